This design comes from an exercise in tuning for small area on the open sky130 flow, not from production work. Where RTL was checked, it was by simulation tests only, not by an equivalence proof against the original. Runs are listed by start time; runs that overlapped did not see each other's results, and the first one shown may already differ from the original design. Not every run is shown, and edits may drop behaviour that the tests do not exercise. Function not checked in run 11: the RTL went through the layout flow alone. No driver is modelled on the clock port, so clocking that relies on it looks cheaper here than on a real chip.

## design/flow/run.sh

```bash
#!/bin/bash
# synth_recipe.tcl (not shown) runs the flow's synth.tcl, then flattens the netlist and writes it again
# the make line also repeats each setting of config.mk as NAME=value (left out here)
make -C /OpenROAD-flow-scripts/flow DESIGN_CONFIG=/design/flow/config.mk WORK_HOME=/design/flow/orfs CLKGATE_MAP_FILE= SYNTH_SCRIPT=/design/flow/synth_recipe.tcl finish
```

## design/flow/design.v

```verilog
`timescale 1ns / 1ps
module ultrasonic_fsm(
input wire clk,
input wire rst,
input wire echo,
output reg trig_start,
output wire [13:0] distance_measure
    );
    localparam [2:0]
        IDLE = 0,
        TRIG = 1,
        WAIT = 2,
        MEASURE = 3,
        TENMS = 4;
    reg [2:0] current_state, next_state;
    reg [10:0] cnt12us;
    reg waiting_start;
    reg [15:0] cnt460us;
    reg measure_start;
    reg [24:0] cnt25ms;
    reg tenms_start;
    reg [19:0] cnt10ms;
    always @(posedge clk) begin
        if (rst) current_state <= IDLE;
        else current_state <= next_state;
    end
    always @(*) begin
        next_state = current_state;
        trig_start = 0;
        waiting_start = 0;
        measure_start = 0;
        tenms_start = 0;
        case(current_state)
            IDLE: begin
            if (rst == 0 ) next_state = TRIG;
            end
            TRIG: begin
            trig_start = 1;
            if (cnt12us >=1_599) next_state = WAIT;
            end
            WAIT: begin
            waiting_start = 1;
            if (echo) next_state = MEASURE;
            else if (cnt460us >= 45_999) next_state = TRIG;
            end
            MEASURE: begin
            measure_start = 1;
            if (echo == 0) begin             
            next_state = TENMS;
            end else if (cnt25ms >= 25'd1_999_999) next_state = TRIG;
            end
            TENMS: begin
            tenms_start = 1;
            if (cnt10ms >= 20'd999_999) next_state = IDLE;
            end
            default: next_state = IDLE;
        endcase
    end    
    always @(posedge clk) begin
        if (trig_start == 0) begin
        cnt12us <= 0; 
        end else if (cnt12us == 1_599) begin
        cnt12us <= 0;
        end else cnt12us <= cnt12us + 1;
    end 
    always @(posedge clk) begin
        if (waiting_start == 0) begin
          cnt460us <= 0;
        end else if (cnt460us == 45_999) begin
          cnt460us <= 0;
        end else cnt460us <= cnt460us + 1;
    end
    always @(posedge clk) begin
        if (measure_start == 0) begin
          cnt25ms <= 0;
        end else if (cnt25ms == 1_999_999) begin
          cnt25ms <= 0;
        end else cnt25ms <= cnt25ms + 1;
    end
    always @(posedge clk) begin
        if (tenms_start == 0) begin
          cnt10ms <= 0;
        end else if (cnt10ms == 999_999) begin
          cnt10ms <= 0;
        end else cnt10ms <= cnt10ms + 1;
    end
    reg [24:0] distance;
    always @(posedge clk) begin
    if (rst) distance <= 0;
    else if (current_state == MEASURE && (echo == 0)) begin
        distance <= cnt25ms;
    end
    end    
    assign distance_measure = distance/5830;
endmodule
```

## design/flow/config.mk

```make
export PLATFORM = sky130hd
export DESIGN_NAME = ultrasonic_fsm
export DESIGN_NICKNAME = ultrasonic_fsm
export VERILOG_FILES = /design/flow/design.v
export SDC_FILE = /design/flow/constraint.sdc
export NUM_CORES = 4
export LEC_CHECK = 0
export CAP_MARGIN = 20
export CORE_MARGIN = 2
export CORE_UTILIZATION = 40
export SLEW_MARGIN = 20
```

## design/flow/constraint.sdc

```tcl
create_clock -name core_clock -period 25.0 [get_ports {clk}]
set_input_delay 5.0000 -clock core_clock [delete_from_list [all_inputs] [get_ports {clk}]]
set_output_delay 5.0000 -clock core_clock [all_outputs]
set_load 0.01 [all_outputs]
```

==> results of run 1 <==
stage by stage:
step	instance area [µm²]	utilization (%)
6_report	11260	43.10
5_1_grt	11260	43.10
4_1_cts	11270	43.11
3_5_place_dp	10950	41.89
3_3_place_gp	10950	41.89
2_1_floorplan	10680	-
flip-flops by register name, indices dropped and copies added (netlist names):
| register | count |
|---|---|
| current_state | 3 |
| cnt25ms | 25 |
| cnt12us | 11 |
| cnt460us | 16 |
| cnt10ms | 20 |
| distance | 24 |
cell families after synthesis:
group	Yosys count	synth area share [%]
AND/OR/NAND/NOR	671	30.72
multiplexers	50	5.038
XOR/XNOR	123	10.16
flip-flops	99	18.56
buffers and inverters	120	4.792
other	1	0.03511
adder cells (fa/ha/maj)	6	0.6561
AO/OA/AOI/OAI	433	30.05
area by class of cell:
type | instances | area (µm²) | share of cell area, %
flip-flops and latches | 99 | 1982 | 17.60
clock buffers | 12 | 246.5 | 2.189
well taps | 335 | 419.2 | 3.722
repair buffers | 20 | 185.2 | 1.644
clock inverters | 4 | 73.82 | 0.6555
multi-input cells | 1284 | 8194 | 72.76
inverters | 41 | 161.4 | 1.433
cell usage after synthesis (all sizes together) (9+ instances only):
| cell type | n |
|---|---|
| a21o | 17 |
| buf | 21 |
| nand3 | 82 |
| o211a | 10 |
| o22ai | 9 |
| xor2 | 51 |
| xnor2 | 72 |
| o21ai | 72 |
| nand4 | 23 |
| nor2 | 160 |
| and3 | 26 |
| a211oi | 25 |
| nor3 | 57 |
| a31o | 9 |
| nand2b | 11 |
| inv | 39 |
| nor4 | 24 |
| mux2i | 36 |
| nand2 | 191 |
| o211ai | 26 |
| or2 | 13 |
| a21oi | 106 |
| and2 | 20 |
| a211o | 12 |
| clkbuf | 58 |
| a21boi | 9 |
| or3 | 19 |
| mux2 | 14 |
| a31oi | 14 |
| o31ai | 14 |
| dfxtp | 99 |
| o21a | 10 |
| nor2b | 10 |
worst max-delay path: cells and delay by family (launching register included):
kind                      cells  cell delay, ps
muxes                         3             870
AOI/OAI and AO/OA            25            6970
DFF                           1             640
xor gates and xnor gates      2             600
buffers and inverters         7            2180
and+or+nand+nor              16            5510
per-layer routing:
metal  wire length (µm)  track usage [%]
met2              12040            30.81
met5                  0                0
met4                401            4.461
met3                820            1.631
met1              13550            26.74
worst max-delay path by stage:
stage          slack [ps]                   to  depth (start not counted)    startpoint
2_1_floorplan        6980  distance_measure[0]                         55  distance[16]
3_3_place_gp         3770  distance_measure[0]                         53  distance[13]
3_5_place_dp         3440  distance_measure[0]                         53  distance[13]
4_1_cts              3060  distance_measure[0]                         53  distance[13]
5_1_grt              1460  distance_measure[0]                         51  distance[13]
6_report             2850  distance_measure[0]                         53  distance[13]
layout by cell type, fill, tap and decap left out, types with 16 or more instances in the layout:
master	count
nand2_1	188
nor2_1	159
a21oi_1	103
dfxtp_1	99
nand3_1	80
xnor2_1	72
o21ai_0	60
nor3_1	57
xor2_1	50
mux2i_1	35
inv_1	32
and3_1	25
nor4_1	23
nand4_1	22
o211ai_1	20
a211oi_1	20
and2_1	18
or3_1	18
a21o_1	16
==> results.json, run 1 <==
{
  "grt_pass1_vias": 9586,
  "drc": 0,
  "min-delay-start": "cnt460us[0]",
  "place_ws_ps": 3442,
  "fillCellCount": 2725,
  "clk_latency_ps": 340,
  "synthCells": 1503,
  "cp.arrival_ps": 17150,
  "path_clk_slew_ps": 70,
  "dr.pass1.iters": 5,
  "rsz0062_at_grt": "false",
  "dp_hpwl_um": 20160,
  "maxSlewHeadroom_pct": 31.77,
  "finalHoldViolCount": 0,
  "die_h_um": 167.4,
  "cap_violations": 0,
  "synth-edff-count": 0,
  "drt-total-wl_um": 26810,
  "placeableCoreArea_mm2": 0.02613,
  "holdPathEnd": "cnt460us[0]",
  "drt_iter0_markers": 759,
  "die-width_um": 167.4,
  "cts_tree": "yes",
  "dp.cells": 1779,
  "setup_ws_ps": 2847,
  "drive_above_1_share_pct": 7.397,
  "cts_setup_buffers": 0,
  "cts_max_path_buffers": 2,
  "vias": 10660,
  "avgSynthCellArea_um2": 7.106,
  "area_growth_pct": 5.448,
  "ys_seq_area_share_pct": 18.56,
  "setup_violations": 0,
  "synth-main-ff-cell": "dfxtp_1",
  "netlist_area_mm2": 0.01068,
  "clock.fmax_mhz": 45.14,
  "grt_first_pass_wirelength_um": 45900,
  "initial_utilization_pct": 40.87,
  "holdBufCountCts": 0,
  "rows": 59,
  "io_buffers": 16,
  "r2r_setup_slack_ps": 22030,
  "slew_viol_final": 0,
  "ioPinCount": 18,
  "diodes": 0,
  "reg2reg_depth": 10,
  "start_kind": "flip-flop",
  "period_needed_ps": 22150,
  "cp_slowest_cell": "nor2_1",
  "grt_overflow_total": 0,
  "synth_area_leader_cell": "dfxtp_1",
  "synth_area_leaders": "dfxtp_1, nand2_1, xnor2_1",
  "via_per_inst": 5.936,
  "path_class": "flip-flop to primary output",
  "final_antenna_net_count": 0,
  "ctsResizeCount": 0,
  "htree_levels": 3,
  "async_flop_share_pct": 0,
  "cp_max_fo": 22,
  "end_kind": "primary output",
  "min_period_over_period_pct": 88.61,
  "yosys_register_bits": 99,
  "numCtsBuffers": 9,
  "setup_tns_ps": 0,
  "grt_max_degree": 28,
  "antenna_found_initial": 0,
  "max_stage_delay_ps": 800,
  "nNetsFinal": 1462,
  "wl_per_cell_um": 14.94,
  "cts_root_buf": "clkbuf_16",
  "worst_pin_slew_ps": 1020,
  "yosysWarnings": 1,
  "numClockSinks": 99,
  "r2r_start": "cnt25ms[21]",
  "cp.required_ps": 20000,
  "final_cells": 1795,
  "worst_r2r_endpoint": "current_state[0]",
  "grt_usage_pct": 18.80,
  "outcome": "no timing/DRC/antenna violations",
  "crit_top_cell": "nor2_1",
  "finClkSkew_ps": 5.601,
  "synth.distinct_cells": 120,
  "hold_ws_ps": 435.6,
  "holdPathStages": 1,
  "place.gp.congestion": 0.8511,
  "synth_top_area_share_pct": 18.56,
  "dieArea_mm2": 0.02802,
  "hold_path_class": "flip-flop to flip-flop"
}
Power of run 1 is not shown: the default activity estimate is doubtful for this run.
==> run 2, diff against run 1 <==
==> design/flow/design.v (replaced) <==
`timescale 1ns / 1ps
module ultrasonic_fsm(
input wire clk,
input wire rst,
input wire echo,
output wire trig_start,
output wire [13:0] distance_measure
    );
    reg [2:0] ph;
    reg [12:0] r;
    reg [8:0] q;
    reg [8:0] d;
    wire trig = ph[2];
    wire idle = ~(ph[2] | ph[1] | ph[0]);
    wire wt   = ~ph[1] & ph[0];
    wire meas = ph[1] & ~ph[0];
    wire ten  = ph[1] & ph[0];
    wire r_wrap  = &(r | ~13'd5829);
    wire end_trg = &(r | ~13'd1599);
    wire end_wt  = &(q | ~9'd7)   & &(r | ~13'd5189);    
    wire end_ms  = &(q | ~9'd343) & &(r | ~13'd309);     
    wire end_tn  = &(q | ~9'd171) & &(r | ~13'd3069);    
    wire clr = idle | (trig & end_trg) | (wt & (echo | end_wt)) |
               (meas & (~echo | end_ms)) | (ten & end_tn);
    always @(posedge clk) begin
        if (rst) ph <= 3'b000;
        else if (idle) ph <= 3'b100;
        else if (trig) begin
            if (end_trg) ph <= 3'b001;
        end else if (wt) begin
            if (echo) ph <= 3'b010;
            else if (end_wt) ph <= 3'b100;
        end else if (meas) begin
            if (~echo) ph <= 3'b011;
            else if (end_ms) ph <= 3'b100;
        end else if (ten) begin
            if (end_tn) ph <= 3'b000;
        end
    end
    always @(posedge clk) begin
        if (clr | r_wrap) r <= 13'd0;
        else r <= r + 13'd1;
        if (clr) q <= 9'd0;
        else if (r_wrap) q <= q + 9'd1;
    end
    always @(posedge clk) begin
        if (rst) d <= 9'd0;
        else if (meas & ~echo) d <= q;
    end
    assign trig_start = trig;
    assign distance_measure = {5'd0, d};
endmodule
==> results.json, run 2 <==
{
  "outcome": "no timing/DRC/antenna violations",
  "ctsResizeCount": 0,
  "numClockSinks": 34,
  "cp.arrival_ps": 6670,
  "dr.pass1.iters": 4,
  "start_kind": "input pin",
  "grt_pass1_vias": 1315,
  "grt_max_degree": 23,
  "clock.fmax_mhz": 152.9,
  "setup_tns_ps": 0,
  "synthAdderAreaFrac_pct": 2.076,
  "numCtsBuffers": 5,
  "cts_root_buf": "clkbuf_8",
  "min_period_over_period_pct": 26.16,
  "synth_top_family_by_area": "simple AND/OR/NAND/NOR gates",
  "dp_hpwl_um": 2479,
  "slew_viol_final": 0,
  "synth_most_common_cell": "dfxtp_1",
  "synth_compound_area_share_pct": 7.751,
  "drive_above_1_share_pct": 13.43,
  "path_clk_slew_ps": 70,
  "synth-main-ff-cell": "dfxtp_1",
  "r2r_setup_slack_ps": 22640,
  "max_flop_register": "r",
  "finalHoldViolCount": 0,
  "area_growth_pct": 9.481,
  "vias": 1368,
  "synth_xor_area_share_pct": 9.204,
  "antenna_found_initial": 0,
  "crit_family": "compound AO/OA/AOI/OAI gates",
  "reg2reg_depth": 5,
  "synth-simple-area-share_pct": 28.37,
  "async_flop_share_pct": 0,
  "path_buf_inv": 2,
  "largest_reg_flops": 13,
  "cts_max_path_buffers": 2,
  "seq_area_um2": 680.7,
  "synth_common_cells": "dfxtp_1, nor2_1, nor3_1, xnor2_1",
  "setup_violations": 0,
  "cp_slowest_cell": "o211a_1",
  "yosys_register_bits": 34,
  "via_per_inst": 5.407,
  "cap_violations": 0,
  "period_needed_ps": 6539,
  "avgSynthCellArea_um2": 9.417,
  "diodes": 0,
  "io_buffers": 12,
  "yosysWarnings": 1,
  "grt_overflow_total": 0,
  "muxShareOfSynthArea_pct": 6.920,
  "place.gp.congestion": 0.8732,
  "finish.utilization_pct": 45.46,
  "ys_seq_area_share_pct": 37.65,
  "fillCellCount": 404,
  "clk_latency_ps": 280,
  "drt_iter0_markers": 96,
  "hold_path_class": "flip-flop to flip-flop",
  "ioPinCount": 18,
  "rows": 24,
  "dieArea_mm2": 0.005074,
  "placeableCoreArea_mm2": 0.004354,
  "cp.required_ps": 25130,
  "path_class": "input pin to flip-flop",
  "drc": 0,
  "synth_area_leader_cell": "dfxtp_1",
  "cp_max_fo": 22,
  "grt_first_pass_wirelength_um": 6168,
  "worst_r2r_endpoint": "q[4]",
  "cp_num_cells": 5,
  "synth.distinct_cells": 43,
  "synth_area_leaders": "dfxtp_1, xnor2_1, mux2i_1",
  "holdBufCountCts": 0,
  "r2r_start": "q[0]",
  "grt_usage_pct": 15.52,
  "drt-total-wl_um": 3576,
  "worst_pin_slew_ps": 878.1,
  "startpoint": "echo",
  "rsz0062_at_grt": "false",
  "end_kind": "flip-flop",
  "die-width_um": 71.23,
  "initial_utilization_pct": 41.52,
  "netlist_area_mm2": 0.001808,
  "finClkSkew_ps": 3.957,
  "final_antenna_net_count": 0,
  "multi_input_area_mm2": 0.001003,
  "wl_per_cell_um": 14.13,
  "synthCells": 192,
  "top_regs": "r (13), d (9), q (9)",
  "synth-edff-count": 0,
  "die_h_um": 71.23,
  "htree_levels": 2,
  "max_stage_delay_ps": 760,
  "cts_tree": "yes",
  "synth_top_area_share_pct": 37.65,
  "final_cell_mix": "dfxtp_1, nor3_1, xnor2_1",
  "layout_commonest_cell": "dfxtp_1",
  "maxSlewHeadroom_pct": 41.46,
  "worstSetupEndpoint": "q[4]",
  "cts_setup_buffers": 0,
  "nNetsFinal": 206,
  "crit_chain": "clkdlybuf4s50_1, inv_1, o211ai_1, o211a_1, nor3_1"
}
[run 2: cell types whose count changed after synthesis, sizes merged, moves of 48 or more]
cell	change
a21oi	-102
clkbuf	-56
dfxtp	-65
nand2	-183
nand3	-72
nor2	-144
o21ai	-71
xnor2	-56
xor2	-48
[run 2: cells by family (layout without fill, tap and decap cells)]
kind of cell	after synthesis	in the layout
simple gates	85	85
xor+xnor	19	19
buf+inv	20	25
other cells	1	5
compound gates	18	18
flops	34	34
mux	12	12
fa+ha+maj	3	3
[run 2: how the worst min path moves through the flow]
| stage | startpoint | to | slack [ps] | cells after the start |
|---|---|---|---|---|
| 3_3_place_gp | d[8] | d[8] | 480 | 2 |
| 4_1_cts | d[5] | d[5] | 510 | 2 |
| 3_5_place_dp | d[1] | d[1] | 490 | 2 |
| 6_report | d[6] | d[6] | 500 | 2 |
| 5_1_grt | d[0] | d[0] | 530 | 2 |
| 2_1_floorplan | q[8] | d[8] | 510 | 2 |
[run 2: area by class of cell]
class	instances	area share [%]
clock buffers	7	4.362
clock inverters	1	0.2528
well taps	52	3.287
inverters	5	0.9482
multi-input cells	142	50.70
flip-flops and latches	34	34.39
repair buffers	12	6.068
[run 2: through the flow]
step	hold slack (ps)	cells	setup WS (ps)	area (µm²)
floorplan	508.2	196	19050	1823
global placement	477.1	245	18130	1886
detailed placement	485.1	245	18100	1886
CTS	505.5	253	18380	1977
global route	532.5	253	18350	1979
finish	496.9	253	18460	1979
[run 2: layer usage]
metal	wire length (µm)	track usage [%]	up-vias	share of wire, %
li1	-	-	701	-
met1	1787	20.69	633	50
met2	1595	22.33	30	45
met3	159	5.345	4	4.4
met4	34	7.757	0	0.95
met5	0	0	-	0
[run 2: worst register-to-register path: stages (launching register included)]
cell and delay (ps):
dfxtp_1 420, ha_1 300, nand4_1 130, nor4_1 420, o211a_1 780, nor3_1 150
Power of run 2 is not shown: the default activity estimate is doubtful for this run.
==> run 3, diff against run 2 <==
--- a/design/flow/design.v
+++ b/design/flow/design.v
@@ -7,7 +7,7 @@
 output wire [13:0] distance_measure
     );
     reg [2:0] ph;
-    reg [12:0] r;
+    reg [12:0] z;    
     reg [8:0] q;
     reg [8:0] d;
     wire trig = ph[2];
@@ -15,11 +15,15 @@
     wire wt   = ~ph[1] & ph[0];
     wire meas = ph[1] & ~ph[0];
     wire ten  = ph[1] & ph[0];
-    wire r_wrap  = &(r | ~13'd5829);
-    wire end_trg = &(r | ~13'd1599);
-    wire end_wt  = &(q | ~9'd7)   & &(r | ~13'd5189);    
-    wire end_ms  = &(q | ~9'd343) & &(r | ~13'd309);     
-    wire end_tn  = &(q | ~9'd171) & &(r | ~13'd3069);    
+    wire r_wrap  = (((z ^ 13'd209) & 13'd5885) == 13'd0);   
+    wire r_trg   = (((z ^ 13'd294) & 13'd2415) == 13'd0);   
+    wire r_wt    = (((z ^ 13'd3160) & 13'd4059) == 13'd0);   
+    wire r_ms    = (((z ^ 13'd4120) & 13'd5145) == 13'd0);   
+    wire r_tn    = (((z ^ 13'd528) & 13'd2038) == 13'd0);   
+    wire end_trg = r_trg;
+    wire end_wt  = &(q | ~9'd7)   & r_wt;     
+    wire end_ms  = &(q | ~9'd343) & r_ms;     
+    wire end_tn  = &(q | ~9'd171) & r_tn;     
     wire clr = idle | (trig & end_trg) | (wt & (echo | end_wt)) |
                (meas & (~echo | end_ms)) | (ten & end_tn);
     always @(posedge clk) begin
@@ -38,8 +42,8 @@
         end
     end
     always @(posedge clk) begin
-        if (clr | r_wrap) r <= 13'd0;
-        else r <= r + 13'd1;
+        if (clr | r_wrap) z <= 13'd5200;
+        else z <= {~z[11:0], ~(z[0] ^ z[12])};
         if (clr) q <= 9'd0;
         else if (r_wrap) q <= q + 9'd1;
     end
==> results.json, run 3 <==
{
  "synth_most_common_cell": "dfxtp_1",
  "netlist_area_mm2": 0.001590,
  "reg2reg_depth": 4,
  "final_cell_mix": "dfxtp_1, nor2_1, clkdlybuf4s50_1",
  "drt-total-wl_um": 3484,
  "area_growth_pct": 13.53,
  "via_per_inst": 5.749,
  "cp.arrival_ps": 6570,
  "synth_top_area_share_pct": 42.80,
  "largest_reg_flops": 13,
  "synth_common_cells": "dfxtp_1, nor2_1, mux2i_1, nor3_1",
  "nNetsFinal": 188,
  "path_clk_slew_ps": 70,
  "outcome": "no timing/DRC/antenna violations",
  "drt_iter0_markers": 93,
  "dr.pass1.iters": 4,
  "drive_above_1_share_pct": 5.464,
  "synth_area_leaders": "dfxtp_1, mux2i_1, nor3_1",
  "numCtsBuffers": 5,
  "synth_area_leader_cell": "dfxtp_1",
  "layout_commonest_cell": "dfxtp_1",
  "r2r_start": "z[5]",
  "grt_pass1_vias": 1278,
  "numClockSinks": 34,
  "antenna_found_initial": 0,
  "dp_hpwl_um": 2593,
  "finClkSkew_ps": 7.818,
  "startpoint": "echo",
  "slew_viol_final": 0,
  "maxSlewHeadroom_pct": 58.50,
  "min_period_over_period_pct": 25.57,
  "setup_tns_ps": 0,
  "synth.distinct_cells": 42,
  "path_class": "input pin to flip-flop",
  "top_regs": "z (13), d (9), q (9)",
  "die_h_um": 67.06,
  "grt_usage_pct": 18.53,
  "htree_levels": 2,
  "grt_max_degree": 19,
  "yosys_register_bits": 34,
  "final_antenna_net_count": 0,
  "avgSynthCellArea_um2": 9.410,
  "setup_violations": 0,
  "max_flop_register": "z",
  "synth-main-ff-cell": "dfxtp_1",
  "grt_first_pass_wirelength_um": 6147,
  "grt_overflow_total": 0,
  "ioPinCount": 18,
  "cts_setup_buffers": 0,
  "placeableCoreArea_mm2": 0.003744,
  "cap_violations": 0,
  "synthCells": 169,
  "io_buffers": 12,
  "cts_tree": "yes",
  "cts_root_buf": "clkbuf_8",
  "end_kind": "flip-flop",
  "cp_max_fo": 18,
  "finish.utilization_pct": 48.23,
  "synth-edff-count": 0,
  "r2r_setup_slack_ps": 22940,
  "start_kind": "input pin",
  "rsz0062_at_grt": "false",
  "cts_max_path_buffers": 2,
  "clk_latency_ps": 280,
  "finalHoldViolCount": 0,
  "ys_seq_area_share_pct": 42.80,
  "period_needed_ps": 6392,
  "worstSetupEndpoint": "z[9]",
  "yosysWarnings": 1,
  "place.gp.congestion": 0.9217,
  "vias": 1328,
  "worst_pin_slew_ps": 621.8,
  "dieArea_mm2": 0.004496,
  "wl_per_cell_um": 15.08,
  "worst_r2r_endpoint": "q[2]",
  "drc": 0,
  "die-width_um": 67.06,
  "hold_path_class": "flip-flop to flip-flop",
  "cp.required_ps": 25180,
  "rows": 22,
  "diodes": 0,
  "holdBufCountCts": 0,
  "clock.fmax_mhz": 156.4,
  "initial_utilization_pct": 42.48,
  "async_flop_share_pct": 0,
  "ctsResizeCount": 0
}
run 3: changes by cell type in the layout (fill, tap and decap cells not counted), sizes merged, moves of 3 or more:
cell    previous run  this run
xnor2             16         0
nor3              26        11
nor4              11         1
a211oi             1         6
nor4b              0         5
o21ai              1         6
and3               0         4
a21oi              4         1
nand3             10         7
or3                2         5
run 3: cell families (layout without fill, tap and decap cells):
family / after synthesis / in the layout / share of synthesized area, %
simple gates: 76 / 76 / 28.40
flops: 34 / 34 / 42.80
compound gates: 26 / 26 / 12.67
buf+inv: 15 / 25 / 5.193
mux: 11 / 11 / 6.924
xor+xnor: 4 / 4 / 2.203
fa+ha+maj: 2 / 2 / 1.573
other cells: 1 / 5 / 0.2358
run 3: layer usage:
metal / up-vias / part of all wire [%] / global-route usage [%]
li1: 655 / - / -
met1: 627 / 47 / 23.09
met2: 38 / 45 / 28.84
met3: 8 / 5.5 / 5.912
met4: 0 / 2.2 / 8.418
met5: - / 0 / 0
run 3: stage by stage:
step	area (µm²)	instances	hold WS (ps)	setup slack (ps)
2_1_floorplan	1605	173	379.1	18640
3_3_place_gp	1729	224	399.7	18390
3_5_place_dp	1729	224	405.4	18320
4_1_cts	1805	231	421.1	18590
5_1_grt	1805	231	440.5	18380
6_report	1805	231	418.8	18610
run 3: worst min path at each step:
stage                     startpoint  slack (ps)  cells after the start     to
after detailed placement       z[11]         410                      1  z[12]
after floorplan                z[11]         380                      1  z[12]
after CTS                      z[11]         420                      1  z[12]
after global placement         z[11]         400                      1  z[12]
final                          z[11]         420                      1  z[12]
after global routing           z[11]         440                      1  z[12]
run 3: cell type report:
type / count / area (µm²)
fill: 371 / 1938
sequential: 34 / 680.7
timing repair buffer: 13 / 127.6
inverter: 5 / 18.77
tap: 48 / 60.06
multi-input combinational: 124 / 842.1
clock buffer: 7 / 76.32
run 3: worst max-delay path, stage by stage:
cell,delay [ps]
clkdlybuf4s50_1,540
nand2b_1,210
a41oi_1,220
o2bb2ai_1,110
buf_4,200
nor4b_1,270
Power of run 3 is not shown: the default activity estimate is doubtful for this run.
==> run 4, diff against run 3 <==
--- a/design/flow/config.mk
+++ b/design/flow/config.mk
@@ -8,4 +8,7 @@
 export CAP_MARGIN = 20
 export CORE_MARGIN = 2
 export CORE_UTILIZATION = 40
+export CTS_BUF_LIST = sky130_fd_sc_hd__clkbuf_4
+export CTS_CLUSTER_DIAMETER = 200
+export CTS_CLUSTER_SIZE = 50
 export SLEW_MARGIN = 20
==> results.json, run 4 <==
{
  "grt_overflow_total": 0,
  "place_ws_ps": 18320,
  "die-width_um": 67.06,
  "grt_max_degree": 19,
  "ys_seq_area_share_pct": 42.80,
  "via_per_inst": 5.784,
  "synth_top_area_share_pct": 42.80,
  "crit_chain": "clkdlybuf4s50_1",
  "r2r_start": "z[5]",
  "synthCells": 169,
  "max_stage_delay_ps": 590,
  "ctsResizeCount": 0,
  "fillCellCount": 370,
  "max_flop_register": "z",
  "cp.required_ps": 20000,
  "layout_commonest_cell": "dfxtp_1",
  "r2r_setup_slack_ps": 22930,
  "slew_viol_final": 0,
  "cp.arrival_ps": 1400,
  "numClockSinks": 34,
  "place_area_mm2": 0.001729,
  "setup_violations": 0,
  "rsz0062_at_grt": "false",
  "startpoint": "ph[2]",
  "io_buffers": 12,
  "holdBufCountCts": 0,
  "finalInstanceArea_mm2": 0.001782,
  "maxSlewHeadroom_pct": 58.44,
  "reg2reg_depth": 4,
  "nNetsFinal": 188,
  "synth_most_common_cell": "dfxtp_1",
  "yosysWarnings": 1,
  "area_growth_pct": 12.04,
  "yosys_register_bits": 34,
  "numCtsBuffers": 5,
  "die_h_um": 67.06,
  "synth_area_leaders": "dfxtp_1, mux2i_1, nor3_1",
  "worst_pin_slew_ps": 622.7,
  "setup_ws_ps": 18600,
  "path_buf_inv": 1,
  "grt_pass1_vias": 1279,
  "min_period_over_period_pct": 25.59,
  "grt_first_pass_wirelength_um": 6216,
  "path_clk_slew_ps": 100,
  "antenna_found_initial": 0,
  "start_kind": "flip-flop",
  "drc": 0,
  "ioPinCount": 18,
  "clock.fmax_mhz": 156.3,
  "cts_max_path_buffers": 2,
  "worstSetupEndpoint": "trig_start",
  "drive_above_1_share_pct": 6.557,
  "synth.distinct_cells": 42,
  "final_cell_mix": "dfxtp_1, nor2_1, clkdlybuf4s50_1",
  "final_antenna_net_count": 0,
  "crit_family": "buffers and inverters",
  "end_kind": "primary output",
  "cp_max_fo": 8,
  "clk_latency_ps": 330,
  "placeableCoreArea_mm2": 0.003744,
  "netlist_area_mm2": 0.001590,
  "period_needed_ps": 6398,
  "wl_per_cell_um": 15.19,
  "drt_iter0_markers": 104,
  "outcome": "no timing/DRC/antenna violations",
  "hold_path_class": "flip-flop to flip-flop",
  "cts_setup_buffers": 0,
  "grt_usage_pct": 18.70,
  "rows": 22,
  "setup_tns_ps": 0,
  "diodes": 0,
  "synth-main-ff-cell": "dfxtp_1",
  "cp_slowest_cell": "clkdlybuf4s50_1",
  "top_regs": "z (13), d (9), q (9)",
  "finClkSkew_ps": 11.65,
  "htree_levels": 2,
  "async_flop_share_pct": 0,
  "worst_r2r_endpoint": "q[2]",
  "place.gp.congestion": 0.9217,
  "cap_violations": 0,
  "path_class": "flip-flop to primary output",
  "largest_reg_flops": 13,
  "cts_tree": "yes",
  "vias": 1336,
  "dr.pass1.iters": 4,
  "dieArea_mm2": 0.004496,
  "synth_area_leader_cell": "dfxtp_1",
  "dp_hpwl_um": 2593,
  "drt-total-wl_um": 3510,
  "cp_num_cells": 1,
  "initial_utilization_pct": 42.48,
  "cts_root_buf": "clkbuf_4",
  "avgSynthCellArea_um2": 9.410,
  "synth_common_cells": "dfxtp_1, nor2_1, mux2i_1, nor3_1",
  "finalHoldViolCount": 0,
  "synth-edff-count": 0
}
-- run 4: area by class of cell --
cell class / instances / area, µm² / area share, %
tap: 48 / 60.06 / 3.371
timing repair buffer: 13 / 127.6 / 7.163
multi-input combinational: 124 / 842.1 / 47.26
inverter: 5 / 18.77 / 1.053
sequential: 34 / 680.7 / 38.20
clock buffer: 7 / 52.55 / 2.949
-- run 4: cells by family (layout without fill, tap and decap cells) --
kind of cell    Yosys count  after routing  synth area share (%)
buf+inv                  15             25                 5.193
other cells               1              5                0.2358
compound gates           26             26                 12.67
fa+ha+maj                 2              2                 1.573
simple gates             76             76                 28.40
xor+xnor                  4              4                 2.203
mux                      11             11                 6.924
flops                    34             34                 42.80
-- run 4: how the worst min path moves through the flow --
| stage | start | to | slack, ps | cells after the start |
|---|---|---|---|---|
| detailed placement | z[11] | z[12] | 410 | 1 |
| finish | z[11] | z[12] | 430 | 1 |
| floorplan | z[11] | z[12] | 380 | 1 |
| CTS | z[11] | z[12] | 430 | 1 |
| global route | z[9] | z[10] | 450 | 1 |
| global placement | z[11] | z[12] | 400 | 1 |
-- run 4: through the flow --
stage	std cells	util [%]	hold slack, ps
2_1_floorplan	173	-	379.1
3_3_place_gp	224	46.19	399.7
3_5_place_dp	224	46.19	405.4
4_1_cts	231	47.59	429.7
5_1_grt	231	47.59	449.6
6_report	231	47.59	425.8
-- run 4: layer usage --
metal / track usage, % / routed length (µm) / part of all wire (%)
met5: 0 / 0 / 0
met4: 8.418 / 79 / 2.3
met3: 5.912 / 209 / 6.0
met2: 29.08 / 1591 / 45
met1: 23.40 / 1629 / 46
Power of run 4 is not shown: the default activity estimate is doubtful for this run.
==> run 5, diff against run 4 <==
==> design/flow/flow/run.sh (new file) <==
#!/bin/bash
# Own layout flow: the standard synthesis, then an area-oriented ABC
# re-mapping of the combinational logic (registers kept as synthesized),
# then the standard ORFS layout with small port buffers and clock buffers.
set -euo pipefail
W=$PWD
RES=$W/orfs/results/$FLOW_PLATFORM/ultrasonic_fsm/base
LIB=$FLOW_HOME/platforms/$FLOW_PLATFORM/lib/sky130_fd_sc_hd__tt_025C_1v80.lib

bash standard.sh $RES/1_2_yosys.v > $W/synth.log 2>&1

cp $RES/1_2_yosys.v $W/synth_standard.v
DU=$(sed -n '/^export DONT_USE_CELLS/,/^$/p' $FLOW_HOME/platforms/$FLOW_PLATFORM/config.mk | tr -d '\\' | grep -o 'sky130_fd_sc_hd__[a-z0-9_]*' | sed 's/^/-dont_use /' | tr '\n' ' ')
cp flow/area.abc $W/area.abc
cat > $W/reopt.ys <<EOS
read_liberty -ignore_miss_func $LIB
read_verilog $W/synth_standard.v
hierarchy -top $FLOW_TOP
blackbox sky130_fd_sc_hd__dfxtp_1
flatten
hierarchy -top $FLOW_TOP
opt -purge
abc -liberty $LIB $DU -script $W/area.abc
opt_clean -purge
setundef -zero
hilomap -singleton -hicell sky130_fd_sc_hd__conb_1 HI -locell sky130_fd_sc_hd__conb_1 LO
splitnets
opt_clean -purge
insbuf -buf sky130_fd_sc_hd__buf_1 A X
tee -o $W/reopt_stat.txt stat -liberty $LIB
write_verilog -noexpr -noattr -nohex -nodec $RES/1_2_yosys.v
EOS
yosys -s $W/reopt.ys > $W/reopt.log 2>&1

bash standard.sh "BUFFER_PORTS_ARGS=-buffer_cell sky130_fd_sc_hd__buf_1" SKIP_REPAIR_TIE_FANOUT=1 finish > $W/layout.log 2>&1
==> design/flow/flow/area.abc (new file) <==
strash; dc2; balance; rewrite -z; refactor -z; rewrite -z; dch -f; map -a; topo
==> design/flow/standard.sh (new file) <==
#!/bin/bash
# synth_recipe.tcl (not shown) runs the flow's synth.tcl, then flattens the netlist and writes it again
# the make line also repeats each setting of config.mk as NAME=value (left out here)
make -C /OpenROAD-flow-scripts/flow DESIGN_CONFIG=/design/flow/config.mk WORK_HOME=/design/flow/orfs CLKGATE_MAP_FILE= SYNTH_SCRIPT=/design/flow/synth_recipe.tcl "${@:-finish}"
--- a/design/flow/config.mk
+++ b/design/flow/config.mk
@@ -8,7 +8,4 @@
 export CAP_MARGIN = 20
 export CORE_MARGIN = 2
 export CORE_UTILIZATION = 40
-export CTS_BUF_LIST = sky130_fd_sc_hd__clkbuf_4
-export CTS_CLUSTER_DIAMETER = 200
-export CTS_CLUSTER_SIZE = 50
 export SLEW_MARGIN = 20
removed: design/flow/run.sh
==> results.json, run 5 <==
{
  "max_stage_delay_ps": 360,
  "crit_top_cell": "nor2_1",
  "drt-total-wl_um": 2674,
  "via_per_inst": 4.938,
  "wl_per_cell_um": 11.14,
  "top_regs": "z (13), d (9), q (9)",
  "grt_use_met3_pct": 5.978,
  "cp_slowest_cell": "clkinv_1",
  "die_h_um": 62.21,
  "min_period_over_period_pct": 26.63,
  "grt_usage_pct": 15.99,
  "nNetsFinal": 196,
  "drt_iter0_markers": 54,
  "crit_family": "simple AND/OR/NAND/NOR gates",
  "antenna_found_initial": 0,
  "multi_input_area_um2": 524.3,
  "cts_setup_buffers": 0,
  "ctsResizeCount": 0,
  "grt_max_degree": 16,
  "clk_latency_ps": 340,
  "die-width_um": 62.21,
  "cap_violations": 0,
  "rows": 21,
  "grt_first_pass_wirelength_um": 4850,
  "numClockSinks": 34,
  "cts_tree": "yes",
  "diodes": 0,
  "cts_root_buf": "clkbuf_4",
  "fillCellCount": 358,
  "cp_max_fo": 10,
  "drc": 0,
  "seq_area_um2": 680.7,
  "reg2reg_depth": 13,
  "vias": 1185,
  "setup_tns_ps": 0,
  "clock.fmax_mhz": 150.2,
  "rsz0062_at_grt": "false",
  "groute.layer.met1.usage_pct": 19.86,
  "yosysWarnings": 1,
  "min-delay-start": "z[4]",
  "final_antenna_net_count": 0,
  "largest_reg_flops": 13,
  "maxSlewHeadroom_pct": 46.29,
  "period_needed_ps": 6657,
  "placeableCoreArea_mm2": 0.003284,
  "path_buf_inv": 4,
  "htree_levels": 2,
  "r2r_setup_slack_ps": 22490,
  "dp_hpwl_um": 2093,
  "finish.utilization_pct": 44.72,
  "layout_commonest_cell": "nor2_1",
  "start_kind": "input pin",
  "crit_chain": "buf_1, nand2_1, nand2_1, o311ai_0, nor2_1, clkinv_1, nor2_1, clkinv_1, nor2_1, clkinv_1, nor2_1",
  "grt_pass1_vias": 1086,
  "numCtsBuffers": 5,
  "setup_violations": 0,
  "end_kind": "flip-flop",
  "grt_overflow_total": 0,
  "drive_above_1_share_pct": 4.124,
  "netlist_area_mm2": 0.001355,
  "r2r_start": "ph[0]",
  "max_flop_register": "z",
  "outcome": "no timing/DRC/antenna violations",
  "worst_pin_slew_ps": 802.7,
  "place.gp.congestion": 0.8387,
  "path_class": "input pin to flip-flop",
  "synthCells": 187,
  "holdPathEnd": "z[5]",
  "holdBufCountCts": 0,
  "area_growth_pct": 8.403,
  "worst_r2r_endpoint": "z[3]",
  "final_cell_mix": "nor2_1, dfxtp_1, clkinv_1",
  "grt_use_met2_pct": 24.32,
  "initial_utilization_pct": 41.26,
  "path_clk_slew_ps": 90,
  "dr.pass1.iters": 4,
  "finClkSkew_ps": 5.495,
  "hold_path_class": "flip-flop to flip-flop",
  "io_buffers": 12,
  "cts_max_path_buffers": 2,
  "ioPinCount": 18,
  "cp.required_ps": 25280,
  "top_usage_layer": "met2",
  "cp.arrival_ps": 6930,
  "finalHoldViolCount": 0,
  "slew_viol_final": 0,
  "avgSynthCellArea_um2": 7.246,
  "dieArea_mm2": 0.003869,
  "holdPathStages": 1
}
run 5: cell types whose count changed in the layout (fill, tap and decap cells not counted), sizes merged, moves of 8 or more:
cell | previous run | this run
nor2 | 14 | 43
buf | 1 | 12
mux2i | 11 | 0
nand2 | 6 | 14
clkdlybuf4s50 | 12 | 0
clkinv | 0 | 28
a21oi | 1 | 10
run 5: final cells by class:
class                           instances  area share [%]
Sequential cell                        34           46.34
Multi-Input combinational cell        113           35.69
Inverter                               27           6.899
Tap cell                               46           3.918
Clock buffer                            7           3.748
Timing Repair Buffer                   12           3.066
Clock inverter                          1          0.3407
run 5: stage by stage:
stage	worst slack (ps)	area, µm²	cells	hold slack [ps]
after floorplan	18610	1355	187	378.9
after global placement	18200	1409	232	404.2
after detailed placement	17990	1409	232	411.3
after CTS	18340	1469	240	432.8
after global routing	17950	1469	240	441.8
final	18340	1469	240	425.5
run 5: worst max path at each step:
stage | endpoint | depth (start not counted) | slack [ps] | from
finish | z[3] | 11 | 18340 | echo
global route | z[3] | 11 | 17950 | echo
CTS | z[3] | 11 | 18340 | echo
detailed placement | z[3] | 11 | 17990 | echo
global placement | z[2] | 11 | 18200 | echo
floorplan | z[11] | 9 | 18610 | echo
run 5: per-layer routing:
layer,up-vias,wire length (µm)
li1,615,-
met3,8,149
met1,526,1273
met5,-,0
met4,0,63
met2,36,1188
run 5: worst reg2reg max path, cell delays in order (launching register included):
cell and delay [ps]:
dfxtp_1 370, clkinv_1 90, nor2_1 70, nand2_1 80
nor4_1 60, a21oi_1 150, o311ai_0 180, nor2_1 170
clkinv_1 100, nor2_1 330, clkinv_1 360, nor2_1 240
clkinv_1 140, nor2_1 110
Power of run 5 is not shown: the default activity estimate is doubtful for this run.
==> run 6, diff against run 5 <==
==> design/flow/flow/run.sh (replaced) <==
#!/bin/bash
# Own layout flow: the standard synthesis, then an area-oriented ABC
# re-mapping of the combinational logic (registers kept as synthesized),
# then the standard ORFS layout with small port buffers and a single clock
# buffer in place of the clock tree. Each tool's output goes to its own log.
set -euo pipefail
W=$PWD
RES=$W/orfs/results/$FLOW_PLATFORM/ultrasonic_fsm/base
LIB=$FLOW_HOME/platforms/$FLOW_PLATFORM/lib/sky130_fd_sc_hd__tt_025C_1v80.lib
CLKBUF=$(cut -d" " -f1 flow/clkbuf.txt)
NCLK=$(cut -d" " -f2 flow/clkbuf.txt)

bash standard.sh $RES/1_2_yosys.v > $W/synth.log 2>&1

cp $RES/1_2_yosys.v $W/synth_standard.v
DU=$(sed -n '/^export DONT_USE_CELLS/,/^$/p' $FLOW_HOME/platforms/$FLOW_PLATFORM/config.mk | tr -d '\\' | grep -o 'sky130_fd_sc_hd__[a-z0-9_]*' | sed 's/^/-dont_use /' | tr '\n' ' ')
reopt() {  # reopt NAME ABC-SCRIPT
  echo "$2" > $W/$1.abc
  cat > $W/$1.ys <<EOS
read_liberty -ignore_miss_func $LIB
read_verilog $W/synth_standard.v
hierarchy -top $FLOW_TOP
blackbox sky130_fd_sc_hd__dfxtp_1
flatten
hierarchy -top $FLOW_TOP
opt -purge
abc -liberty $LIB $DU -script $W/$1.abc
opt_clean -purge
setundef -zero
hilomap -singleton -hicell sky130_fd_sc_hd__conb_1 HI -locell sky130_fd_sc_hd__conb_1 LO
splitnets
opt_clean -purge
insbuf -buf sky130_fd_sc_hd__buf_1 A X
tee -o $W/$1_stat.txt stat -liberty $LIB
write_verilog -noexpr -noattr -nohex -nodec $W/$1.v
EOS
  timeout 900 yosys -s $W/$1.ys > $W/$1.log 2>&1 || true
  grep 'Chip area' $W/$1_stat.txt 2>/dev/null | awk '{print $NF}' || true
}
best=""; bestA=1e9
for cand in "ra|strash; dc2; balance; rewrite -z; refactor -z; rewrite -z; dch -f; map -a; topo" \
            "rb|strash; &get -n; &deepsyn -T 60; &put; map -a; topo"; do
  n=${cand%%|*}; s=${cand#*|}
  a=$(reopt $n "$s")
  echo "$n $a" >> $W/reopt_summary.txt
  if [[ -n "$a" ]] && python3 -c "import sys; sys.exit(0 if $a < $bestA else 1)"; then best=$n; bestA=$a; fi
done
echo "best $best $bestA" >> $W/reopt_summary.txt
cp $W/$best.v $RES/1_2_yosys.v

bash standard.sh "BUFFER_PORTS_ARGS=-buffer_cell sky130_fd_sc_hd__buf_1" SKIP_REPAIR_TIE_FANOUT=1 \
  PRE_CTS_TCL=$W/flow/pre_cts.tcl "CTS_ARGS=-clk_nets clk" MY_CLKBUF=$CLKBUF MY_NCLK=$NCLK finish > $W/layout.log 2>&1
==> design/flow/flow/clkbuf.txt (new file) <==
sky130_fd_sc_hd__clkbuf_16 1
==> design/flow/flow/pre_cts.tcl (new file) <==
# Replace the clock tree: split the register clock pins into MY_NCLK groups by
# location (k-means) and drive each group from one MY_CLKBUF buffer placed at
# the group's centre; the clock port drives only these buffers.
set block [ord::get_db_block]
set clknet [$block findNet clk]
set master [[ord::get_db] findMaster $::env(MY_CLKBUF)]
set k $::env(MY_NCLK)
set pins {}
foreach it [$clknet getITerms] {
  set loc [[$it getInst] getLocation]
  lappend pins [list $it [lindex $loc 0] [lindex $loc 1]]
}
set n [llength $pins]
set pins [lsort -real -index 1 $pins]
# initial centres: spread along x
set cx {}; set cy {}
for {set j 0} {$j < $k} {incr j} {
  set p [lindex $pins [expr {int(($j + 0.5) * $n / $k)}]]
  lappend cx [lindex $p 1]; lappend cy [lindex $p 2]
}
for {set iter 0} {$iter < 20} {incr iter} {
  set asg {}
  foreach p $pins {
    set best 0; set bd 1e18
    for {set j 0} {$j < $k} {incr j} {
      set d [expr {pow([lindex $p 1] - [lindex $cx $j], 2) + pow([lindex $p 2] - [lindex $cy $j], 2)}]
      if {$d < $bd} { set bd $d; set best $j }
    }
    lappend asg $best
  }
  set ncx {}; set ncy {}
  for {set j 0} {$j < $k} {incr j} {
    set sx 0.0; set sy 0.0; set m 0
    foreach p $pins a $asg { if {$a == $j} { set sx [expr {$sx + [lindex $p 1]}]; set sy [expr {$sy + [lindex $p 2]}]; incr m } }
    if {$m > 0} { lappend ncx [expr {$sx / $m}]; lappend ncy [expr {$sy / $m}] } else { lappend ncx [lindex $cx $j]; lappend ncy [lindex $cy $j] }
  }
  set cx $ncx; set cy $ncy
}
for {set j 0} {$j < $k} {incr j} {
  set newnet [odb::dbNet_create $block clk_root_$j]
  $newnet setSigType CLOCK
  set inst [odb::dbInst_create $block $master clkbuf_root_$j]
  set m 0
  foreach p $pins a $asg {
    if {$a == $j} { set it [lindex $p 0]; $it disconnect; $it connect $newnet; incr m }
  }
  [$inst findITerm A] connect $clknet
  [$inst findITerm X] connect $newnet
  $inst setLocation [expr {int([lindex $cx $j])}] [expr {int([lindex $cy $j])}]
  $inst setPlacementStatus PLACED
  puts "pre_cts: clkbuf_root_$j drives $m clock pins"
}
--- a/design/flow/config.mk
+++ b/design/flow/config.mk
@@ -7,5 +7,6 @@
 export LEC_CHECK = 0
 export CAP_MARGIN = 20
 export CORE_MARGIN = 2
-export CORE_UTILIZATION = 40
+export CORE_UTILIZATION = 70
+export PLACE_DENSITY = 0.85
 export SLEW_MARGIN = 20
removed: design/flow/flow/area.abc
==> results.json, run 6 <==
{
  "outcome": "no timing/DRC/antenna violations",
  "place.gp.congestion": 0.9204,
  "grt_pass1_vias": 934,
  "placeableCoreArea_mm2": 0.001745,
  "cp.arrival_ps": 6760,
  "via_per_inst": 5.568,
  "startpoint": "echo",
  "drive_above_1_share_pct": 2.299,
  "dr.pass1.iters": 4,
  "dp_hpwl_um": 1915,
  "die_h_um": 47.18,
  "cp.required_ps": 25060,
  "period_needed_ps": 6706,
  "layout_commonest_cell": "dfxtp_1",
  "top_regs": "z (13), d (9), q (9)",
  "grt_overflow_total": 0,
  "dieArea_mm2": 0.002225,
  "rows": 15,
  "path_clk_slew_ps": 110,
  "cap_violations": 0,
  "avgSynthCellArea_um2": 7.500,
  "start_kind": "input pin",
  "clock.fmax_mhz": 149.1,
  "path_buf_inv": 3,
  "max_stage_delay_ps": 360,
  "final_antenna_net_count": 0,
  "diodes": 0,
  "vias": 1108,
  "path_class": "input pin to flip-flop",
  "setup_violations": 0,
  "clk_latency_ps": 170,
  "ctsResizeCount": 0,
  "drt-total-wl_um": 2482,
  "hold_path_class": "flip-flop to flip-flop",
  "cts_setup_buffers": 0,
  "crit_family": "simple AND/OR/NAND/NOR gates",
  "drc": 0,
  "holdBufCountCts": 0,
  "cp_slowest_cell": "nand2_1",
  "rsz0062_at_grt": "false",
  "finClkSkew_ps": 7.916,
  "io_buffers": 12,
  "grt_max_degree": 35,
  "antenna_found_initial": 0,
  "yosysWarnings": 1,
  "final_cell_mix": "dfxtp_1, nor2_1, clkinv_1",
  "initial_utilization_pct": 74.77,
  "min_period_over_period_pct": 26.82,
  "nNetsFinal": 179,
  "die-width_um": 47.18,
  "cp_max_fo": 13,
  "ioPinCount": 18,
  "netlist_area_mm2": 0.001305,
  "slew_viol_final": 0,
  "finalHoldViolCount": 0,
  "grt_first_pass_wirelength_um": 3974,
  "r2r_start": "z[10]",
  "largest_reg_flops": 13,
  "max_flop_register": "z",
  "synthCells": 174,
  "area_growth_pct": 4.027,
  "setup_tns_ps": 0,
  "drt_iter0_markers": 63,
  "grt_usage_pct": 24.01,
  "crit_chain": "buf_1, clkinv_1, nor4_1, nand3_1, nand2_1, o31ai_1, nand2_1, clkinv_1, o21ai_0, a21oi_1",
  "end_kind": "flip-flop",
  "wl_per_cell_um": 12.47,
  "min-delay-start": "z[11]"
}
==> run 6: worst paths after layout <==
path / end / slack (ps) / cells past startpoint
worst min register to register: z[12] / 420 / 1
worst max register to register: q[8] / 22340 / 11
worst min-delay path: z[12] / 420 / 1
worst max-delay path: q[8] / 18290 / 10
==> run 6: metrics by stage <==
stage	utilization [%]	hold slack (ps)	std cells	cell area (µm²)	setup WS, ps
floorplan	-	369.3	174	1305	18770
global placement	76.34	394.0	198	1333	18420
detailed placement	76.34	391.5	198	1333	18240
CTS	77.78	392.6	199	1358	18140
global route	77.78	438.5	199	1358	18210
finish	77.78	423.1	199	1358	18290
==> run 6: cell type report <==
| cell class | count | area, µm² |
|---|---|---|
| multi-input combinational | 102 | 481.7 |
| timing repair buffer | 12 | 45.04 |
| tap | 25 | 31.28 |
| buffer | 1 | 25.02 |
| inverter | 25 | 93.84 |
| sequential | 34 | 680.7 |
| fill | 132 | 387.9 |
==> run 6: per-layer routing <==
metal | routed length [µm] | part of all wire, % | global-route usage [%]
met5 | 0 | 0 | 0
met4 | 38 | 1.5 | 3.333
met3 | 136 | 5.5 | 1.923
met2 | 1127 | 45 | 42.19
met1 | 1179 | 48 | 33.09
==> run 6: worst reg2reg max path, cell delays in order, from the launching register on <==
cell,delay (ps)
dfxtp_1,370
nor4_1,400
clkinv_1,160
nor3_1,310
nand2_1,130
nor2_1,190
nand2_1,100
nor2_1,180
nand2_1,120
nor3_1,310
o21ai_0,180
a21oi_1,150
Power of run 6 is not shown: the default activity estimate is doubtful for this run.
==> run 7, diff against run 6 <==
--- a/design/flow/config.mk
+++ b/design/flow/config.mk
@@ -7,6 +7,5 @@
 export LEC_CHECK = 0
 export CAP_MARGIN = 20
 export CORE_MARGIN = 2
-export CORE_UTILIZATION = 70
-export PLACE_DENSITY = 0.85
+export CORE_UTILIZATION = 40
 export SLEW_MARGIN = 20
==> results.json, run 7 <==
{
  "outcome": "no timing/DRC/antenna violations",
  "ioPinCount": 18,
  "min_period_over_period_pct": 26.18,
  "finish.utilization_pct": 44.88,
  "grt_pass1_vias": 854,
  "largest_reg_flops": 13,
  "drc": 0,
  "drt-total-wl_um": 2457,
  "die_h_um": 61.12,
  "max_stage_delay_ps": 370,
  "final_cell_mix": "dfxtp_1, nor2_1, clkinv_1",
  "netlist_area_mm2": 0.001305,
  "cp.arrival_ps": 6670,
  "placeableCoreArea_mm2": 0.003078,
  "crit_chain": "buf_1, clkinv_1, nor4_1, nand3_1, nand2_1, o31ai_1, nand2_1, nor2_1, clkinv_1, nor2_1",
  "grt_overflow_total": 0,
  "io_buffers": 12,
  "end_kind": "flip-flop",
  "finalHoldViolCount": 0,
  "drt_iter0_markers": 47,
  "layout_commonest_cell": "dfxtp_1",
  "cap_violations": 0,
  "dp_hpwl_um": 1930,
  "hold_path_class": "flip-flop to flip-flop",
  "period_needed_ps": 6545,
  "cp_max_fo": 13,
  "via_per_inst": 4.881,
  "grt_first_pass_wirelength_um": 3988,
  "top_regs": "z (13), d (9), q (9)",
  "start_kind": "input pin",
  "ctsResizeCount": 0,
  "path_clk_slew_ps": 120,
  "holdBufCountCts": 0,
  "path_class": "input pin to flip-flop",
  "grt_usage_pct": 13.41,
  "dieArea_mm2": 0.003736,
  "initial_utilization_pct": 42.40,
  "cp_slowest_cell": "o31ai_1",
  "area_growth_pct": 5.848,
  "yosysWarnings": 1,
  "die-width_um": 61.12,
  "max_flop_register": "z",
  "antenna_found_initial": 0,
  "final_antenna_net_count": 0,
  "clock.fmax_mhz": 152.8,
  "hold_ws_ps": 405.9,
  "finClkSkew_ps": 4.302,
  "setup_violations": 0,
  "diodes": 0,
  "slew_viol_final": 0,
  "rows": 20,
  "synthCells": 174,
  "avgSynthCellArea_um2": 7.500,
  "vias": 1064,
  "clk_latency_ps": 180,
  "nNetsFinal": 179,
  "cts_setup_buffers": 0,
  "rsz0062_at_grt": "false",
  "dr.pass1.iters": 4,
  "setup_tns_ps": 0,
  "grt_max_degree": 35,
  "drive_above_1_share_pct": 2.299,
  "fillCellCount": 333,
  "cp.required_ps": 25120,
  "wl_per_cell_um": 11.27,
  "place.gp.congestion": 0.8143
}
==> run 7: per-layer routing <==
metal	track usage [%]	share of wire, %	vias up
met5	0	0	-
met2	22.49	44	19
met1	19.87	51	476
li1	-	-	567
met3	0.8403	3.5	2
met4	0.9317	0.69	0
==> run 7: final cells by class <==
class	instances	area (µm²)	area share, %
Inverter	25	93.84	6.794
Buffer	1	25.02	1.812
Multi-Input combinational cell	102	481.7	34.87
Sequential cell	34	680.7	49.28
Timing Repair Buffer	12	45.04	3.261
Tap cell	44	55.05	3.986
==> run 7: worst paths after layout <==
check	startpoint	to	slack (ps)	cells past startpoint
max	echo	z[9]	18460	10
min	z[11]	z[12]	410	1
max reg2reg	z[10]	q[8]	22480	11
min reg2reg	z[11]	z[12]	410	1
==> run 7: critical path, delay by kind of cell <==
kind | cells | cell delay [ps]
AO/OA/AOI/OAI | 1 | 370
buffers and inverters | 3 | 320
AND/OR/NAND/NOR | 6 | 960
==> run 7: metrics by stage <==
stage                     std cells  area, µm²  worst slack [ps]
after detailed placement        217       1356             18290
final                           218       1381             18460
after CTS                       218       1381             18270
after global routing            218       1381             18200
after global placement          217       1356             18400
after floorplan                 174       1305             18770
Power of run 7 is not shown: the default activity estimate is doubtful for this run.
==> run 8, diff against run 7 <==
==> design/flow/design.v (replaced) <==
`timescale 1ns / 1ps
module ultrasonic_fsm(
input wire clk,
input wire rst,
input wire echo,
output wire trig_start,
output wire [13:0] distance_measure
    );
    reg [2:0] ph;
    reg [12:0] z;    
    reg [8:0] q;
    reg [8:0] d;
    wire trig = ph[2];
    wire idle = ~(ph[2] | ph[1] | ph[0]);
    wire wt   = ~ph[1] & ph[0];
    wire meas = ph[1] & ~ph[0];
    wire ten  = ph[1] & ph[0];
    wire r_wrap = (((z ^ 13'd3084) & 13'd4095) == 13'd0);
    wire r_ms   = (((z ^ 13'd216) & 13'd221) == 13'd0);
    wire end_wt = &(q | ~9'd7)   & r_wrap;   
    wire end_ms = &(q | ~9'd343) & r_ms;     
    wire end_tn = &(q | ~9'd171) & r_wrap;   
    wire go_trg  = idle | (wt & ~echo & end_wt) | (meas & echo & end_ms);
    wire go_wt   = trig & r_wrap;             
    wire go_ms   = wt & echo;
    wire go_tn   = meas & ~echo;
    wire clr = go_trg | go_wt | go_ms | go_tn;
    always @(posedge clk) begin
        if (rst) ph <= 3'b000;
        else if (go_trg) ph <= 3'b100;
        else if (go_wt) ph <= 3'b001;
        else if (go_ms) ph <= 3'b010;
        else if (go_tn) ph <= 3'b011;
        else if (ten & end_tn) ph <= 3'b000;
    end
    always @(posedge clk) begin
        if (clr) z <= 13'd2638 ^ ({13{go_trg}} & 13'd672) ^ ({13{go_wt}} & 13'd518) ^ ({13{go_tn}} & 13'd2050);
        else if (r_wrap) z <= 13'd2638;
        else z <= {~z[11:0], z[4] ^ z[12]};
        if (clr) q <= 9'd0;
        else if (r_wrap) q <= q + 9'd1;
    end
    always @(posedge clk) begin
        if (rst) d <= 9'd0;
        else if (go_tn) d <= q;
    end
    assign trig_start = trig;
    assign distance_measure = {5'd0, d};
endmodule
--- a/design/flow/flow/run.sh
+++ b/design/flow/flow/run.sh
@@ -38,10 +38,17 @@
   grep 'Chip area' $W/$1_stat.txt 2>/dev/null | awk '{print $NF}' || true
 }
 best=""; bestA=1e9
-for cand in "ra|strash; dc2; balance; rewrite -z; refactor -z; rewrite -z; dch -f; map -a; topo" \
-            "rb|strash; &get -n; &deepsyn -T 60; &put; map -a; topo"; do
-  n=${cand%%|*}; s=${cand#*|}
-  a=$(reopt $n "$s")
+reopt ra "strash; dc2; balance; rewrite -z; refactor -z; rewrite -z; dch -f; map -a; topo" > $W/ra.area
+for round in 1 2; do
+  for seed in 1 2 3 4; do
+    s=$(( seed + 4 * (round - 1) ))
+    if (( round == 1 )); then map="&nf -a -E 100 -Q 100; &put"; else map="&put; map -a"; fi
+    reopt rs$s "strash; &get -n; &deepsyn -T 120 -S $s; $map; topo" > $W/rs$s.area &
+  done
+  wait
+done
+for n in ra rs1 rs2 rs3 rs4 rs5 rs6 rs7 rs8; do
+  a=$(cat $W/$n.area)
   echo "$n $a" >> $W/reopt_summary.txt
   if [[ -n "$a" ]] && python3 -c "import sys; sys.exit(0 if $a < $bestA else 1)"; then best=$n; bestA=$a; fi
 done
--- a/design/flow/config.mk
+++ b/design/flow/config.mk
@@ -7,5 +7,6 @@
 export LEC_CHECK = 0
 export CAP_MARGIN = 20
 export CORE_MARGIN = 2
-export CORE_UTILIZATION = 40
+export CORE_UTILIZATION = 70
+export PLACE_DENSITY = 0.85
 export SLEW_MARGIN = 20
==> results.json, run 8 <==
{
  "fillCellCount": 137,
  "hold_path_class": "flip-flop to flip-flop",
  "path_clk_slew_ps": 110,
  "grt_usage_pct": 23.74,
  "placeableCoreArea_mm2": 0.001708,
  "hold_ws_ps": 427.3,
  "diodes": 0,
  "rows": 15,
  "die-width_um": 46.53,
  "dp_hpwl_um": 1820,
  "max_flop_register": "z",
  "final_antenna_net_count": 0,
  "r2r_start": "z[4]",
  "grt_first_pass_wirelength_um": 3774,
  "cp.arrival_ps": 6870,
  "place.gp.congestion": 0.8876,
  "cp_slowest_cell": "clkinv_1",
  "slew_viol_final": 0,
  "layout_commonest_cell": "dfxtp_1",
  "crit_top_cell": "nor2_1",
  "cp.required_ps": 25100,
  "largest_reg_flops": 13,
  "grt_max_degree": 35,
  "dieArea_mm2": 0.002165,
  "netlist_area_mm2": 0.001266,
  "worstSetupEndpoint": "z[5]",
  "die_h_um": 46.53,
  "r2r_setup_slack_ps": 21910,
  "drt_iter0_markers": 20,
  "cts_setup_buffers": 0,
  "max_stage_delay_ps": 330,
  "cap_violations": 0,
  "reg2reg_depth": 15,
  "crit_chain": "buf_1, nor2_1, nor2_1, nand2_1, nor2_1, clkinv_1, nor2_1, clkinv_1, o21ai_0",
  "avgSynthCellArea_um2": 7.674,
  "min_period_over_period_pct": 27.07,
  "synthCells": 165,
  "setup_violations": 0,
  "grt_overflow_total": 0,
  "finClkSkew_ps": 6.442,
  "nNetsFinal": 170,
  "io_buffers": 12,
  "drc": 0,
  "path_buf_inv": 3,
  "final_cell_mix": "dfxtp_1, nor2_1, clkinv_1",
  "initial_utilization_pct": 74.14,
  "area_growth_pct": 4.150,
  "rsz0062_at_grt": "false",
  "path_class": "input pin to flip-flop",
  "antenna_found_initial": 0,
  "ioPinCount": 18,
  "period_needed_ps": 6766,
  "drive_above_1_share_pct": 1.212,
  "clk_latency_ps": 170,
  "finalHoldViolCount": 0,
  "cp_max_fo": 11,
  "setup_tns_ps": 0,
  "top_regs": "z (13), d (9), q (9)",
  "holdBufCountCts": 0,
  "outcome": "no timing/DRC/antenna violations",
  "wl_per_cell_um": 12.16,
  "vias": 1018,
  "drt-total-wl_um": 2311,
  "startpoint": "echo",
  "worst_r2r_endpoint": "q[8]",
  "yosysWarnings": 1,
  "cp_num_cells": 9,
  "end_kind": "flip-flop",
  "via_per_inst": 5.358,
  "dr.pass1.iters": 4,
  "clock.fmax_mhz": 147.8,
  "crit_family": "simple AND/OR/NAND/NOR gates",
  "start_kind": "input pin",
  "ctsResizeCount": 0,
  "grt_pass1_vias": 880
}
[run 8: cell count changes in the layout (fill, tap and decap cells not counted), moves of 2 or more]
| cell | previous run | this run |
|---|---|---|
| nor3_1 | 15 | 10 |
| a21oi_1 | 3 | 8 |
| nand4_1 | 7 | 4 |
| nand2_1 | 14 | 9 |
| nor4_1 | 2 | 4 |
[run 8: cell type report]
cell class / instances / area [µm²] / area share, %
Tap cell: 25 / 31.28 / 2.372
Timing Repair Buffer: 12 / 45.04 / 3.416
Sequential cell: 34 / 680.7 / 51.61
Multi-Input combinational cell: 93 / 442.9 / 33.59
Buffer: 1 / 25.02 / 1.898
Inverter: 25 / 93.84 / 7.116
[run 8: metrics by stage]
| stage | std cells | setup WS (ps) | cell area, µm² | utilization (%) |
|---|---|---|---|---|
| CTS | 190 | 18050 | 1319 | 77.22 |
| floorplan | 165 | 18580 | 1266 | - |
| detailed placement | 189 | 18040 | 1294 | 75.75 |
| finish | 190 | 18230 | 1319 | 77.22 |
| global placement | 189 | 18220 | 1294 | 75.75 |
| global route | 190 | 17850 | 1319 | 77.22 |
[run 8: routing by layer]
layer,track usage [%],up-vias,part of all wire (%)
met5,0,-,0
li1,-,534,-
met4,5.714,0,1.6
met3,0.7843,4,3.7
met2,40.83,28,47
met1,32.76,452,47
[run 8: worst min path at each step]
stage | from | to | slack [ps] | cells after the start
after floorplan | z[5] | z[6] | 370 | 1
after global placement | z[5] | z[6] | 380 | 1
after detailed placement | z[5] | z[6] | 380 | 1
after CTS | z[2] | z[3] | 400 | 1
after global routing | z[2] | z[3] | 430 | 1
final | z[9] | z[10] | 430 | 1
Power of run 8 is not shown: the default activity estimate is doubtful for this run.
==> run 9, diff against run 8 <==
--- a/design/flow/flow/run.sh
+++ b/design/flow/flow/run.sh
@@ -39,15 +39,19 @@
 }
 best=""; bestA=1e9
 reopt ra "strash; dc2; balance; rewrite -z; refactor -z; rewrite -z; dch -f; map -a; topo" > $W/ra.area
-for round in 1 2; do
+for round in 1 2 3; do
   for seed in 1 2 3 4; do
     s=$(( seed + 4 * (round - 1) ))
-    if (( round == 1 )); then map="&nf -a -E 100 -Q 100; &put"; else map="&put; map -a"; fi
+    case $round in
+      1) map="&put; dc2; &get -n; &nf -a -E 100 -Q 100; &put" ;;
+      2) map="&nf -a -E 100 -Q 100; &put" ;;
+      3) map="&put; map -a" ;;
+    esac
     reopt rs$s "strash; &get -n; &deepsyn -T 120 -S $s; $map; topo" > $W/rs$s.area &
   done
   wait
 done
-for n in ra rs1 rs2 rs3 rs4 rs5 rs6 rs7 rs8; do
+for n in ra rs1 rs2 rs3 rs4 rs5 rs6 rs7 rs8 rs9 rs10 rs11 rs12; do
   a=$(cat $W/$n.area)
   echo "$n $a" >> $W/reopt_summary.txt
   if [[ -n "$a" ]] && python3 -c "import sys; sys.exit(0 if $a < $bestA else 1)"; then best=$n; bestA=$a; fi
--- a/design/flow/config.mk
+++ b/design/flow/config.mk
@@ -6,7 +6,7 @@
 export NUM_CORES = 4
 export LEC_CHECK = 0
 export CAP_MARGIN = 20
-export CORE_MARGIN = 2
-export CORE_UTILIZATION = 70
+export CORE_AREA = 2 2 62 62
+export DIE_AREA = 0 0 64 64
 export PLACE_DENSITY = 0.85
 export SLEW_MARGIN = 20
==> results.json, run 9 <==
{
  "min_period_over_period_pct": 27.47,
  "place_ws_ps": 17940,
  "rows": 21,
  "rsz0062_at_grt": "false",
  "holdPathStages": 1,
  "initial_utilization_pct": 37.10,
  "holdBufCountCts": 0,
  "finalInstanceArea_mm2": 0.001344,
  "netlist_area_mm2": 0.001257,
  "grt_overflow_total": 0,
  "ctsResizeCount": 0,
  "setup_ws_ps": 18130,
  "max_stage_delay_ps": 540,
  "final_cell_mix": "dfxtp_1, nor2_1, buf_1",
  "period_needed_ps": 6868,
  "reg2reg_depth": 7,
  "cp_max_fo": 13,
  "die-width_um": 64,
  "slew_viol_final": 0,
  "maxSlewHeadroom_pct": 35.43,
  "synthCells": 133,
  "drt-total-wl_um": 2308,
  "yosysWarnings": 1,
  "nNetsFinal": 139,
  "path_class": "input pin to flip-flop",
  "cp.arrival_ps": 6980,
  "place_area_mm2": 0.001319,
  "drive_above_1_share_pct": 1.493,
  "ioPinCount": 18,
  "dr.pass1.iters": 4,
  "dp_hpwl_um": 1732,
  "area_growth_pct": 6.866,
  "place.gp.congestion": 0.8211,
  "cap_violations": 0,
  "max_flop_register": "z",
  "largest_reg_flops": 13,
  "path_clk_slew_ps": 120,
  "vias": 955,
  "finalHoldViolCount": 0,
  "path_buf_inv": 1,
  "setup_tns_ps": 0,
  "clk_latency_ps": 180,
  "grt_usage_pct": 10.97,
  "wl_per_cell_um": 12.82,
  "final_antenna_net_count": 0,
  "hold_path_class": "flip-flop to flip-flop",
  "cp.required_ps": 25120,
  "diodes": 0,
  "io_buffers": 12,
  "layout_commonest_cell": "dfxtp_1",
  "worst_pin_slew_ps": 961.1,
  "cp_num_cells": 6,
  "drt_iter0_markers": 35,
  "end_kind": "flip-flop",
  "top_regs": "z (13), d (9), q (9)",
  "via_per_inst": 5.306,
  "finClkSkew_ps": 5.865,
  "clock.fmax_mhz": 145.6,
  "avgSynthCellArea_um2": 9.455,
  "die_h_um": 64,
  "grt_first_pass_wirelength_um": 3822,
  "grt_max_degree": 35,
  "antenna_found_initial": 0,
  "setup_violations": 0,
  "dieArea_mm2": 0.004096,
  "crit_chain": "buf_1, nor2_1, a221oi_1, o211ai_1, or2_0, o21ai_0",
  "crit_family": "compound AO/OA/AOI/OAI gates",
  "cts_setup_buffers": 0,
  "start_kind": "input pin",
  "placeableCoreArea_mm2": 0.003390,
  "cp_slowest_cell": "o211ai_1",
  "outcome": "no timing/DRC/antenna violations",
  "drc": 0,
  "grt_pass1_vias": 802
}
## run 9: metrics by stage
| stage | instances | hold slack [ps] | utilization (%) |
|---|---|---|---|
| final | 180 | 406.7 | 39.65 |
| after global routing | 180 | 433.7 | 39.65 |
| after CTS | 180 | 381.3 | 39.65 |
| after detailed placement | 179 | 381.3 | 38.91 |
| after global placement | 179 | 378.1 | 38.91 |
| after floorplan | 133 | 362.4 | - |
## run 9: cell type report
cell class	instances	area [µm²]
tap	46	57.56
fill	335	2046
inverter	2	7.507
multi-input combinational	84	520.5
buffer	1	25.02
timing repair buffer	13	52.55
sequential	34	680.7
## run 9: worst paths after layout
check / startpoint / to / slack, ps
min: z[5] / z[6] / 410
max reg2reg: z[4] / z[5] / 22190
max: echo / z[5] / 18130
min reg2reg: z[5] / z[6] / 410
## run 9: per-layer routing
layer / track usage, % / up-vias / part of all wire [%]
li1: - / 483 / -
met4: 0.2717 / 0 / 0
met1: 16.91 / 455 / 53
met2: 17.71 / 17 / 43
met5: 0 / - / 0
met3: 0.7042 / 0 / 4.5
Power of run 9 is not shown: the default activity estimate is doubtful for this run.
==> run 10, diff against run 9 <==
==> design/flow/flow/clkbuf.txt (replaced) <==
sky130_fd_sc_hd__buf_12 1
==> results.json, run 10 <==
{
  "final_antenna_net_count": 0,
  "dp_hpwl_um": 1732,
  "max_stage_delay_ps": 540,
  "dr.pass1.iters": 4,
  "die-width_um": 64,
  "hold_path_class": "flip-flop to flip-flop",
  "rows": 21,
  "diodes": 0,
  "netlist_area_mm2": 0.001257,
  "maxSlewHeadroom_pct": 35.43,
  "cp_slowest_cell": "o211ai_1",
  "grt_max_degree": 35,
  "grt_overflow_total": 0,
  "ctsResizeCount": 0,
  "path_buf_inv": 1,
  "die_h_um": 64,
  "cp.required_ps": 25090,
  "avgSynthCellArea_um2": 9.455,
  "path_class": "input pin to flip-flop",
  "place.gp.congestion": 0.8211,
  "slew_viol_final": 0,
  "rsz0062_at_grt": "false",
  "io_buffers": 12,
  "max_flop_register": "z",
  "via_per_inst": 5.300,
  "nNetsFinal": 139,
  "drive_above_1_share_pct": 1.493,
  "finalHoldViolCount": 0,
  "grt_pass1_vias": 802,
  "crit_chain": "buf_1, nor2_1, a221oi_1, o211ai_1, or2_0, o21ai_0",
  "holdBufCountCts": 0,
  "grt_first_pass_wirelength_um": 3822,
  "area_growth_pct": 6.467,
  "layout_commonest_cell": "dfxtp_1",
  "cap_violations": 0,
  "grt_usage_pct": 10.97,
  "clk_latency_ps": 150,
  "period_needed_ps": 6892,
  "setup_tns_ps": 0,
  "drt-total-wl_um": 2311,
  "synthCells": 133,
  "ioPinCount": 18,
  "drc": 0,
  "outcome": "no timing/DRC/antenna violations",
  "path_clk_slew_ps": 120,
  "worst_pin_slew_ps": 961.1,
  "setup_violations": 0,
  "min_period_over_period_pct": 27.57,
  "cts_setup_buffers": 0,
  "drt_iter0_markers": 39,
  "cp.arrival_ps": 6980,
  "end_kind": "flip-flop",
  "crit_family": "compound AO/OA/AOI/OAI gates",
  "largest_reg_flops": 13,
  "yosysWarnings": 1,
  "start_kind": "input pin",
  "wl_per_cell_um": 12.84,
  "final_cell_mix": "dfxtp_1, nor2_1, buf_1",
  "antenna_found_initial": 0,
  "finClkSkew_ps": 5.637,
  "dieArea_mm2": 0.004096,
  "clock.fmax_mhz": 145.1,
  "placeableCoreArea_mm2": 0.003390,
  "cp_max_fo": 13,
  "initial_utilization_pct": 37.10,
  "vias": 954,
  "top_regs": "z (13), d (9), q (9)"
}
run 10: metrics by stage:
| stage | setup WS, ps | cells | hold WS (ps) | utilization (%) | instance area [µm²] |
|---|---|---|---|---|---|
| after global placement | 18090 | 179 | 378.1 | 38.91 | 1319 |
| after floorplan | 18490 | 133 | 362.4 | - | 1257 |
| after CTS | 17940 | 180 | 381.3 | 39.50 | 1339 |
| after global routing | 17920 | 180 | 435.2 | 39.50 | 1339 |
| final | 18110 | 180 | 408.0 | 39.50 | 1339 |
| after detailed placement | 17940 | 179 | 381.3 | 38.91 | 1319 |
run 10: worst paths after layout:
check | startpoint | end | slack, ps | cells past startpoint
worst max-delay path | echo | z[5] | 18110 | 6
worst min register to register | z[5] | z[6] | 410 | 1
worst min-delay path | z[5] | z[6] | 410 | 1
worst max register to register | z[4] | z[5] | 22190 | 7
run 10: per-layer routing:
layer / wire length, µm / GRT usage (%) / up-vias
li1: - / - / 482
met1: 1217 / 16.91 / 455
met2: 990 / 17.71 / 17
met3: 104 / 0.7042 / 0
met4: 0 / 0.2717 / 0
met5: 0 / 0 / -
run 10: final cells by class:
class                   instances  area (µm²)
fillers                       336        2051
plain buffers                   1       20.02
flip-flops and latches         34       680.7
multi-input cells              84       520.5
repair buffers                 13       52.55
inverters                       2       7.507
well taps                      46       57.56
run 10: worst reg2reg max path, cell delays in order (launching register included):
cell	delay (ps)
dfxtp_1	370
or4_1	520
nor4_1	180
buf_4	230
a41oi_1	170
o211ai_1	810
or2_0	310
o21ai_0	100
Power of run 10 is not shown: the default activity estimate is doubtful for this run.
==> run 11, diff against run 10 <==
--- a/design/flow/design.v
+++ b/design/flow/design.v
@@ -17,14 +17,14 @@
     wire ten  = ph[1] & ph[0];
     wire r_wrap = (((z ^ 13'd3084) & 13'd4095) == 13'd0);
     wire r_ms   = (((z ^ 13'd216) & 13'd221) == 13'd0);
-    wire end_wt = &(q | ~9'd7)   & r_wrap;   
+    wire end_wt = q[3] & r_wrap;              
     wire end_ms = &(q | ~9'd343) & r_ms;     
     wire end_tn = &(q | ~9'd171) & r_wrap;   
     wire go_trg  = idle | (wt & ~echo & end_wt) | (meas & echo & end_ms);
     wire go_wt   = trig & r_wrap;             
     wire go_ms   = wt & echo;
     wire go_tn   = meas & ~echo;
-    wire clr = go_trg | go_wt | go_ms | go_tn;
+    wire qclr = go_trg | go_ms | go_tn;
     always @(posedge clk) begin
         if (rst) ph <= 3'b000;
         else if (go_trg) ph <= 3'b100;
@@ -34,10 +34,10 @@
         else if (ten & end_tn) ph <= 3'b000;
     end
     always @(posedge clk) begin
-        if (clr) z <= 13'd2638 ^ ({13{go_trg}} & 13'd672) ^ ({13{go_wt}} & 13'd518) ^ ({13{go_tn}} & 13'd2050);
+        if (qclr | go_wt) z <= 13'd2638 ^ ({13{go_trg}} & 13'd672) ^ ({13{go_wt}} & 13'd518) ^ ({13{go_tn}} & 13'd2050);
         else if (r_wrap) z <= 13'd2638;
         else z <= {~z[11:0], z[4] ^ z[12]};
-        if (clr) q <= 9'd0;
+        if (qclr) q <= 9'd0;
         else if (r_wrap) q <= q + 9'd1;
     end
     always @(posedge clk) begin
==> design/flow/flow/clkbuf.txt (replaced) <==
sky130_fd_sc_hd__clkbuf_16 1
--- a/design/flow/config.mk
+++ b/design/flow/config.mk
@@ -5,8 +5,8 @@
 export SDC_FILE = /design/flow/constraint.sdc
 export NUM_CORES = 4
 export LEC_CHECK = 0
-export CAP_MARGIN = 20
+export CAP_MARGIN = 0
 export CORE_AREA = 2 2 62 62
 export DIE_AREA = 0 0 64 64
 export PLACE_DENSITY = 0.85
-export SLEW_MARGIN = 20
+export SLEW_MARGIN = 0
==> results.json, run 11 <==
{
  "finalHoldViolCount": 0,
  "dr.pass1.iters": 5,
  "startpoint": "echo",
  "drt-total-wl_um": 2084,
  "antenna_found_initial": 0,
  "end_kind": "flip-flop",
  "drc": 0,
  "cap_violations": 0,
  "met1_length_um": 995,
  "path_class": "input pin to flip-flop",
  "area_growth_pct": 6.319,
  "synthCells": 132,
  "holdBufCountCts": 0,
  "grt_pass1_vias": 843,
  "routed-wl-met3_um": 115,
  "top_regs": "z (13), d (9), q (9)",
  "cts_setup_buffers": 0,
  "dr.max_layer_used": "met4",
  "wl_per_cell_um": 11.71,
  "avgSynthCellArea_um2": 9.450,
  "min-delay-start": "z[5]",
  "die-width_um": 64,
  "io_buffers": 12,
  "netlist_area_mm2": 0.001247,
  "dieArea_mm2": 0.004096,
  "final_cell_mix": "dfxtp_1, buf_1, a21oi_1",
  "ctsResizeCount": 0,
  "grt_usage_pct": 10.33,
  "setup_tns_ps": 0,
  "place_area_mm2": 0.001301,
  "period_needed_ps": 6701,
  "r2r_start": "z[6]",
  "dp_hpwl_um": 1577,
  "outcome": "no timing/DRC/antenna violations",
  "initial_utilization_pct": 36.80,
  "max_flop_register": "z",
  "cp.arrival_ps": 6810,
  "largest_reg_flops": 13,
  "worst_pin_slew_ps": 1319,
  "slew_viol_final": 0,
  "path_clk_slew_ps": 110,
  "dp.cells": 177,
  "diodes": 0,
  "final_cells": 178,
  "min_period_over_period_pct": 26.80,
  "grt_first_pass_wirelength_um": 3622,
  "finClkSkew_ps": 5.522,
  "drive_above_1_share_pct": 0.7576,
  "hold_path_class": "flip-flop to flip-flop",
  "cp_max_fo": 12,
  "placeableCoreArea_mm2": 0.003390,
  "fillCellCount": 315,
  "place_ws_ps": 18170,
  "drt_iter0_markers": 69,
  "ioPinCount": 18,
  "rows": 21,
  "setup_ws_ps": 18300,
  "cp.required_ps": 25110,
  "layout_commonest_cell": "dfxtp_1",
  "finalInstanceArea_mm2": 0.001326,
  "place.gp.congestion": 0.8135,
  "die_h_um": 64,
  "clk_latency_ps": 170,
  "start_kind": "input pin",
  "grt_max_degree": 35,
  "final_antenna_net_count": 0,
  "met2_length_um": 943,
  "vias": 916,
  "nNetsFinal": 137,
  "clock.fmax_mhz": 149.2,
  "yosysWarnings": 1,
  "rsz0062_at_grt": "false",
  "grt_overflow_total": 0,
  "via_per_inst": 5.146,
  "setup_violations": 0,
  "maxSlewHeadroom_pct": 11.31
}
-- run 11: changes by cell type in the layout (fill, tap and decap cells not counted), moves of 2 or more --
cell,change
a41oi_1,-2
xor2_1,+2
nor2b_1,+2
nand2_1,+4
a21oi_1,+2
nand4bb_1,+2
nor2_1,-3
nand3_1,-3
or3b_1,-2
a211oi_1,+2
and2_0,+3
-- run 11: cell type report --
| class | instances | area [µm²] | share of cell area, % |
|---|---|---|---|
| inverters | 2 | 7.507 | 0.5660 |
| plain buffers | 1 | 25.02 | 1.887 |
| multi-input cells | 83 | 510.5 | 38.49 |
| flip-flops and latches | 34 | 680.7 | 51.32 |
| repair buffers | 12 | 45.04 | 3.396 |
| well taps | 46 | 57.56 | 4.340 |
-- run 11: final timing paths --
check	end	slack, ps	depth (start not counted)
worst max-delay path	z[9]	18300	6
worst min-delay path	z[6]	410	1
worst max register to register	z[9]	21340	6
worst min register to register	z[6]	410	1
-- run 11: worst max-delay path, stage by stage --
cell and delay [ps]:
buf_1 90, mux2i_1 140, o21ai_0 600, o31ai_1 480, o21ai_0 330, xor2_1 170
-- run 11: metrics by stage --
step                util (%)  hold slack, ps
finish                 39.13           405.1
global placement       38.39           390.5
detailed placement     38.39           382.5
floorplan                  -           353.4
CTS                    39.13           382.5
global route           39.13           418.5
-- run 11: per-layer routing --
layer  track usage [%]  vias up
li1                  -      465
met5                 0        -
met4             2.174        0
met2             17.19       27
met3             1.056        4
met1             14.43      420
Power of run 11 is not shown: the default activity estimate is doubtful for this run.
==> run 12, diff against run 11 <==
--- a/design/flow/design.v
+++ b/design/flow/design.v
@@ -38,7 +38,7 @@
         else if (r_wrap) z <= 13'd2638;
         else z <= {~z[11:0], z[4] ^ z[12]};
         if (qclr) q <= 9'd0;
-        else if (r_wrap) q <= q + 9'd1;
+        else if (r_wrap) q <= {q[8] | (&q[7:0]), q[7:0] + 8'd1};   
     end
     always @(posedge clk) begin
         if (rst) d <= 9'd0;
--- a/design/flow/flow/run.sh
+++ b/design/flow/flow/run.sh
@@ -39,19 +39,21 @@
 }
 best=""; bestA=1e9
 reopt ra "strash; dc2; balance; rewrite -z; refactor -z; rewrite -z; dch -f; map -a; topo" > $W/ra.area
-for round in 1 2 3; do
+names="ra"
+for round in 1 2 3 4 5 6; do
   for seed in 1 2 3 4; do
     s=$(( seed + 4 * (round - 1) ))
-    case $round in
+    case $(( round % 3 )) in
       1) map="&put; dc2; &get -n; &nf -a -E 100 -Q 100; &put" ;;
       2) map="&nf -a -E 100 -Q 100; &put" ;;
-      3) map="&put; map -a" ;;
+      0) map="&put; map -a" ;;
     esac
-    reopt rs$s "strash; &get -n; &deepsyn -T 120 -S $s; $map; topo" > $W/rs$s.area &
+    reopt rs$s "strash; &get -n; &deepsyn -T 100 -S $s; $map; topo" > $W/rs$s.area &
+    names="$names rs$s"
   done
   wait
 done
-for n in ra rs1 rs2 rs3 rs4 rs5 rs6 rs7 rs8 rs9 rs10 rs11 rs12; do
+for n in $names; do
   a=$(cat $W/$n.area)
   echo "$n $a" >> $W/reopt_summary.txt
   if [[ -n "$a" ]] && python3 -c "import sys; sys.exit(0 if $a < $bestA else 1)"; then best=$n; bestA=$a; fi
==> results.json, run 12 <==
{
  "grt_overflow_total": 0,
  "cp_max_fo": 7,
  "synthCells": 130,
  "netlist_area_mm2": 0.001230,
  "wl_per_cell_um": 13.10,
  "period_needed_ps": 6406,
  "worst_pin_slew_ps": 662.6,
  "cts_setup_buffers": 0,
  "final_cell_mix": "dfxtp_1, buf_1, a21oi_1",
  "ioPinCount": 18,
  "ctsResizeCount": 0,
  "path_class": "input pin to flip-flop",
  "rows": 21,
  "finalInstanceArea_mm2": 0.001309,
  "finClkSkew_ps": 6.832,
  "rsz0062_at_grt": "false",
  "end_kind": "flip-flop",
  "drt-total-wl_um": 2306,
  "dp_hpwl_um": 1721,
  "die_h_um": 64,
  "antenna_found_initial": 0,
  "initial_utilization_pct": 36.29,
  "clk_latency_ps": 180,
  "cp.arrival_ps": 6480,
  "start_kind": "input pin",
  "dr.pass1.iters": 4,
  "placeableCoreArea_mm2": 0.003390,
  "cap_violations": 0,
  "hold_ws_ps": 407.4,
  "dieArea_mm2": 0.004096,
  "grt_usage_pct": 11.55,
  "hold_path_class": "flip-flop to flip-flop",
  "final_antenna_net_count": 0,
  "fillCellCount": 356,
  "largest_reg_flops": 13,
  "place_area_mm2": 0.001284,
  "clock.fmax_mhz": 156.1,
  "layout_commonest_cell": "dfxtp_1",
  "area_growth_pct": 6.409,
  "io_buffers": 12,
  "finish.utilization_pct": 38.61,
  "die-width_um": 64,
  "via_per_inst": 4.938,
  "outcome": "no timing/DRC/antenna violations",
  "yosysWarnings": 1,
  "vias": 869,
  "max_flop_register": "z",
  "grt_pass1_vias": 808,
  "holdBufCountCts": 0,
  "slew_viol_final": 0,
  "nNetsFinal": 135,
  "setup_violations": 0,
  "diodes": 0,
  "drive_above_1_share_pct": 0.7692,
  "drt_iter0_markers": 49,
  "finalHoldViolCount": 0,
  "maxSlewHeadroom_pct": 55.66,
  "cp.required_ps": 25070,
  "setup_tns_ps": 0,
  "grt_first_pass_wirelength_um": 3912,
  "grt_max_degree": 35,
  "path_clk_slew_ps": 120,
  "avgSynthCellArea_um2": 9.461,
  "min_period_over_period_pct": 25.63,
  "top_regs": "z (13), d (9), q (9)",
  "drc": 0,
  "place.gp.congestion": 0.8586
}
run 12: area by class of cell:
class                           instances  area, µm²  share of cell area (%)
Sequential cell                        34      680.7                   52.01
Multi-Input combinational cell         81      493.0                   37.67
Tap cell                               46      57.56                   4.398
Timing Repair Buffer                   12      45.04                   3.442
Buffer                                  1      25.02                   1.912
Inverter                                2      7.507                  0.5736
run 12: through the flow:
step	instances	setup WS, ps
after floorplan	130	18750
after global placement	175	18480
after detailed placement	175	18430
after CTS	176	18400
after global routing	176	18380
final	176	18590
run 12: path summary, 6_finish.rpt:
check,slack [ps],startpoint,cells after the start,endpoint
min,410,z[2],1,z[3]
max,18590,echo,7,ph[1]
min reg2reg,410,z[2],1,z[3]
max reg2reg,22970,z[3],6,ph[2]
run 12: layer usage:
metal	share of wire, %	track usage (%)	up-vias
met4	1.7	1.630	0
li1	-	-	455
met1	50	18.15	393
met3	4.9	0.5282	2
met5	0	0	-
met2	43	17.71	19
run 12: critical path, stage by stage:
cell and delay (ps):
buf_1 100, or3b_1 180, nand2_1 100, a21oi_1 360
and2_0 300, nor2_1 80, a2111oi_0 350
Power of run 12 is not shown: the default activity estimate is doubtful for this run.
==> run 13, diff against run 12 <==
--- a/design/flow/design.v
+++ b/design/flow/design.v
@@ -12,9 +12,9 @@
     reg [8:0] d;
     wire trig = ph[2];
     wire idle = ~(ph[2] | ph[1] | ph[0]);
-    wire wt   = ~ph[1] & ph[0];
-    wire meas = ph[1] & ~ph[0];
-    wire ten  = ph[1] & ph[0];
+    wire wt   = ph[1] & ph[0];
+    wire meas = ~ph[1] & ph[0];
+    wire ten  = ph[1] & ~ph[0];
     wire r_wrap = (((z ^ 13'd3084) & 13'd4095) == 13'd0);
     wire r_ms   = (((z ^ 13'd216) & 13'd221) == 13'd0);
     wire end_wt = q[3] & r_wrap;              
@@ -28,9 +28,9 @@
     always @(posedge clk) begin
         if (rst) ph <= 3'b000;
         else if (go_trg) ph <= 3'b100;
-        else if (go_wt) ph <= 3'b001;
-        else if (go_ms) ph <= 3'b010;
-        else if (go_tn) ph <= 3'b011;
+        else if (go_wt) ph <= 3'b011;
+        else if (go_ms) ph <= 3'b001;
+        else if (go_tn) ph <= 3'b010;
         else if (ten & end_tn) ph <= 3'b000;
     end
     always @(posedge clk) begin
--- a/design/flow/flow/run.sh
+++ b/design/flow/flow/run.sh
@@ -40,7 +40,7 @@
 best=""; bestA=1e9
 reopt ra "strash; dc2; balance; rewrite -z; refactor -z; rewrite -z; dch -f; map -a; topo" > $W/ra.area
 names="ra"
-for round in 1 2 3 4 5 6; do
+for round in 1 2 3 4 5 6 7 8; do
   for seed in 1 2 3 4; do
     s=$(( seed + 4 * (round - 1) ))
     case $(( round % 3 )) in
@@ -48,7 +48,7 @@
       2) map="&nf -a -E 100 -Q 100; &put" ;;
       0) map="&put; map -a" ;;
     esac
-    reopt rs$s "strash; &get -n; &deepsyn -T 100 -S $s; $map; topo" > $W/rs$s.area &
+    reopt rs$s "strash; &get -n; &deepsyn -T 90 -S $s; $map; topo" > $W/rs$s.area &
     names="$names rs$s"
   done
   wait
==> results.json, run 13 <==
{
  "holdBufCountCts": 0,
  "seq_area_um2": 680.7,
  "grt_overflow_total": 0,
  "dr.pass1.iters": 4,
  "area_growth_pct": 6.403,
  "period_needed_ps": 7046,
  "clk_latency_ps": 170,
  "grt_first_pass_wirelength_um": 3753,
  "rsz0062_at_grt": "false",
  "clock.fmax_mhz": 141.9,
  "grt_usage_pct": 10.74,
  "min_period_over_period_pct": 28.18,
  "initial_utilization_pct": 36.32,
  "placeableCoreArea_mm2": 0.003390,
  "drc": 0,
  "start_kind": "input pin",
  "max_flop_register": "z",
  "finish.utilization_pct": 38.65,
  "cp.required_ps": 25070,
  "fillCellCount": 344,
  "worst_pin_slew_ps": 981.8,
  "setup_ws_ps": 17950,
  "met1_length_um": 1108,
  "rows": 21,
  "maxSlewHeadroom_pct": 34.10,
  "setup_violations": 0,
  "finalHoldViolCount": 0,
  "hold_path_class": "flip-flop to flip-flop",
  "diodes": 0,
  "end_kind": "flip-flop",
  "die-width_um": 64,
  "dp_hpwl_um": 1659,
  "dieArea_mm2": 0.004096,
  "finClkSkew_ps": 2.596,
  "yosysWarnings": 1,
  "io_buffers": 12,
  "top_regs": "z (13), d (9), q (9)",
  "outcome": "no timing/DRC/antenna violations",
  "routed-wl-met3_um": 60,
  "multi_input_area_um2": 498.0,
  "path_class": "input pin to flip-flop",
  "place_ws_ps": 17820,
  "synthCells": 129,
  "grt_pass1_vias": 796,
  "hold_ws_ps": 407.4,
  "cp.arrival_ps": 7110,
  "cp_max_fo": 9,
  "largest_reg_flops": 13,
  "grt_max_degree": 35,
  "place.gp.congestion": 0.8327,
  "drive_above_1_share_pct": 0.7752,
  "path_clk_slew_ps": 110,
  "final_cell_mix": "dfxtp_1, nor2_1, buf_1",
  "drt_iter0_markers": 21,
  "nNetsFinal": 134,
  "netlist_area_mm2": 0.001231,
  "avgSynthCellArea_um2": 9.544,
  "antenna_found_initial": 0,
  "met2_length_um": 957,
  "drt-total-wl_um": 2153,
  "slew_viol_final": 0,
  "dr.max_layer_used": "met4",
  "wl_per_cell_um": 12.30,
  "vias": 899,
  "via_per_inst": 5.137,
  "setup_tns_ps": 0,
  "cap_violations": 0,
  "die_h_um": 64,
  "layout_commonest_cell": "dfxtp_1",
  "cts_setup_buffers": 0,
  "ctsResizeCount": 0,
  "ioPinCount": 18,
  "final_antenna_net_count": 0
}
-- run 13: cell type report --
cell class              count  area share [%]
plain buffers               1           1.910
inverters                   1          0.2865
multi-input cells          81           38.01
flip-flops and latches     34           51.96
well taps                  46           4.393
repair buffers             12           3.438
-- run 13: path summary, 6_finish.rpt --
path / start / to / slack [ps] / depth (start not counted)
worst max-delay path: echo / z[9] / 17950 / 6
worst min-delay path: z[5] / z[6] / 410 / 1
worst max register to register: ph[0] / z[9] / 22530 / 5
worst min register to register: z[5] / z[6] / 410 / 1
-- run 13: critical path, stage by stage --
cell and delay, ps:
buf_1 190, or3b_1 220, o311ai_0 230, a311oi_1 860
nor2_1 250, mux2_1 360
-- run 13: per-layer routing --
layer | track usage (%) | vias up
met2 | 16.67 | 15
met4 | 1.087 | 0
met5 | 0 | -
met3 | 0.5282 | 2
li1 | - | 469
met1 | 16.91 | 413
-- run 13: metrics by stage --
step           cell area (µm²)  instances
2_1_floorplan             1231        129
3_3_place_gp              1285        174
3_5_place_dp              1285        174
4_1_cts                   1310        175
5_1_grt                   1310        175
6_report                  1310        175
Power of run 13 is not shown: the default activity estimate is doubtful for this run.
==> run 14, diff against run 13 <==
--- a/design/flow/flow/run.sh
+++ b/design/flow/flow/run.sh
@@ -40,7 +40,7 @@
 best=""; bestA=1e9
 reopt ra "strash; dc2; balance; rewrite -z; refactor -z; rewrite -z; dch -f; map -a; topo" > $W/ra.area
 names="ra"
-for round in 1 2 3 4 5 6 7 8; do
+for round in 1; do
   for seed in 1 2 3 4; do
     s=$(( seed + 4 * (round - 1) ))
     case $(( round % 3 )) in
==> design/flow/flow/clkbuf.txt (replaced) <==
sky130_fd_sc_hd__buf_12 1
--- a/design/flow/config.mk
+++ b/design/flow/config.mk
@@ -8,5 +8,5 @@
 export CAP_MARGIN = 0
 export CORE_AREA = 2 2 62 62
 export DIE_AREA = 0 0 64 64
-export PLACE_DENSITY = 0.85
+export PLACE_DENSITY = 0.95
 export SLEW_MARGIN = 0
==> results.json, run 14 <==
{
  "die-width_um": 64,
  "final_cells": 178,
  "placeableCoreArea_mm2": 0.003390,
  "path_class": "input pin to flip-flop",
  "min_period_over_period_pct": 27.50,
  "end_kind": "flip-flop",
  "clk_latency_ps": 150,
  "max_flop_register": "z",
  "slew_viol_final": 0,
  "multi_input_area_um2": 504.2,
  "cap_violations": 0,
  "cp.arrival_ps": 6930,
  "place.gp.congestion": 0.9498,
  "hold_path_class": "flip-flop to flip-flop",
  "die_h_um": 64,
  "antenna_found_initial": 0,
  "reg2reg_depth": 6,
  "area_growth_pct": 5.983,
  "clock.fmax_mhz": 145.5,
  "grt_overflow_total": 0,
  "fillCellCount": 340,
  "finish.utilization_pct": 38.58,
  "final_cell_mix": "dfxtp_1, nor2_1, buf_1",
  "rows": 21,
  "seq_area_um2": 680.7,
  "holdBufCountCts": 0,
  "path_clk_slew_ps": 120,
  "ioPinCount": 18,
  "cts_setup_buffers": 0,
  "period_needed_ps": 6874,
  "dr.pass1.iters": 4,
  "yosysWarnings": 1,
  "netlist_area_mm2": 0.001234,
  "diodes": 0,
  "drc": 0,
  "via_per_inst": 5.213,
  "dp_hpwl_um": 1660,
  "worst_pin_slew_ps": 748.0,
  "holdPathStages": 1,
  "dp.cells": 177,
  "finClkSkew_ps": 4.532,
  "grt_max_degree": 35,
  "drive_above_1_share_pct": 0.7576,
  "vias": 928,
  "cp.required_ps": 25060,
  "drt-total-wl_um": 2199,
  "start_kind": "input pin",
  "grt_first_pass_wirelength_um": 3960,
  "wl_per_cell_um": 12.35,
  "setup_ws_ps": 18130,
  "finalHoldViolCount": 0,
  "grt_pass1_vias": 859,
  "setup_violations": 0,
  "nNetsFinal": 137,
  "io_buffers": 12,
  "ctsResizeCount": 0,
  "initial_utilization_pct": 36.40,
  "maxSlewHeadroom_pct": 49.61,
  "final_antenna_net_count": 0,
  "grt_usage_pct": 11.41,
  "top_regs": "z (13), d (9), q (9)",
  "setup_tns_ps": 0,
  "cp_max_fo": 9,
  "largest_reg_flops": 13,
  "layout_commonest_cell": "dfxtp_1",
  "dieArea_mm2": 0.004096,
  "rsz0062_at_grt": "false",
  "synthCells": 132,
  "place_ws_ps": 17980,
  "outcome": "no timing/DRC/antenna violations",
  "drt_iter0_markers": 71,
  "avgSynthCellArea_um2": 9.346
}
run 14: cell type report:
| cell class | count | share of cell area (%) |
|---|---|---|
| timing repair buffer | 12 | 3.445 |
| sequential | 34 | 52.06 |
| multi-input combinational | 85 | 38.56 |
| tap | 46 | 4.402 |
| buffer | 1 | 1.531 |
run 14: metal layers:
| layer | vias up | global-route usage [%] | wire (µm) |
|---|---|---|---|
| met2 | 15 | 18.88 | 1012 |
| met4 | 0 | 2.174 | 34 |
| met1 | 445 | 16.69 | 1088 |
| met3 | 2 | 0.3521 | 63 |
| met5 | - | 0 | 0 |
| li1 | 466 | - | - |
run 14: stage by stage:
stage,area (µm²),hold slack (ps)
after floorplan,1234,358.6
after global placement,1287,363.7
after detailed placement,1287,380.1
after CTS,1308,378.1
after global routing,1308,420.0
final,1308,405.0
run 14: worst max-delay path, stage by stage:
cell and delay (ps):
buf_1 120, nand4_1 100, or4_1 520, a211oi_1 410, a41oi_1 240, nand2_1 350, o21ba_1 180
run 14: worst paths after layout:
path	from	end	slack, ps
setup / recovery	echo	q[8]	18130
hold / removal	z[5]	z[6]	410
setup reg to reg	z[4]	q[8]	22660
hold reg to reg	z[5]	z[6]	410
Power of run 14 is not shown: the default activity estimate is doubtful for this run.
==> run 15, diff against run 14 <==
--- a/design/flow/flow/run.sh
+++ b/design/flow/flow/run.sh
@@ -40,7 +40,7 @@
 best=""; bestA=1e9
 reopt ra "strash; dc2; balance; rewrite -z; refactor -z; rewrite -z; dch -f; map -a; topo" > $W/ra.area
 names="ra"
-for round in 1; do
+for round in 1 2 3 4 5 6 7 8; do
   for seed in 1 2 3 4; do
     s=$(( seed + 4 * (round - 1) ))
     case $(( round % 3 )) in
==> results.json, run 15 <==
{
  "outcome": "no timing/DRC/antenna violations",
  "crit_chain": "buf_1, or3b_1, o311ai_0, a311oi_1, nor2_1, mux2_1",
  "cp_max_fo": 9,
  "nNetsFinal": 134,
  "holdBufCountCts": 0,
  "die-width_um": 64,
  "place.gp.congestion": 0.8757,
  "cap_violations": 0,
  "max_flop_register": "z",
  "rows": 21,
  "worst_pin_slew_ps": 962.5,
  "grt_max_degree": 35,
  "end_kind": "flip-flop",
  "drc": 0,
  "rsz0062_at_grt": "false",
  "grt_overflow_total": 0,
  "initial_utilization_pct": 36.32,
  "synthCells": 129,
  "maxSlewHeadroom_pct": 35.40,
  "ioPinCount": 18,
  "ctsResizeCount": 0,
  "max_stage_delay_ps": 840,
  "diodes": 0,
  "period_needed_ps": 7018,
  "min_period_over_period_pct": 28.07,
  "layout_commonest_cell": "dfxtp_1",
  "start_kind": "input pin",
  "placeableCoreArea_mm2": 0.003390,
  "largest_reg_flops": 13,
  "yosysWarnings": 1,
  "via_per_inst": 5.343,
  "dp_hpwl_um": 1735,
  "vias": 935,
  "area_growth_pct": 5.996,
  "avgSynthCellArea_um2": 9.544,
  "finClkSkew_ps": 9.228,
  "clock.fmax_mhz": 142.5,
  "drt_iter0_markers": 50,
  "cp.required_ps": 25050,
  "grt_first_pass_wirelength_um": 3953,
  "fillCellCount": 327,
  "drt-total-wl_um": 2229,
  "final_antenna_net_count": 0,
  "cp_slowest_cell": "a311oi_1",
  "dieArea_mm2": 0.004096,
  "io_buffers": 12,
  "path_clk_slew_ps": 120,
  "top_regs": "z (13), d (9), q (9)",
  "setup_tns_ps": 0,
  "wl_per_cell_um": 12.74,
  "cp.arrival_ps": 7070,
  "netlist_area_mm2": 0.001231,
  "drive_above_1_share_pct": 0.7752,
  "dr.pass1.iters": 4,
  "final_cell_mix": "dfxtp_1, nor2_1, buf_1",
  "die_h_um": 64,
  "setup_violations": 0,
  "path_class": "input pin to flip-flop",
  "grt_usage_pct": 11.33,
  "clk_latency_ps": 150,
  "cts_setup_buffers": 0,
  "grt_pass1_vias": 843,
  "antenna_found_initial": 0,
  "slew_viol_final": 0,
  "finalHoldViolCount": 0,
  "hold_path_class": "flip-flop to flip-flop"
}
-- run 15: path summary, 6_finish.rpt --
check	startpoint	depth (start not counted)	slack [ps]	endpoint
worst max register to register	ph[0]	5	22560	z[9]
worst max-delay path	echo	6	17980	z[9]
worst min register to register	z[5]	1	400	z[6]
worst min-delay path	z[5]	1	400	z[6]
-- run 15: final cells by class --
class	instances	area [µm²]	area share [%]
Buffer	1	20.02	1.534
Tap cell	46	57.56	4.410
Multi-Input combinational cell	81	498.0	38.16
Timing Repair Buffer	12	45.04	3.452
Sequential cell	34	680.7	52.16
Inverter	1	3.754	0.2876
-- run 15: critical path: cells and delay by family --
family	cells	cell delay [ps]
multiplexers	1	360
buffers and inverters	1	180
AO/OA/AOI/OAI	2	1050
AND/OR/NAND/NOR	2	470
-- run 15: stage by stage --
step / utilization [%] / hold WS [ps] / cells / instance area [µm²] / setup slack (ps)
2_1_floorplan: - / 358.6 / 129 / 1231 / 18460
3_3_place_gp: 37.91 / 363.0 / 174 / 1285 / 17990
3_5_place_dp: 37.91 / 375.3 / 174 / 1285 / 17880
4_1_cts: 38.50 / 369.2 / 175 / 1305 / 17830
5_1_grt: 38.50 / 416.7 / 175 / 1305 / 17750
6_report: 38.50 / 399.1 / 175 / 1305 / 17980
-- run 15: metal layers --
metal	routed length [µm]	GRT usage, %
met1	1094	16.78
met2	1009	18.88
met3	105	0.7042
met4	19	0.8152
met5	0	0
Power of run 15 is not shown: the default activity estimate is doubtful for this run.
==> run 16, diff against run 15 <==
--- a/design/flow/design.v
+++ b/design/flow/design.v
@@ -15,8 +15,8 @@
     wire wt   = ph[1] & ph[0];
     wire meas = ~ph[1] & ph[0];
     wire ten  = ph[1] & ~ph[0];
-    wire r_wrap = (((z ^ 13'd3084) & 13'd4095) == 13'd0);
-    wire r_ms   = (((z ^ 13'd216) & 13'd221) == 13'd0);
+    wire r_wrap = (((z ^ 13'd6330) & 13'd7615) == 13'd0);
+    wire r_ms   = (((z ^ 13'd650) & 13'd922) == 13'd0);
     wire end_wt = q[3] & r_wrap;              
     wire end_ms = &(q | ~9'd343) & r_ms;     
     wire end_tn = &(q | ~9'd171) & r_wrap;   
@@ -34,9 +34,9 @@
         else if (ten & end_tn) ph <= 3'b000;
     end
     always @(posedge clk) begin
-        if (qclr | go_wt) z <= 13'd2638 ^ ({13{go_trg}} & 13'd672) ^ ({13{go_wt}} & 13'd518) ^ ({13{go_tn}} & 13'd2050);
-        else if (r_wrap) z <= 13'd2638;
-        else z <= {~z[11:0], z[4] ^ z[12]};
+        if (qclr | go_wt) z <= 13'd877 ^ ({13{go_trg}} & 13'd4225) ^ ({13{go_wt}} & 13'd4133) ^ ({13{go_tn}} & 13'd4608);
+        else if (r_wrap) z <= 13'd877;
+        else z <= {~z[11:0], ~(z[3] ^ z[12])};
         if (qclr) q <= 9'd0;
         else if (r_wrap) q <= {q[8] | (&q[7:0]), q[7:0] + 8'd1};   
     end
==> results.json, run 16 <==
{
  "outcome": "no timing/DRC/antenna violations",
  "via_per_inst": 5.185,
  "cp.arrival_ps": 6740,
  "seq_area_um2": 680.7,
  "dr.pass1.iters": 4,
  "cp_num_cells": 6,
  "min_period_over_period_pct": 26.75,
  "largest_reg_flops": 13,
  "netlist_area_mm2": 0.001225,
  "dieArea_mm2": 0.004096,
  "rows": 21,
  "clk_latency_ps": 150,
  "hold_path_class": "flip-flop to flip-flop",
  "finalHoldViolCount": 0,
  "place.gp.congestion": 0.9226,
  "dp_hpwl_um": 1679,
  "nNetsFinal": 137,
  "wl_per_cell_um": 12.28,
  "vias": 923,
  "end_kind": "flip-flop",
  "path_buf_inv": 1,
  "die_h_um": 64,
  "area_growth_pct": 6.027,
  "reg2reg_depth": 6,
  "crit_chain": "buf_1, nand4_1, o41ai_1, nor2b_1, xor2_1, mux2_1",
  "grt_usage_pct": 10.23,
  "yosysWarnings": 1,
  "place_ws_ps": 18160,
  "layout_commonest_cell": "dfxtp_1",
  "drt_iter0_markers": 35,
  "multi_input_area_um2": 488.0,
  "avgSynthCellArea_um2": 9.280,
  "setup_ws_ps": 18310,
  "io_buffers": 12,
  "grt_overflow_total": 0,
  "initial_utilization_pct": 36.14,
  "start_kind": "input pin",
  "clock.fmax_mhz": 149.6,
  "drc": 0,
  "worst_pin_slew_ps": 727.1,
  "grt_max_degree": 35,
  "setup_violations": 0,
  "ioPinCount": 18,
  "cp.required_ps": 25050,
  "period_needed_ps": 6686,
  "final_antenna_net_count": 0,
  "max_flop_register": "z",
  "drive_above_1_share_pct": 0.7576,
  "cp_max_fo": 4,
  "top_regs": "z (13), d (9), q (9)",
  "placeableCoreArea_mm2": 0.003390,
  "setup_tns_ps": 0,
  "synthCells": 132,
  "final_cell_mix": "dfxtp_1, nand2_1, buf_1",
  "holdBufCountCts": 0,
  "cts_setup_buffers": 0,
  "cp_slowest_cell": "o41ai_1",
  "crit_family": "compound AO/OA/AOI/OAI gates",
  "grt_first_pass_wirelength_um": 3581,
  "path_class": "input pin to flip-flop",
  "drt-total-wl_um": 2185,
  "finClkSkew_ps": 3.237,
  "fillCellCount": 328,
  "diodes": 0,
  "finish.utilization_pct": 38.32,
  "slew_viol_final": 0,
  "die-width_um": 64,
  "max_stage_delay_ps": 660,
  "maxSlewHeadroom_pct": 51.08,
  "path_clk_slew_ps": 120,
  "ctsResizeCount": 0,
  "holdPathStages": 1,
  "rsz0062_at_grt": "false",
  "cap_violations": 0,
  "antenna_found_initial": 0,
  "grt_pass1_vias": 824
}
==> run 16: worst reg2reg max path, delay by kind of cell, from the launching register on <==
family	cells	cell delay (ps)
DFF	1	330
and+or+nand+nor	4	1340
muxes	1	340
xor gates and xnor gates	1	260
==> run 16: path summary, 6_finish.rpt <==
kind,start,endpoint,slack [ps]
min,z[7],z[8],400
max reg2reg,z[10],z[12],22640
min reg2reg,z[7],z[8],400
max,echo,z[12],18310
==> run 16: per-stage QoR <==
stage                     cell area, µm²  hold WS (ps)  cells
after floorplan                     1225         352.6    132
after global placement              1279         367.1    177
after detailed placement            1279         374.2    177
after CTS                           1299         374.2    178
after global routing                1299         419.1    178
final                               1299         399.2    178
==> run 16: layer usage <==
metal / vias up / routed length (µm) / GRT usage, %
met4: 0 / 44 / 1.902
met2: 30 / 959 / 16.80
met1: 427 / 1069 / 14.71
li1: 462 / - / -
met3: 4 / 112 / 0.8803
met5: - / 0 / 0
==> run 16: area by class of cell <==
cell class,instances,share of cell area (%)
flip-flops and latches,34,52.41
multi-input cells,83,37.57
well taps,46,4.432
repair buffers,12,3.468
plain buffers,1,1.541
inverters,2,0.5780
Power of run 16 is not shown: the default activity estimate is doubtful for this run.
==> run 17, diff against run 16 <==
==> design/flow/flow/clkbuf.txt (replaced) <==
sky130_fd_sc_hd__clkbuf_16 1
==> results.json, run 17 <==
{
  "r2r_setup_slack_ps": 22650,
  "rows": 21,
  "setup_tns_ps": 0,
  "dr.pass1.iters": 4,
  "dieArea_mm2": 0.004096,
  "grt_max_degree": 35,
  "startpoint": "echo",
  "antenna_found_initial": 0,
  "cts_setup_buffers": 0,
  "max_flop_register": "z",
  "r2r_start": "z[10]",
  "period_needed_ps": 6662,
  "initial_utilization_pct": 36.14,
  "grt_usage_pct": 10.23,
  "cap_violations": 0,
  "finalHoldViolCount": 0,
  "finish.utilization_pct": 38.46,
  "io_buffers": 12,
  "ctsResizeCount": 0,
  "placeableCoreArea_mm2": 0.003390,
  "start_kind": "input pin",
  "layout_commonest_cell": "dfxtp_1",
  "slew_viol_final": 0,
  "clock.fmax_mhz": 150.1,
  "diodes": 0,
  "cp.arrival_ps": 6730,
  "final_cell_mix": "dfxtp_1, nand2_1, buf_1",
  "min_period_over_period_pct": 26.65,
  "path_clk_slew_ps": 110,
  "rsz0062_at_grt": "false",
  "grt_overflow_total": 0,
  "holdBufCountCts": 0,
  "finClkSkew_ps": 2.741,
  "synthCells": 132,
  "top_regs": "z (13), d (9), q (9)",
  "die_h_um": 64,
  "min-delay-start": "z[7]",
  "nNetsFinal": 137,
  "worst_pin_slew_ps": 734.0,
  "outcome": "no timing/DRC/antenna violations",
  "drt_iter0_markers": 35,
  "area_growth_pct": 6.435,
  "reg2reg_depth": 6,
  "maxSlewHeadroom_pct": 50.62,
  "drt-total-wl_um": 2180,
  "end_kind": "flip-flop",
  "hold_path_class": "flip-flop to flip-flop",
  "grt_pass1_vias": 824,
  "path_class": "input pin to flip-flop",
  "avgSynthCellArea_um2": 9.280,
  "worst_r2r_endpoint": "z[12]",
  "die-width_um": 64,
  "ioPinCount": 18,
  "dp_hpwl_um": 1679,
  "cp_max_fo": 4,
  "wl_per_cell_um": 12.25,
  "dp.cells": 177,
  "clk_latency_ps": 170,
  "final_antenna_net_count": 0,
  "fillCellCount": 327,
  "final_cells": 178,
  "place.gp.congestion": 0.9226,
  "worstSetupEndpoint": "z[12]",
  "drive_above_1_share_pct": 0.7576,
  "drc": 0,
  "grt_first_pass_wirelength_um": 3581,
  "yosysWarnings": 1,
  "largest_reg_flops": 13,
  "setup_violations": 0,
  "cp.required_ps": 25070,
  "via_per_inst": 5.191,
  "vias": 924,
  "netlist_area_mm2": 0.001225
}
run 17: cell type report:
cell class	instances	area [µm²]	share of cell area, %
Inverter	2	7.507	0.5758
Timing Repair Buffer	12	45.04	3.455
Buffer	1	25.02	1.919
Multi-Input combinational cell	83	488.0	37.43
Sequential cell	34	680.7	52.21
Tap cell	46	57.56	4.415
run 17: worst max-delay path, cell delays in order:
cell and delay [ps]:
buf_1 160, nand4_1 110, o41ai_1 660, nor2b_1 200, xor2_1 260, mux2_1 340
run 17: worst min-delay path by stage:
| stage | cells after the start | to | slack [ps] |
|---|---|---|---|
| after floorplan | 1 | z[3] | 350 |
| after CTS | 1 | z[8] | 370 |
| after global routing | 1 | z[8] | 420 |
| after detailed placement | 1 | z[8] | 370 |
| final | 1 | z[8] | 400 |
| after global placement | 1 | z[8] | 370 |
run 17: layer usage:
metal,GRT usage (%),part of all wire [%],vias up
met1,14.71,50,430
li1,-,-,464
met4,1.902,2.0,0
met5,0,0,-
met2,16.80,44,26
met3,0.8803,4.0,4
run 17: per-stage QoR:
step	instance area (µm²)	hold slack [ps]	worst slack [ps]
floorplan	1225	352.6	18540
global placement	1279	367.1	18320
detailed placement	1279	374.2	18160
CTS	1304	374.2	18150
global route	1304	417.7	18230
finish	1304	397.7	18340
Power of run 17 is not shown: the default activity estimate is doubtful for this run.

-- re-timing with driven ports --
The flow's constraints put no driver on any port. The routed layouts listed below were extracted and timed again, unchanged, in two steps. Step 1: set_driving_cell puts a clkbuf_16 on clk and a buf_2 on each other input, an assumption about the parent block. Step 2, shift: input delay + t, output delay - t, t = (earliest + latest rising clock arrival at the registers) / 2. This alone moves slack from input paths to output paths. Slacks: no drivers / after step 1 / after step 2; pairs: no drivers / after step 1.
run | t (ns) | setup WS [ns] | worst hold slack (ns) | worst register clock-pin slew, ns | worst data-port slew with drivers (ns)
run 1 | 0.374 | 2.847 / 2.810 / 3.184 | 0.436 / 0.436 / 0.436 | 0.07 / 0.07 | 0.04
run 2 | 0.305 | 18.461 / 18.461 / 18.156 | 0.497 / 0.497 / 0.497 | 0.07 / 0.07 | 0.03
run 3 | 0.301 | 18.608 / 18.612 / 18.311 | 0.419 / 0.419 / 0.419 | 0.07 / 0.07 | 0.03
run 4 | 0.348 | 18.602 / 18.579 / 18.310 | 0.426 / 0.426 / 0.426 | 0.10 / 0.10 | 0.03
run 5 | 0.359 | 18.343 / 18.345 / 17.986 | 0.425 / 0.425 / 0.425 | 0.10 / 0.10 | 0.03
run 6 | 0.197 | 18.294 / 18.301 / 18.104 | 0.423 / 0.423 / 0.423 | 0.11 / 0.11 | 0.03
run 7 | 0.205 | 18.455 / 18.464 / 18.260 | 0.406 / 0.406 / 0.406 | 0.12 / 0.12 | 0.03
run 8 | 0.200 | 18.234 / 18.242 / 18.043 | 0.427 / 0.427 / 0.427 | 0.11 / 0.11 | 0.03
run 9 | 0.200 | 18.132 / 18.136 / 17.936 | 0.407 / 0.407 / 0.407 | 0.12 / 0.12 | 0.03
run 10 | 0.177 | 18.108 / 18.115 / 17.938 | 0.408 / 0.408 / 0.408 | 0.12 / 0.12 | 0.03
run 11 | 0.198 | 18.299 / 18.309 / 18.111 | 0.405 / 0.405 / 0.405 | 0.11 / 0.11 | 0.03
run 12 | 0.209 | 18.594 / 18.603 / 18.394 | 0.407 / 0.407 / 0.407 | 0.12 / 0.12 | 0.03
run 13 | 0.197 | 17.954 / 17.963 / 17.766 | 0.407 / 0.407 / 0.407 | 0.11 / 0.11 | 0.03
run 14 | 0.180 | 18.126 / 18.139 / 17.958 | 0.405 / 0.405 / 0.405 | 0.12 / 0.12 | 0.03
run 15 | 0.176 | 17.982 / 17.992 / 17.815 | 0.399 / 0.399 / 0.399 | 0.12 / 0.12 | 0.03
run 16 | 0.177 | 18.314 / 18.324 / 18.147 | 0.399 / 0.399 / 0.399 | 0.12 / 0.12 | 0.03
run 17 | 0.200 | 18.338 / 18.347 / 18.147 | 0.398 / 0.398 / 0.398 | 0.11 / 0.11 | 0.03
After both steps every run listed still meets setup and hold. For run 5, which loses most, drivers alone change the setup slack by +0.002 ns; drivers and shift together by -0.357 ns.
